From an optimization exercise on the open Yosys and OpenROAD flow, aimed at small area, a short achievable clock period and few clock cycles; shortcuts taken in it are not production practice.
Function was checked by simulation only, so behaviour that the tests miss may differ from the original.
Runs are listed by start time; runs that overlapped did not see each other's results, and the first one shown may already differ from the original design.
The series may have gaps, and a smaller design here may also do less where the tests do not look.
Power and IR drop assume default switching activity.

--- config.mk ---
export PLATFORM = sky130hd
export DESIGN_NAME = berexp_x
export DESIGN_NICKNAME = berexp_x
export VERILOG_FILES = /design/flow/design.v
export SDC_FILE = /design/flow/constraint.sdc
export NUM_CORES = 4
export LEC_CHECK = 0
export CAP_MARGIN = 20
export CORE_MARGIN = 2
export CORE_UTILIZATION = 40
export PLACE_DENSITY = 0.55
export SETUP_SLACK_MARGIN = 0.8
export SLEW_MARGIN = 20
--- constraint.sdc ---
create_clock -name core_clock -period 18.0 [get_ports {clk}]
set_input_delay 3.6000 -clock core_clock [delete_from_list [all_inputs] [get_ports {clk}]]
set_output_delay 3.6000 -clock core_clock [all_outputs]
set_load 0.01 [all_outputs]
--- design.v ---
module MUL81 (
    input logic [80:0] MUL_data_in_a,
    input logic [80:0] MUL_data_in_b,
    input logic        MUL_data_valid,
    output logic [80:0] MUL_data_out
);
    logic [161:0] MUL_data_out_ex;
    assign MUL_data_out_ex = MUL_data_in_a * MUL_data_in_b;
always_comb begin
    if (MUL_data_valid) begin
        MUL_data_out = MUL_data_out_ex[152:72];
    end else begin
        MUL_data_out = 'b0;
    end
end
endmodule
module SUB81 (
    input logic [80:0] data_in_a,
    input logic [80:0] data_in_b,
    input logic        data_valid,
    output logic [80:0] data_out
);
    always_comb begin
        if (data_valid) begin
            data_out = data_in_a - data_in_b;
        end else begin
            data_out = 'b0;
        end
    end
endmodule
module bef_loop #(
parameter iLN2 = 73'h171547652b820000000, 
parameter LN2  = 72'hb17217f7d1d0000000
)
( 
   input clk,
    input rst_n,
    input logic valid,
    input logic [7:0] rdm8,
    input logic [4:0] z0,
    input logic [71:0] r_72,
    input logic [71:0] sqr2_isigma,
    output logic [62:0] z_63,
    output logic [5:0] s_6,
    input logic [80:0] MUL_data_out,
    output logic      MUL_data_valid,
    output logic [80:0] MUL_data_in_a,
    output logic [80:0] MUL_data_in_b,
    output logic done
);
logic [80:0] SUB_data_out;
logic       SUB_data_valid;
logic [80:0] SUB_data_in_a;
logic [80:0] SUB_data_in_b;
logic [2:0] cnt;
logic [80:0] z_r;
logic [80:0] sqr_z_r;
logic [7:0] s_tmp; 
logic [80:0] MUL_tmp; 
logic [80:0] MUL_tmp2,MUL_tmp3; 
logic [80:0] x_81;
logic [71:0] r_Ber; 
wire b = rdm8[0]; 
always_ff @(posedge clk or negedge rst_n) begin
    if (!rst_n) begin
        cnt <= 'd0;
    end else if (valid) begin
        cnt <= (cnt < 'd7)? cnt + 'd1 : cnt;
    end else begin
        cnt <= 'd0;
    end
end
always_ff @(posedge clk or negedge rst_n) begin
    if (!rst_n) begin
        done <= 'b0;
    end else if (valid && (cnt == 'd6)) begin
        done <= 'b1;
    end else begin
        done <= 'b0;
    end
end
always_comb begin
    case (cnt) 
        'd1: begin SUB_data_valid = '1;
                  SUB_data_in_a = (b == 'd0)? {4'b0,z0,r_72} : {4'b0,z0,72'b0} + '1; 
                  SUB_data_in_b = (b == 'd0)? 'd0             : {9'b0,r_72};
        end
        'd4: begin SUB_data_valid = 'd1; SUB_data_in_a = MUL_tmp; SUB_data_in_b = MUL_tmp2; end
        'd7: begin SUB_data_valid = 'd1; SUB_data_in_a = x_81 ; SUB_data_in_b = MUL_tmp3; end
        default : begin SUB_data_valid = 'd0; SUB_data_in_a = 'd0; SUB_data_in_b = 'd0; end
        endcase
end
always_ff @(posedge clk) begin if (cnt == 'd1) z_r <= SUB_data_out; end
always_ff @(posedge clk) begin if (cnt == 'd4) x_81 <= SUB_data_out; end
always_ff @(posedge clk) begin if (cnt == 'd7) r_Ber <= SUB_data_out[71:0]; end
always_comb begin
    case (cnt)
    'd2: begin MUL_data_valid = 'd1; MUL_data_in_a = z_r; MUL_data_in_b = z_r; end
    'd3: begin MUL_data_valid = 'd1; MUL_data_in_a = sqr_z_r; MUL_data_in_b = sqr2_isigma; end
    'd5: begin MUL_data_valid = 'd1; MUL_data_in_a = x_81; MUL_data_in_b = {8'b0,iLN2}; end
    'd6: begin MUL_data_valid = 'd1; MUL_data_in_a = {1'b0,s_tmp,72'b0}; MUL_data_in_b = {9'b0,LN2}; end
    default: begin MUL_data_valid = 'd0; MUL_data_in_a = 'd0; MUL_data_in_b = 'd0;end
    endcase
end
always_ff @(posedge clk) begin if (cnt == 'd2) sqr_z_r <= MUL_data_out;end
always_ff @(posedge clk) begin if (cnt == 'd3) MUL_tmp <= MUL_data_out;end
always_ff @(posedge clk) begin if (cnt == 'd5) s_tmp = MUL_data_out[79:72];end
always_ff @(posedge clk) begin if (cnt == 'd6) MUL_tmp3 = MUL_data_out;end
always_comb begin
    case (z0)
    'd0:  MUL_tmp2 = 81'h000000000000000000000000000;
    'd1:  MUL_tmp2 = 81'h0000000004d3e2f060ef0000000;
    'd2:  MUL_tmp2 = 81'h00000000134f8bc183bc0000000;
    'd3:  MUL_tmp2 = 81'h000000002b72fa7368670000000;
    'd4:  MUL_tmp2 = 81'h000000004d3e2f060ef00000000;
    'd5:  MUL_tmp2 = 81'h0000000078b1297977570000000;
    'd6:  MUL_tmp2 = 81'h00000000adcbe9cda19c0000000;
    'd7:  MUL_tmp2 = 81'h00000000ec8e70028dbf0000000;
    'd8:  MUL_tmp2 = 81'h0000000134f8bc183bc00000000;
    'd9:  MUL_tmp2 = 81'h00000001870ace0eab9f0000000;
    'd10: MUL_tmp2 = 81'h00000001e2c4a5e5dd5c0000000;
    'd11: MUL_tmp2 = 81'h000000024826439dd0f70000000;
    'd12: MUL_tmp2 = 81'h00000002b72fa73686700000000;
    'd13: MUL_tmp2 = 81'h000000032fe0d0affdc70000000;
    'd14: MUL_tmp2 = 81'h00000003b239c00a36fc0000000;
    'd15: MUL_tmp2 = 81'h000000043e3a7545320f0000000;
    'd16: MUL_tmp2 = 81'h00000004d3e2f060ef000000000;
    'd17: MUL_tmp2 = 81'h000000057333315d6dcf0000000;
    'd18: MUL_tmp2 = 81'h000000061c2b383aae7c0000000;
    default: MUL_tmp2 = 81'h000000000000000000000000000;
    endcase
end
always_ff @(posedge clk or negedge rst_n) begin 
    if (!rst_n) begin 
        s_6 <= 'd0;
    end else if (cnt == 'd6) begin
        s_6 <= (s_tmp < 'd63)? s_tmp[5:0] : 'd63;
    end
end
assign z_63   = r_Ber[71:9];
SUB81 uSUB81 (
    .data_in_a(SUB_data_in_a),
    .data_in_b(SUB_data_in_b),
    .data_out(SUB_data_out),
    .data_valid(SUB_data_valid)
);
endmodule
module berexp_x (
    input  logic        clk,
    input  logic        rst_n,
    input  logic        valid,
    input  logic        b,
    input  logic [4:0]  z0,
    input  logic [71:0] r_72,
    input  logic [71:0] sqr2_isigma,
    output logic [62:0] z_63,
    output logic [5:0]  s_6,
    output logic        done
);
    logic [80:0] mul_a;
    logic [80:0] mul_b;
    logic [80:0] mul_out;
    logic        mul_valid;
    bef_loop u_bef_loop (
        .clk            (clk),
        .rst_n          (rst_n),
        .valid          (valid),
        .rdm8           ({7'd0, b}),
        .z0             (z0),
        .r_72           (r_72),
        .sqr2_isigma    (sqr2_isigma),
        .z_63           (z_63),
        .s_6            (s_6),
        .MUL_data_out   (mul_out),
        .MUL_data_valid (mul_valid),
        .MUL_data_in_a  (mul_a),
        .MUL_data_in_b  (mul_b),
        .done           (done)
    );
    MUL81 u_mul81 (
        .MUL_data_in_a  (mul_a),
        .MUL_data_in_b  (mul_b),
        .MUL_data_out   (mul_out),
        .MUL_data_valid (mul_valid)
    );
endmodule
--- run.sh ---
#!/bin/bash
# synth_recipe.tcl (not shown) runs the flow's synth.tcl, then flattens the netlist and writes it again
# the make line also repeats each setting of config.mk as NAME=value (left out here)
make -C /OpenROAD-flow-scripts/flow DESIGN_CONFIG=/design/flow/config.mk WORK_HOME=/design/flow/orfs CLKGATE_MAP_FILE= SYNTH_SCRIPT=/design/flow/synth_recipe.tcl finish
==> qor.csv, run 1 <==
stage;metric;value;unit
worst_setup_path;critPathKind;input pin to register;
timing;setup_ws;1.766;ns
cells_and_area;nFillCells;55040;
route;route.vias.total;180500;
synth;netlist_instances;25170;
worst_setup_path;start_kind;input pin;
worst_setup_path;required;18.31;ns
timing;tightest_slew;1.280;ns
route;drt_iter0_drc;20800;
die;ioPinCount;223;
timing;post-route-period-util;90.19;%
synth;synth_edf_count;476;
power_and_ir_drop;irDropWorstVdd;0.07827;mV
clock_tree;cts_setup_buffers;0;
global_route;grt_max_degree;104;
cells_and_area;seqCellArea;14550;um^2
clock_tree;postCtsHoldBufs;0;
synth;ys_types;90;
clock_tree;root_buffer;clkbuf_16;
die;initial_utilization;40.09;%
route;ant_nets;0;
synth;synth.net_count;32350;
power_and_ir_drop;pwr-share-comb;66.3;%
die;dieArea;558800;um^2
route;finalWirelength;1031;mm
clock_tree;cts_tree;yes;
power_and_ir_drop;netSwitchingFraction;58.07;%
cells_and_area;area_growth;6.271;%
placed_design;dp_hpwl;831.0;mm
global_route;grt_overflow_total;0;
die;rows;273;
clock_tree;cts_max_level;2;
synth;synth.avg_cell_area;8.787;um^2
min_path;hold_path_class;register to register;
die;core_area;551600;um^2
clock_tree;numCtsBuffers;45;
placed_design;place_ws;1.938;ns
outcome;outcome;finished clean;
timing;tns;0;ns
route;post-route-drc-count;0;
timing;grt_setup_unrepaired;false;
power_and_ir_drop;power.share.clock;14.2;%
timing;max_freq;61.60;MHz
die;die_x;747.5;um
timing;max-slew-margin-rel;14.65;%
synth;yosysWarnings;3;
cells_and_area;multiInputGateArea;178600;um^2
cells_and_area;drive_gt1_share;3.957;%
clock_tree;cts_resized;0;
timing;fin_crit;16.23;ns
global_route;grt_pass1_vias;188900;
timing;finalClockSkew;0.06063;ns
clock_tree;cts_max_path_buffers;3;
worst_setup_path;end_kind;register;
timing;finalHoldViolCount;0;
clock_tree;clock_sinks;486;
clock_tree;clkSlewWorstSetupHoldPaths;0.08;ns
global_route;antenna_found_initial;111;
worst_setup_path;crit_top_cell;fa_1;
worst_setup_path;slowest_stage;nor4_1;
global_route;grt_usage;37.14;%
synth;seq_area_frac_synth;6.577;%
route;wire_per_inst;32.32;um
cells_and_area;nets;31670;
power_and_ir_drop;power_leakage;0.1150;uW
route;first_pass_iters;7;
power_and_ir_drop;power_density;30.41;nW/um^2
worst_setup_path;slowest_delay;0.97;ns
placed_design;io_buffers;222;
timing;finalSetupViolCount;0;
flow_run;drv_cap;0;
die;die_y;747.5;um
placed_design;gp_congestion;1.107;
power_and_ir_drop;p_int;2996;uW
synth;synthFlopType;edfxtp_1;
global_route;grt_first_pass_wirelength;1453;mm
power_and_ir_drop;pwr-share-seq;19.5;%
synth;syn_area;221100;um^2
synth;async_flop_share;2.058;%
power_and_ir_drop;p_switching;4150;uW
clock_tree;insertion_delay;0.64;ns
timing;final-max-slew-violation-count;0;
synth;ys_ff_latch;486;
worst_setup_path;crit_arrival;16.55;ns
worst_setup_path;path_max_fanout;22;
route;viasPerCell;5.661;
-- kinds of logic (layout without fill, tap and decap cells) --
logic type	count (synthesis)	after routing	synth area share, %
compound gates	1310	1310	3.756
mux	17	17	0.08770
fa+ha+maj	7032	7032	60.87
flops	486	486	6.577
buf+inv	7914	7261	13.44
simple gates	8236	8236	14.59
xor+xnor	172	172	0.6812
other cells	0	85	0
-- power by group through the flow --
stage          combinational, uW  clock (uW)  sequential, uW
2_1_floorplan               2170           0            1410
4_1_cts                     4520        1020            1390
3_5_place_dp                4500           0            1410
6_report                    4740        1020            1390
3_3_place_gp                4510           0            1410
5_1_grt                     4830        1060            1390
-- final timing paths --
| check | cells after the start | slack (ns) | startpoint | to |
|---|---|---|---|---|
| max reg2reg | 37 | 2.58 | u_bef_loop.cnt[0] | u_bef_loop.MUL_tmp[73] |
| max in group asynchronous | 1 | 14.12 | rst_n | u_bef_loop.cnt[2] |
| min in group asynchronous | 1 | 3.37 | rst_n | u_bef_loop.s_6[4] |
| max | 31 | 1.77 | sqr2_isigma[50] | u_bef_loop.MUL_tmp[73] |
| min reg2reg | 2 | 0.51 | u_bef_loop.s_6[5] | u_bef_loop.s_6[5] |
| min | 2 | 0.51 | u_bef_loop.s_6[5] | u_bef_loop.s_6[5] |
-- per-layer routing --
metal / track usage [%] / vias up / wire length [um]
met4: 27.16 / 48 / 96350
met3: 11.73 / 3018 / 125200
li1: - / 70270 / -
met1: 45.02 / 95130 / 360300
met2: 55.86 / 12040 / 448100
met5: 0 / - / 614
-- critical path, delay by kind of cell --
| family | cells | cell delay, ns |
|---|---|---|
| and+or+nand+nor | 7 | 3.60 |
| adders and majority gates | 11 | 5.02 |
| buffers and inverters | 7 | 0.91 |
| AOI/OAI and AO/OA | 6 | 3.33 |
-- cell usage after synthesis (20+ instances only) --
library cell / number / area [um^2]
a211oi_1: 22 / 165.2
a21o_1: 134 / 1006
a21oi_1: 405 / 2027
a221oi_1: 27 / 236.5
a222oi_1: 32 / 320.3
a22oi_1: 81 / 608.1
a31oi_1: 58 / 362.9
and2_1: 105 / 656.9
and3_1: 69 / 431.7
buf_1: 181 / 679.4
clkbuf_1: 1333 / 5004
edfxtp_1: 476 / 14290
fa_1: 6210 / 124300
ha_1: 822 / 10280
inv_1: 6386 / 23970
nand2_1: 5101 / 19150
nand3_1: 191 / 955.9
nand4_1: 89 / 556.8
nor2_1: 2508 / 9414
nor2b_1: 21 / 131.4
nor3_1: 51 / 255.2
nor4_1: 20 / 125.1
o211ai_1: 28 / 210.2
o21a_1: 33 / 247.7
o21ai_0: 288 / 1441
o21bai_1: 64 / 480.5
o31ai_1: 22 / 165.2
xnor2_1: 112 / 980.9
xor2_1: 60 / 525.5
-- area by class of cell --
cell class / instances / share of cell area (%)
antenna: 85 / 0.09051
clock buffer: 50 / 0.4872
clock inverter: 29 / 0.1416
inverter: 6390 / 10.21
multi-input combinational: 16770 / 76.01
sequential: 486 / 6.189
tap: 7287 / 3.880
timing repair buffer: 792 / 2.990
-- through the flow --
stage / power (uW) / hold slack, ns / util (%) / instances / instance area (um^2)
2_1_floorplan: 3578 / 0.4824 / - / 25170 / 221100
3_3_place_gp: 5920 / 0.4847 / 42.26 / 31720 / 233100
3_5_place_dp: 5913 / 0.4841 / 42.27 / 31720 / 233200
4_1_cts: 6932 / 0.5082 / 42.54 / 31800 / 234700
5_1_grt: 7283 / 0.5532 / 42.56 / 31800 / 234800
6_report: 7146 / 0.5080 / 42.60 / 31890 / 235000
-- cell usage in the layout, fill, tap and decap left out, types with 20 or more instances in the layout --
| cell type | netlist | final |
|---|---|---|
| o21a_1 | 33 | 33 |
| nand3_2 | 0 | 21 |
| o31ai_1 | 22 | 22 |
| buf_4 | 1 | 528 |
| o21ai_0 | 288 | 281 |
| nand2_1 | 5101 | 5022 |
| a21oi_1 | 405 | 360 |
| clkbuf_16 | 0 | 45 |
| xor2_1 | 60 | 60 |
| diode_2 | 0 | 85 |
| clkdlybuf4s50_1 | 0 | 219 |
| o21bai_1 | 64 | 64 |
| and3_1 | 69 | 41 |
| nand3_1 | 191 | 153 |
| a22oi_1 | 81 | 81 |
| a222oi_1 | 32 | 32 |
| a21o_1 | 134 | 132 |
| buf_12 | 0 | 38 |
| nor3_1 | 51 | 50 |
| nand2_4 | 0 | 24 |
| inv_1 | 6386 | 6383 |
| ha_1 | 822 | 817 |
| nor2_1 | 2508 | 2489 |
| nor2b_1 | 21 | 20 |
| and2_1 | 105 | 77 |
| fa_1 | 6210 | 6210 |
| nand2_2 | 0 | 55 |
| a221oi_1 | 27 | 27 |
| edfxtp_1 | 476 | 476 |
| nand4_1 | 89 | 89 |
| a21oi_4 | 0 | 42 |
| o211ai_1 | 28 | 28 |
| a211oi_1 | 22 | 21 |
| xnor2_1 | 112 | 112 |
| a31oi_1 | 58 | 40 |
Testbench counts, summed over its fixed seeds: cycles 12,800.
==> inputs of run 2 (changes only) <==
==> design.v (replaced) <==
module berexp_x (
    input  logic        clk,
    input  logic        rst_n,
    input  logic        valid,
    input  logic        b,
    input  logic [4:0]  z0,
    input  logic [71:0] r_72,
    input  logic [71:0] sqr2_isigma,
    output logic [62:0] z_63,
    output logic [5:0]  s_6,
    output logic        done
);
    localparam int W   = 9;                     
    localparam int MW  = 81 + W;                
    localparam int K1  = (72 + W - 1) / W + 1;  
    localparam int O1  = W * (K1 - 1) - 72;     
    localparam int K2  = (72 + W - 1) / W;      
    localparam int O2  = W * K2 - 72;           
    localparam int K3  = (45 + W - 1) / W;      
    localparam int SB  = 116 - W * (K3 - 1);    
    localparam int S_SQ  = 1;
    localparam int S_M2  = S_SQ + K1;
    localparam int S_T   = S_M2 + K2;
    localparam int S_M3  = S_T + 1;
    localparam int S_RR  = S_M3 + K3;
    localparam int S_END = S_RR + 1;
    localparam logic [80:0] NC1  = 81'h1ffb2c1d0f9f110000000;  
    localparam logic [80:0] NLN2 = 81'h1ff4e8de8082e30000000;  
    localparam logic [W*K3-1:0] KI = (W*K3)'(45'h171547652b82);  
    logic [5:0]    st;
    logic [80:0]   a_reg;
    logic [W-1:0]  d_reg;
    logic [MW-1:0] acc;
    logic [80:0]     zr;
    logic [W*K1-1:0] zr_sh;
    logic [W*K2-1:0] isg_sh;
    logic [8:0]      z0sq;
    assign zr     = {(b ? {4'b0, z0} + 9'h1ff : {4'b0, z0}), r_72 ^ {72{b}}};
    assign zr_sh  = (W*K1)'(zr) << O1;
    assign isg_sh = (W*K2)'(sqr2_isigma) << O2;
    always_comb begin
        case (z0)
            5'd1: z0sq = 9'd1;
            5'd2: z0sq = 9'd4;
            5'd3: z0sq = 9'd9;
            5'd4: z0sq = 9'd16;
            5'd5: z0sq = 9'd25;
            5'd6: z0sq = 9'd36;
            5'd7: z0sq = 9'd49;
            5'd8: z0sq = 9'd64;
            5'd9: z0sq = 9'd81;
            5'd10: z0sq = 9'd100;
            5'd11: z0sq = 9'd121;
            5'd12: z0sq = 9'd144;
            5'd13: z0sq = 9'd169;
            5'd14: z0sq = 9'd196;
            5'd15: z0sq = 9'd225;
            5'd16: z0sq = 9'd256;
            5'd17: z0sq = 9'd289;
            5'd18: z0sq = 9'd324;
            default: z0sq = 9'd0;
        endcase
    end
    logic          c_fb_sh, c_fb_x, c_a_c1, c_a_ln2;
    logic [80:0]   a_eff;
    logic [MW-1:0] fb;
    logic [MW-1:0] mac;
    always_comb begin
        a_eff = c_a_c1 ? NC1 : (c_a_ln2 ? NLN2 : a_reg);
        fb    = c_fb_sh ? acc >> W : (c_fb_x ? MW'(a_reg) : '0);
    end
    localparam int NR = 4;
    localparam logic [MW-1:0] BC = MW'(0) - (MW'(1) << 82) - (MW'(1) << 84)
                                   - (MW'(1) << 86) - (MW'(1) << 88);
    logic [W:0]    dx;
    logic [MW-1:0] row [0:NR];
    logic [MW-1:0] negs;
    assign dx = {1'b0, d_reg};
    always_comb begin
        negs = '0;
        for (int j = 0; j <= NR; j++) begin
            logic b0, b1, b2, one, two, neg;
            logic [81:0] sel;
            b0  = (j == 0) ? 1'b0 : dx[2*j-1];
            b1  = dx[2*j];
            b2  = dx[2*j+1];
            one = b1 ^ b0;
            two = (b2 & ~b1 & ~b0) | (~b2 & b1 & b0);
            neg = b2 & ~(b1 & b0);
            sel = ({1'b0, a_eff} & {82{one}}) | ({a_eff, 1'b0} & {82{two}});
            if (j < NR) begin
                row[j] = MW'({~neg, sel ^ {82{neg}}}) << (2*j);
                negs[2*j] = neg;
            end else begin
                row[j] = MW'(sel) << (2*j);
            end
        end
    end
    assign mac = fb + row[0] + row[1] + row[2] + row[3] + row[4] + negs + BC;
    logic [W-1:0] d_nxt;
    always_comb begin
        d_nxt = '0;
        if (st == 0)
            d_nxt = zr_sh[W-1:0];
        for (int k = 1; k < K1; k++)
            if (st == S_SQ + k - 1) d_nxt = zr_sh[k*W +: W];
        if (st == S_M2 - 1) d_nxt = isg_sh[W-1:0];
        for (int k = 1; k < K2; k++)
            if (st == S_M2 + k - 1) d_nxt = isg_sh[k*W +: W];
        if (st == S_T - 1) d_nxt = W'(z0sq);
        if (st == S_M3 - 1) d_nxt = KI[W-1:0];
        for (int k = 1; k < K3; k++)
            if (st == S_M3 + k - 1) d_nxt = KI[k*W +: W];
        if (st == S_RR - 1) d_nxt = W'(mac[SB+7:SB]);
    end
    always_ff @(posedge clk) begin
        acc   <= mac;
        d_reg <= d_nxt;
        if (st == 0)
            a_reg <= zr;
        else if (st == S_M2 - 1 || st == S_T)
            a_reg <= mac[80:0];
    end
    logic [5:0] st_n;
    always_comb begin
        if (!valid)           st_n = '0;
        else if (st != S_END) st_n = st + 6'd1;
        else                  st_n = st;
    end
    always_ff @(posedge clk) begin
        c_fb_sh <= (st_n > S_SQ && st_n < S_M2) || (st_n > S_M2 && st_n <= S_T)
                || (st_n > S_M3 && st_n < S_RR);
        c_fb_x  <= (st_n == S_RR);
        c_a_c1  <= (st_n == S_T);
        c_a_ln2 <= (st_n == S_RR);
    end
    always_ff @(posedge clk or negedge rst_n) begin
        if (!rst_n) begin
            st   <= '0;
            done <= 1'b0;
        end else begin
            done <= valid && (st == S_RR - 1);
            st   <= st_n;
        end
    end
    assign s_6  = (d_reg[7:6] != 2'b00) ? 6'd63 : d_reg[5:0];
    assign z_63 = acc[71:9];
endmodule
==> qor.csv, run 2 <==
stage;metric;value;unit;change
clock_tree;cts_resized;0;;unchanged
outcome;outcome;finished clean;;unchanged
synth;synth_area_leaders;fa_1, xnor2_1, edfxtp_1;;was fa_1, inv_1, nand2_1
synth;synth_top_area_share;19.88;%;was 56.22%
cells_and_area;seqCellArea;4482;um^2;was 14,550 um^2
cells_and_area;drive_gt1_share;4.241;%;was 3.957%
worst_setup_path;path_buf_inv;5;;was 7
global_route;grt_pass1_vias;29550;;was 188,900
route;m1WireLength;57.27;mm;was 360.3 mm
route;wire_per_inst;27.46;um;was 32.32 um
route;finalWirelength;134.6;mm;was 1031 mm
worst_setup_path;crit_chain;buf_4, ha_2, buf_4, buf_4, and2_1, a22oi_1, xnor2_1, fa_1, fa_1, inv_1, fa_1, inv_1, ha_1, nand4_2, or4_4, nor3_1, o211ai_1, a2111oi_0, a41oi_1, nand2_1, xor2_1, a21o_1;;
clock_tree;cts_setup_buffers;0;;unchanged
timing;finalHoldViolCount;0;;unchanged
clock_tree;cts_max_level;4;;was 2
timing;max-slew-margin-rel;29.85;%;was 14.65%
clock_tree;cts_tree;yes;;unchanged
synth;yosysWarnings;2;;was 3
synth;synthFlopType;dfxtp_1;;was edfxtp_1
die;initial_utilization;40.21;%;was 40.09%
cells_and_area;nets;4427;;was 31,670
route;dr_wl_met3;13.37;mm;was 125.2 mm
worst_setup_path;slowest_delay;0.73;ns;was 0.97 ns
route;drt_iter0_drc;3469;;was 20,800
global_route;grt_first_pass_wirelength;200.2;mm;was 1453 mm
timing;grt_setup_unrepaired;false;;unchanged
cells_and_area;final_common_cell;inv_1;;unchanged
cells_and_area;area_growth;8.280;%;was 6.271%
worst_setup_path;required;18.27;ns;was 18.31 ns
timing;tns;0;ns;unchanged
synth;ys_types;99;;was 90
placed_design;place_ws;9.408;ns;was 1.938 ns
die;rows;104;;was 273
route;wl_met2;59.16;mm;was 448.1 mm
die;die_x;287.9;um;was 747.5 um
global_route;grt_usage;32.40;%;was 37.14%
clock_tree;clkSlewWorstSetupHoldPaths;0.08;ns;about the same
timing;final-max-slew-violation-count;0;;unchanged
synth;ys_ff_latch;181;;was 486
worst_setup_path;timing.rr.start;d_reg[1];;was u_bef_loop.cnt[0]
cells_and_area;multiInputGateArea;24310;um^2;was 178,600 um^2
global_route;grt_overflow_total;0;;unchanged
synth;yosys.area.top_type;fa_1;;unchanged
synth;seq_area_frac_synth;13.87;%;was 6.577%
timing;setup_ws;9.165;ns;was 1.766 ns
clock_tree;clock_sinks;181;;was 486
timing;post-route-period-util;49.08;%;was 90.19%
die;dieArea;82860;um^2;was 558,800 um^2
placed_design;dp_hpwl;99.68;mm;was 831.0 mm
route;route.vias.total;30390;;was 180,500
cells_and_area;n_antenna_cell;0;;was 85
worst_setup_path;start_kind;register;;was input pin
route;viasPerCell;6.198;;was 5.661
timing;tightest_slew;1.045;ns;was 1.280 ns
cells_and_area;nFillCells;8138;;was 55,040
clock_tree;root_buffer;clkbuf_16;;unchanged
timing;fin_crit;8.835;ns;was 16.23 ns
timing;finalSetupViolCount;0;;unchanged
synth;yosysMostFrequentCell;inv_1;;unchanged
timing;finalClockSkew;0.01363;ns;was 0.06063 ns
worst_setup_path;slowest_stage;dfxtp_4;;was nor4_1
cells_and_area;fin_cells;4903;;was 31,890
placed_design;place_inst;4871;;was 31,720
placed_design;gp_congestion;0.9954;;was 1.107
synth;synth.avg_cell_area;8.151;um^2;was 8.787 um^2
clock_tree;cts_max_path_buffers;2;;was 3
worst_setup_path;path_max_fanout;51;;was 22
route;post-route-drc-count;0;;unchanged
global_route;antenna_found_initial;4;;was 111
worst_setup_path;end_kind;register;;unchanged
timing;max_freq;113.2;MHz;was 61.60 MHz
min_path;hold_path_class;register to register;;unchanged
worst_setup_path;crit_family;adder cells;;unchanged
cells_and_area;final_cell_mix;inv_1, xnor2_1, fa_1, nor2_1, a22oi_1;;was inv_1, fa_1, nand2_1, nor2_1, ha_1
die;ioPinCount;223;;unchanged
global_route;grt_max_degree;74;;was 104
clock_tree;numCtsBuffers;17;;was 45
cells_and_area;fin_util;43.54;%;was 42.60%
route;dr.max_layer_used;met5;;unchanged
synth;netlist_instances;3954;;was 25,170
placed_design;io_buffers;222;;unchanged
worst_setup_path;critPathKind;register to register;;was input pin to register
worst_setup_path;crit_path_start;d_reg[1];;was sqr2_isigma[50]
synth;synth.net_count;4551;;was 32,350
clock_tree;insertion_delay;0.51;ns;was 0.64 ns
die;die_y;287.9;um;was 747.5 um
synth;syn_area;32230;um^2;was 221,100 um^2
synth;synthTopCellsByCount;inv_1, xnor2_1, fa_1;;was inv_1, fa_1, nand2_1
min_path;hold_start;acc[9];;was u_bef_loop.s_6[5]
route;first_pass_iters;6;;was 7
route;ant_nets;0;;unchanged
die;core_area;80160;um^2;was 551,600 um^2
synth;synth_edf_count;81;;was 476
clock_tree;postCtsHoldBufs;0;;unchanged
flow_run;drv_cap;0;;unchanged
synth;async_flop_share;3.867;%;was 2.058%
worst_setup_path;crit_arrival;9.10;ns;was 16.55 ns
[run 2: cell count changes after synthesis, moves of 234 or more]
cell      before  now
clkbuf_1    1333  289
nand2_1     5101  271
xnor2_1      112  359
ha_1         822  124
edfxtp_1     476   81
a21oi_1      405  171
nor2_1      2508  311
fa_1        6210  320
inv_1       6386  432
[run 2: kinds of logic after synthesis]
group | count (synthesis) | share of synthesized area (%)
adder cells (fa/ha/maj) | 444 | 24.69
buffers and inverters | 849 | 11.04
AO/OA/AOI/OAI | 1182 | 25.87
multiplexers | 61 | 1.929
AND/OR/NAND/NOR | 825 | 11.39
flip-flops | 181 | 13.87
XOR/XNOR | 412 | 11.22
[run 2: metrics by stage]
stage          instance area, um^2  hold slack (ns)
2_1_floorplan                32230           0.7094
3_3_place_gp                 34340           0.8323
3_5_place_dp                 34340           0.8400
4_1_cts                      34900           0.8612
5_1_grt                      34900           0.9210
6_report                     34900           0.8456
[run 2: path summary, 6_finish.rpt]
| kind | slack, ns | cells past startpoint | end |
|---|---|---|---|
| setup / recovery | 9.17 | 22 | a_reg[79] |
| hold / removal | 0.85 | 3 | a_reg[0] |
| setup reg to reg | 9.17 | 22 | a_reg[79] |
| hold reg to reg | 0.85 | 3 | a_reg[0] |
| max in group asynchronous | 14.38 | 1 | st[3] |
| min in group asynchronous | 3.36 | 1 | st[1] |
[run 2: layout make-up]
cell class	instances	share of cell area (%)
clock buffer	18	1.258
clock inverter	14	0.3334
inverter	435	4.679
multi-input combinational	2924	69.66
sequential	181	12.84
tap	1060	3.800
timing repair buffer	271	7.425
[run 2: metal layers]
| layer | global-route usage, % | vias up |
|---|---|---|
| met4 | 11.17 | 2 |
| met1 | 45.31 | 15040 |
| met2 | 49.51 | 1782 |
| li1 | - | 13340 |
| met5 | 0 | - |
| met3 | 6.727 | 225 |
[run 2: tightest hold or removal path, stage by stage, from the launching register on]
cell	delay [ns]
dfxtp_1	0.35
nand2_1	0.10
a221o_1	0.15
o21ai_0	0.07
Testbench counts for the RTL of run 2, summed over its fixed seeds: cycles 40,000.
Power of run 2 is not shown: default switching activity piles up to over one toggle a cycle in this logic, so the estimate is an artifact.
==> inputs of run 3 (changes only) <==
--- a/design.v
+++ b/design.v
@@ -29,7 +29,7 @@
     localparam logic [W*K3-1:0] KI = (W*K3)'(45'h171547652b82);  
     logic [5:0]    st;
     logic [80:0]   a_reg;
-    logic [W-1:0]  d_reg;
+    logic [5:0]    s6_r;
     logic [MW-1:0] acc;
     logic [80:0]     zr;
     logic [W*K1-1:0] zr_sh;
@@ -72,25 +72,17 @@
     localparam int NR = 4;
     localparam logic [MW-1:0] BC = MW'(0) - (MW'(1) << 82) - (MW'(1) << 84)
                                    - (MW'(1) << 86) - (MW'(1) << 88);
-    logic [W:0]    dx;
+    logic [NR:0]   b_one, b_two, b_neg;      
     logic [MW-1:0] row [0:NR];
     logic [MW-1:0] negs;
-    assign dx = {1'b0, d_reg};
     always_comb begin
         negs = '0;
         for (int j = 0; j <= NR; j++) begin
-            logic b0, b1, b2, one, two, neg;
             logic [81:0] sel;
-            b0  = (j == 0) ? 1'b0 : dx[2*j-1];
-            b1  = dx[2*j];
-            b2  = dx[2*j+1];
-            one = b1 ^ b0;
-            two = (b2 & ~b1 & ~b0) | (~b2 & b1 & b0);
-            neg = b2 & ~(b1 & b0);
-            sel = ({1'b0, a_eff} & {82{one}}) | ({a_eff, 1'b0} & {82{two}});
+            sel = ({1'b0, a_eff} & {82{b_one[j]}}) | ({a_eff, 1'b0} & {82{b_two[j]}});
             if (j < NR) begin
-                row[j] = MW'({~neg, sel ^ {82{neg}}}) << (2*j);
-                negs[2*j] = neg;
+                row[j] = MW'({~b_neg[j], sel ^ {82{b_neg[j]}}}) << (2*j);
+                negs[2*j] = b_neg[j];
             end else begin
                 row[j] = MW'(sel) << (2*j);
             end
@@ -113,9 +105,22 @@
             if (st == S_M3 + k - 1) d_nxt = KI[k*W +: W];
         if (st == S_RR - 1) d_nxt = W'(mac[SB+7:SB]);
     end
+    logic [W:0] dx;
+    assign dx = {1'b0, d_nxt};
+    always_ff @(posedge clk) begin
+        for (int j = 0; j <= NR; j++) begin
+            logic b0, b1, b2;
+            b0 = (j == 0) ? 1'b0 : dx[2*j-1];
+            b1 = dx[2*j];
+            b2 = dx[2*j+1];
+            b_one[j] <= b1 ^ b0;
+            b_two[j] <= (b2 & ~b1 & ~b0) | (~b2 & b1 & b0);
+            b_neg[j] <= b2 & ~(b1 & b0);
+        end
+    end
     always_ff @(posedge clk) begin
         acc   <= mac;
-        d_reg <= d_nxt;
+        s6_r  <= (mac[SB+7:SB+6] != 2'b00) ? 6'd63 : mac[SB+5:SB];
         if (st == 0)
             a_reg <= zr;
         else if (st == S_M2 - 1 || st == S_T)
@@ -143,6 +148,6 @@
             st   <= st_n;
         end
     end
-    assign s_6  = (d_reg[7:6] != 2'b00) ? 6'd63 : d_reg[5:0];
+    assign s_6  = s6_r;
     assign z_63 = acc[71:9];
 endmodule
==> flow/run.sh (new file) <==
#!/bin/bash
# The standard layout (standard synthesis, floorplan, placement, CTS,
# routing), with one change: the timing repair steps aim for a setup slack
# of 11 ns at the design's 18 ns clock, so that the resizer works on the
# design's real critical paths instead of stopping once 18 ns is met.
# The clock period and the SDC constraints are those of the design.
set -euo pipefail
bash standard.sh SETUP_SLACK_MARGIN=11 finish > standard_flow.log 2>&1
==> standard.sh (new file) <==
#!/bin/bash
# synth_recipe.tcl (not shown) runs the flow's synth.tcl, then flattens the netlist and writes it again
# the make line also repeats each setting of config.mk as NAME=value (left out here)
make -C /OpenROAD-flow-scripts/flow DESIGN_CONFIG=/design/flow/config.mk WORK_HOME=/design/flow/orfs CLKGATE_MAP_FILE= SYNTH_SCRIPT=/design/flow/synth_recipe.tcl "${@:-finish}"
--- a/config.mk
+++ b/config.mk
@@ -9,5 +9,4 @@
 export CORE_MARGIN = 2
 export CORE_UTILIZATION = 40
 export PLACE_DENSITY = 0.55
-export SETUP_SLACK_MARGIN = 0.8
 export SLEW_MARGIN = 20
removed: run.sh
==> qor.csv, run 3 <==
stage;metric;value;unit;change
synth;synth_edf_count;81;;unchanged
route;ant_nets;0;;unchanged
cells_and_area;final_cell_mix;inv_1, xnor2_1, a22oi_1, fa_1, nor2_1;;was inv_1, xnor2_1, fa_1, nor2_1, a22oi_1
global_route;grt_usage;31.70;%;was 32.40%
die;core_area;79000;um^2;was 80,160 um^2
clock_tree;cts_max_path_buffers;2;;unchanged
global_route;grt_first_pass_wirelength;196.0;mm;was 200.2 mm
synth;synth_top_area_share;20.06;%;was 19.88%
route;wire_per_inst;27.19;um;was 27.46 um
route;route.vias.total;29500;;was 30,390
worst_setup_path;required;18.27;ns;about the same
timing;setup_ws;11.17;ns;was 9.165 ns
timing;grt_setup_unrepaired;false;;unchanged
timing;tns;0;ns;unchanged
synth;ys_types;97;;was 99
synth;seq_area_frac_synth;14.68;%;was 13.87%
die;dieArea;82120;um^2;was 82,860 um^2
placed_design;io_buffers;222;;unchanged
worst_setup_path;crit_path_start;c_a_ln2;;was d_reg[1]
placed_design;dp_hpwl;96.35;mm;was 99.68 mm
clock_tree;numCtsBuffers;17;;unchanged
clock_tree;postCtsHoldBufs;0;;unchanged
route;viasPerCell;6.121;;was 6.198
die;rows;103;;was 104
route;drt_iter0_drc;3409;;was 3,469
synth;synthTopCellsByCount;inv_1, xnor2_1, a22oi_1;;was inv_1, xnor2_1, fa_1
synth;synth.avg_cell_area;8.267;um^2;was 8.151 um^2
route;finalWirelength;131.0;mm;was 134.6 mm
timing;max_freq;146.4;MHz;was 113.2 MHz
worst_setup_path;worst_r2r_endpoint;a_reg[58];;was a_reg[79]
cells_and_area;multiInputGateArea;23930;um^2;was 24,310 um^2
cells_and_area;area_growth;9.364;%;was 8.280%
placed_design;place_ws;9.827;ns;was 9.408 ns
outcome;outcome;finished clean;;unchanged
global_route;grt_overflow_total;0;;unchanged
worst_setup_path;timing.rr.start;c_a_ln2;;was d_reg[1]
worst_setup_path;critPathKind;register to register;;unchanged
global_route;grt_max_degree;88;;was 74
synth;async_flop_share;3.646;%;was 3.867%
clock_tree;clock_sinks;192;;was 181
synth;synth_area_leaders;fa_1, xnor2_1, a22oi_1;;was fa_1, xnor2_1, edfxtp_1
clock_tree;cts_tree;yes;;unchanged
clock_tree;insertion_delay;0.52;ns;was 0.51 ns
route;first_pass_iters;9;;was 6
timing;finalHoldViolCount;0;;unchanged
timing;finalClockSkew;0.01346;ns;was 0.01363 ns
global_route;grt_pass1_vias;29490;;was 29,550
timing;post-route-period-util;37.94;%;was 49.08%
synth;yosys.area.top_type;fa_1;;unchanged
synth;yosysWarnings;2;;unchanged
clock_tree;root_buffer;clkbuf_16;;unchanged
cells_and_area;nFillCells;7995;;was 8,138
worst_setup_path;endpoint;a_reg[58];;was a_reg[79]
synth;ys_ff_latch;192;;was 181
die;die_x;286.6;um;was 287.9 um
synth;synthFlopType;dfxtp_1;;unchanged
timing;finalSetupViolCount;0;;unchanged
cells_and_area;nets;4350;;was 4,427
timing;final-max-slew-violation-count;0;;unchanged
cells_and_area;seqCellArea;4723;um^2;was 4482 um^2
timing;max-slew-margin-rel;26.20;%;was 29.85%
synth;yosysMostFrequentCell;inv_1;;unchanged
die;initial_utilization;40.43;%;was 40.21%
clock_tree;cts_max_level;4;;unchanged
worst_setup_path;crit_arrival;7.09;ns;was 9.10 ns
timing;fin_crit;6.829;ns;was 8.835 ns
worst_setup_path;end_kind;register;;unchanged
worst_setup_path;slowest_delay;0.52;ns;was 0.73 ns
worst_setup_path;reg2reg_depth;23;;was 22
worst_setup_path;slowest_stage;a21oi_1;;was dfxtp_4
placed_design;gp_congestion;0.9721;;was 0.9954
cells_and_area;final_common_cell;inv_1;;unchanged
worst_setup_path;reg2reg_slack;11.17;ns;was 9.17 ns
synth;syn_area;31940;um^2;was 32,230 um^2
global_route;antenna_found_initial;8;;was 4
die;ioPinCount;223;;unchanged
cells_and_area;drive_gt1_share;4.805;%;was 4.241%
synth;netlist_instances;3863;;was 3,954
worst_setup_path;path_max_fanout;49;;was 51
route;post-route-drc-count;0;;unchanged
flow_run;drv_cap;0;;unchanged
timing;tightest_slew;1.107;ns;was 1.045 ns
min_path;hold_path_class;register to register;;unchanged
die;die_y;286.6;um;was 287.9 um
synth;synth.net_count;4459;;was 4,551
clock_tree;clkSlewWorstSetupHoldPaths;0.08;ns;about the same
worst_setup_path;start_kind;register;;unchanged
worst_setup_path;crit_chain;buf_12, clkinvlp_4, buf_4, nor2_4, buf_12, a22o_1, fa_1, fa_1, inv_1, fa_1, inv_1, ha_1, a21oi_1, o21ai_0, a221oi_1, nand2b_1, o21ba_2, a21oi_1, o21bai_1, a21oi_1, o21bai_1, xor2_1, mux2_2;;was buf_4, ha_2, buf_4, buf_4, and2_1, a22oi_1, xnor2_1, fa_1, fa_1, inv_1, fa_1, inv_1, ha_1, nand4_2, or4_4, nor3_1, o211ai_1, a2111oi_0, a41oi_1, nand2_1, xor2_1, a21o_1
==> run 3: worst min-delay path by stage <==
stage | cells past startpoint | endpoint | start
finish | 2 | a_reg[0] | acc[9]
detailed placement | 2 | a_reg[0] | acc[9]
floorplan | 2 | a_reg[0] | acc[9]
global route | 2 | a_reg[0] | acc[9]
global placement | 2 | a_reg[0] | acc[9]
CTS | 2 | a_reg[0] | acc[9]
==> run 3: critical path: cells and delay by family, from the launching register on <==
kind	cells	cell delay, ns
AO/OA/AOI/OAI	9	2.44
XOR/XNOR	1	0.19
adder cells (fa/ha/maj)	4	1.81
buffers and inverters	6	0.99
flip-flops	1	0.45
multiplexers	1	0.28
AND/OR/NAND/NOR	2	0.31
==> run 3: layout make-up <==
class / count / share of cell area, %
Clock buffer: 22 / 1.419
Antenna cell: 2 / 0.01433
Inverter: 443 / 4.772
Tap cell: 1050 / 3.762
Timing Repair Buffer: 273 / 7.749
Clock inverter: 10 / 0.2472
Multi-Input combinational cell: 2827 / 68.51
Sequential cell: 192 / 13.52
==> run 3: logic make-up (layout without fill, tap and decap cells) <==
kind of cell | Yosys count | count (layout) | share of synthesized area, %
AND/OR/NAND/NOR | 779 | 781 | 11.02
multiplexers | 16 | 16 | 0.5368
adder cells (fa/ha/maj) | 443 | 443 | 24.88
other | 0 | 2 | 0
flip-flops | 192 | 192 | 14.68
XOR/XNOR | 491 | 491 | 13.49
buffers and inverters | 846 | 748 | 10.94
AO/OA/AOI/OAI | 1096 | 1096 | 24.45
==> run 3: per-stage QoR <==
stage | hold slack, ns | area (um^2) | cells | utilization, %
after CTS | 0.7760 | 34740 | 4813 | 43.98
after global routing | 0.8569 | 34920 | 4818 | 44.21
after floorplan | 0.6063 | 31940 | 3863 | -
after global placement | 0.7589 | 34040 | 4777 | 43.09
after detailed placement | 0.7335 | 34040 | 4777 | 43.09
final | 0.7996 | 34930 | 4819 | 44.21
==> run 3: timing repair <==
item,4_1_cts,5_1_grt
pin swaps,2,1
resized for setup,26,29
gates cloned,2,0
setup buffers,2,4
setup endpoints to repair,125,40
==> run 3: per-layer routing <==
metal | vias to the layer above | share of wire [%] | global-route usage, %
li1 | 12950 | - | -
met1 | 14500 | 42 | 43.56
met2 | 1800 | 45 | 49.72
met3 | 244 | 9.9 | 6.486
met4 | 2 | 3.4 | 10.43
met5 | - | 0.0099 | 0
Testbench counts for the RTL of run 3, summed over its fixed seeds: cycles 40,000.
Power of run 3 is left out for the same reason.
==> inputs of run 4 (changes only) <==
==> design.v (replaced) <==
module berexp_x (
    input  logic        clk,
    input  logic        rst_n,
    input  logic        valid,
    input  logic        b,
    input  logic [4:0]  z0,
    input  logic [71:0] r_72,
    input  logic [71:0] sqr2_isigma,
    output logic [62:0] z_63,
    output logic [5:0]  s_6,
    output logic        done
);
    localparam int W  = 9;
    localparam int MW = 90;
    localparam logic [80:0] NC1  = 81'h1ffb2c1d0f9f110000000;  
    localparam logic [80:0] NLN2 = 81'h1ff4e8de8082e30000000;  
    localparam logic [44:0] KI = 45'(45'h171547652b82);  
    localparam logic [MW-1:0] BC = 90'h2ac00000000000000000000;  
    logic [4:0] st, st_n;
    logic [80:0]   a_reg;
    logic [5:0]    s6_r;
    logic [MW-1:0] acc, ps, pc;
    logic [80:0]      zr;
    logic [80:0] zr_sh;
    logic [71:0] isg_sh;
    logic [8:0]       z0sq;
    assign zr     = {(b ? {4'b0, z0} + 9'h1ff : {4'b0, z0}), r_72 ^ {72{b}}};
    assign zr_sh  = 81'(zr) << 0;
    assign isg_sh = 72'(sqr2_isigma) << 0;
    always_comb begin
        case (z0)
            5'd1: z0sq = 9'd1;
            5'd2: z0sq = 9'd4;
            5'd3: z0sq = 9'd9;
            5'd4: z0sq = 9'd16;
            5'd5: z0sq = 9'd25;
            5'd6: z0sq = 9'd36;
            5'd7: z0sq = 9'd49;
            5'd8: z0sq = 9'd64;
            5'd9: z0sq = 9'd81;
            5'd10: z0sq = 9'd100;
            5'd11: z0sq = 9'd121;
            5'd12: z0sq = 9'd144;
            5'd13: z0sq = 9'd169;
            5'd14: z0sq = 9'd196;
            5'd15: z0sq = 9'd225;
            5'd16: z0sq = 9'd256;
            5'd17: z0sq = 9'd289;
            5'd18: z0sq = 9'd324;
            default: z0sq = 9'd0;
        endcase
    end
    logic c_fb_sh, c_fb_z, c_a_ln2, c_am, c_ao, c_az, c_s;
    logic [4:0] b_one, b_two, b_neg;
    logic [80:0] a_eff;
    assign a_eff = c_a_ln2 ? NLN2 : a_reg;
    logic [81:0] sel0;
    assign sel0 = ({1'b0, a_eff} & {82{b_one[0]}}) | ({a_eff, 1'b0} & {82{b_two[0]}});
    logic [81:0] sel1;
    assign sel1 = ({1'b0, a_eff} & {82{b_one[1]}}) | ({a_eff, 1'b0} & {82{b_two[1]}});
    logic [81:0] sel2;
    assign sel2 = ({1'b0, a_eff} & {82{b_one[2]}}) | ({a_eff, 1'b0} & {82{b_two[2]}});
    logic [81:0] sel3;
    assign sel3 = ({1'b0, a_eff} & {82{b_one[3]}}) | ({a_eff, 1'b0} & {82{b_two[3]}});
    logic [81:0] sel4;
    assign sel4 = ({1'b0, a_eff} & {82{b_one[4]}}) | ({a_eff, 1'b0} & {82{b_two[4]}});
    logic [MW-1:0] r0_0;
    assign r0_0 = 90'({~b_neg[0], sel0 ^ {82{b_neg[0]}}});
    logic [MW-1:0] r0_1;
    assign r0_1 = (90'({~b_neg[1], sel1 ^ {82{b_neg[1]}}}) << 2) | (90'(b_neg[0]) << 0);
    logic [MW-1:0] r0_2;
    assign r0_2 = (90'({~b_neg[2], sel2 ^ {82{b_neg[2]}}}) << 4) | (90'(b_neg[1]) << 2);
    logic [MW-1:0] r0_3;
    assign r0_3 = (90'({~b_neg[3], sel3 ^ {82{b_neg[3]}}}) << 6) | (90'(b_neg[2]) << 4);
    logic [MW-1:0] r0_4;
    assign r0_4 = (90'(sel4) << 8) | (90'(b_neg[3]) << 6);
    logic [MW-1:0] s1_0, c1_0;
    assign s1_0 = r0_0 ^ r0_1 ^ r0_2;
    assign c1_0 = ((r0_0 & r0_1) | (r0_0 & r0_2) | (r0_1 & r0_2)) << 1;
    logic [MW-1:0] s1_1, c1_1;
    assign s1_1 = r0_3 ^ r0_4 ^ BC;
    assign c1_1 = ((r0_3 & r0_4) | (r0_3 & BC) | (r0_4 & BC)) << 1;
    logic [MW-1:0] s2_0, c2_0;
    assign s2_0 = s1_0 ^ c1_0 ^ s1_1;
    assign c2_0 = ((s1_0 & c1_0) | (s1_0 & s1_1) | (c1_0 & s1_1)) << 1;
    logic [MW-1:0] s3_0, c3_0;
    assign s3_0 = s2_0 ^ c2_0 ^ c1_1;
    assign c3_0 = ((s2_0 & c2_0) | (s2_0 & c1_1) | (c2_0 & c1_1)) << 1;
    always_ff @(posedge clk) begin
        ps <= s3_0;
        pc <= c3_0;
    end
    logic [MW-1:0] fb, mac;
    assign fb  = c_fb_sh ? acc >> W : (c_fb_z ? '0 : MW'(a_reg));
    assign mac = fb + ps + pc;
    always_ff @(posedge clk) begin
        acc <= mac;
        if (c_am || c_ao)
            a_reg <= c_am ? mac[80:0] : (c_az ? zr : NC1);
        if (c_s)
            s6_r <= (mac[87:86] != 2'b00) ? 6'd63 : mac[85:80];
    end
    logic [W-1:0] d_stage, d_nxt;
    always_comb begin
        d_nxt = '0;
        case (st)
            5'd0: d_nxt = zr_sh[17:9];
            5'd1: d_nxt = zr_sh[26:18];
            5'd2: d_nxt = zr_sh[35:27];
            5'd3: d_nxt = zr_sh[44:36];
            5'd4: d_nxt = zr_sh[53:45];
            5'd5: d_nxt = zr_sh[62:54];
            5'd6: d_nxt = zr_sh[71:63];
            5'd7: d_nxt = zr_sh[80:72];
            5'd9: d_nxt = isg_sh[8:0];
            5'd10: d_nxt = isg_sh[17:9];
            5'd11: d_nxt = isg_sh[26:18];
            5'd12: d_nxt = isg_sh[35:27];
            5'd13: d_nxt = isg_sh[44:36];
            5'd14: d_nxt = isg_sh[53:45];
            5'd15: d_nxt = isg_sh[62:54];
            5'd16: d_nxt = isg_sh[71:63];
            5'd17: d_nxt = W'(z0sq);
            5'd19: d_nxt = KI[8:0];
            5'd20: d_nxt = KI[17:9];
            5'd21: d_nxt = KI[26:18];
            5'd22: d_nxt = KI[35:27];
            5'd23: d_nxt = KI[44:36];
            default: d_nxt = '0;
        endcase
    end
    always_ff @(posedge clk) d_stage <= d_nxt;
    function automatic logic [14:0] booth_enc(input logic [W-1:0] d);
        logic [W+1:0] x;
        x = 11'(d);
        for (int j = 0; j <= 4; j++) begin
            logic b0, b1, b2;
            b0 = (j == 0) ? 1'b0 : x[2*j-1];
            b1 = x[2*j];
            b2 = x[2*j+1];
            booth_enc[3*j]   = b1 ^ b0;
            booth_enc[3*j+1] = (b2 & ~b1 & ~b0) | (~b2 & b1 & b0);
            booth_enc[3*j+2] = b2 & ~(b1 & b0);
        end
    endfunction
    logic [14:0] enc_d, enc_s, enc_n;
    assign enc_d = c_az ? booth_enc(zr_sh[8:0]) : booth_enc(d_stage);
    assign enc_s = booth_enc(W'(mac[87:80]));
    assign enc_n = c_s ? enc_s : enc_d;
    always_ff @(posedge clk) begin
        for (int j = 0; j <= 4; j++) begin
            b_one[j] <= enc_n[3*j];
            b_two[j] <= enc_n[3*j+1];
            b_neg[j] <= enc_n[3*j+2];
        end
    end
    always_comb begin
        if (!valid)             st_n = '0;
        else if (st != 5'd29) st_n = st + 5'd1;
        else                    st_n = st;
    end
    always_ff @(posedge clk) begin
        c_fb_sh <= !(st_n == 5'd2 || st_n == 5'd12 || st_n == 5'd22
                     || st_n == 5'd28);
        c_fb_z  <= (st_n != 5'd28);
        c_a_ln2 <= (st_n == 5'd27);
        c_am    <= (st_n == 5'd10) || (st_n == 5'd20);
        c_ao    <= (st_n == 5'd0) || (st_n == 5'd18);
        c_az    <= (st_n == 5'd0);
        c_s     <= (st_n == 5'd26);
    end
    always_ff @(posedge clk or negedge rst_n) begin
        if (!rst_n) begin
            st   <= '0;
            done <= 1'b0;
        end else begin
            done <= valid && (st == 5'd27);
            st   <= st_n;
        end
    end
    assign s_6  = s6_r;
    assign z_63 = acc[71:9];
endmodule
==> flow/run.sh (replaced) <==
#!/bin/bash
# The standard layout (standard synthesis, floorplan, placement, CTS,
# routing), with one change: the timing repair steps aim for a setup slack
# of 13 ns at the design's 18 ns clock, so that the resizer works on the
# design's real critical paths instead of stopping once 18 ns is met.
# The clock period and the SDC constraints are those of the design.
set -euo pipefail
bash standard.sh SETUP_SLACK_MARGIN=13 finish > standard_flow.log 2>&1
==> qor.csv, run 4 <==
stage;metric;value;unit;change
synth;synthXorXnorAreaFrac;12.25;%;was 13.49%
worst_setup_path;path_buf_inv;1;;was 6
die;die_y;301.8;um;was 286.6 um
worst_setup_path;end_kind;output port;;was register
cells_and_area;final_common_cell;xnor2_1;;was inv_1
worst_setup_path;start_kind;register;;unchanged
clock_tree;postCtsHoldBufs;0;;unchanged
placed_design;io_buffers;222;;unchanged
worst_setup_path;critPathKind;register to output port;;was register to register
global_route;grt_first_pass_wirelength;219.5;mm;was 196.0 mm
clock_tree;clkSlewWorstSetupHoldPaths;0.06;ns;was 0.08 ns
worst_setup_path;required;14.40;ns;was 18.27 ns
global_route;grt_pass1_vias;30700;;was 29,490
die;die_x;301.8;um;was 286.6 um
cells_and_area;largest_register_ff_count;90;;
synth;ys_ff_latch;380;;was 192
timing;finalHoldViolCount;0;;unchanged
clock_tree;numCtsBuffers;48;;was 17
cells_and_area;area_growth;12.56;%;was 9.364%
global_route;grt_usage;32.96;%;was 31.70%
die;dieArea;91070;um^2;was 82,120 um^2
timing;max_freq;201.6;MHz;was 146.4 MHz
die;initial_utilization;40.26;%;was 40.43%
synth;ys_types;84;;was 97
clock_tree;cts_max_level;2;;was 4
synth;yosysWarnings;1;;was 2
cells_and_area;nets;4390;;was 4,350
timing;tightest_slew;1.163;ns;was 1.107 ns
synth;synth-simple-area-share;9.829;%;was 11.02%
synth;seq_area_frac_synth;23.99;%;was 14.68%
synth;syn_area;35470;um^2;was 31,940 um^2
route;post-route-drc-count;0;;unchanged
placed_design;gp_congestion;0.9930;;was 0.9721
route;ant_nets;0;;unchanged
flow_run;drv_cap;0;;unchanged
die;ioPinCount;223;;unchanged
worst_setup_path;slowest_delay;0.42;ns;was 0.52 ns
synth;synth.net_count;4447;;was 4,459
min_path;hold_path_class;register to register;;unchanged
cells_and_area;drive_gt1_share;7.937;%;was 4.805%
worst_setup_path;crit_family;flip-flops;;was compound AO/OA/AOI/OAI gates
worst_setup_path;reg2reg_slack;13.05;ns;was 11.17 ns
timing;whs;0.6755;ns;was 0.7996 ns
worst_setup_path;path_max_fanout;2;;was 49
timing;final-max-slew-violation-count;0;;unchanged
worst_setup_path;crit_chain;dlygate4sd2_1;;was buf_12, clkinvlp_4, buf_4, nor2_4, buf_12, a22o_1, fa_1, fa_1, inv_1, fa_1, inv_1, ha_1, a21oi_1, o21ai_0, a221oi_1, nand2b_1, o21ba_2, a21oi_1, o21bai_1, a21oi_1, o21bai_1, xor2_1, mux2_2
die;rows;109;;was 103
synth;yosysMostFrequentCell;xnor2_1;;was inv_1
timing;finalSetupViolCount;0;;unchanged
clock_tree;clock_sinks;380;;was 192
cells_and_area;final_area;39920;um^2;was 34,930 um^2
timing;finalClockSkew;0.01790;ns;was 0.01346 ns
placed_design;placed_cell_area;37870;um^2;was 34,040 um^2
synth;synthMuxAreaShare;0.08467;%;was 0.5367%
clock_tree;cts_tree;yes;;unchanged
synth;synth_area_leaders;fa_1, dfxtp_1, xnor2_1;;was fa_1, xnor2_1, a22oi_1
cells_and_area;top_register;ps;;
placed_design;dp_hpwl;113.5;mm;was 96.35 mm
route;drt_iter0_drc;3255;;was 3,409
global_route;antenna_found_initial;10;;was 8
synth;synth_top_area_share;17.95;%;was 20.06%
timing;grt_setup_unrepaired;false;;unchanged
timing;tns;0;ns;unchanged
route;viasPerCell;6.295;;was 6.121
global_route;grt_overflow_total;0;;unchanged
synth;synth_fa_ha_area_share;25.57;%;was 24.88%
clock_tree;cts_max_path_buffers;3;;was 2
worst_setup_path;slowest_stage;dfxtp_1;;was a21oi_1
route;finalWirelength;150.7;mm;was 131.0 mm
worst_setup_path;crit_arrival;1.36;ns;was 7.09 ns
synth;synth_compound_area_share;22.45;%;was 24.45%
cells_and_area;final_cell_mix;xnor2_1, nor2_1, a22oi_1, fa_1, dfxtp_1;;was inv_1, xnor2_1, a22oi_1, fa_1, nor2_1
timing;max-slew-margin-rel;22.45;%;was 26.20%
synth;synth.avg_cell_area;9.433;um^2;was 8.267 um^2
die;core_area;88100;um^2;was 79,000 um^2
cells_and_area;nFillCells;8620;;was 7,995
synth;synth_top_family_by_area;adder cells;;unchanged
route;first_pass_iters;6;;was 9
outcome;outcome;finished clean;;unchanged
synth;synthTopCellsByCount;xnor2_1, nor2_1, a22oi_1, fa_1, dfxtp_1;;was inv_1, xnor2_1, a22oi_1
route;route.vias.total;30910;;was 29,500
route;wire_per_inst;30.69;um;was 27.19 um
timing;post-route-period-util;27.56;%;was 37.94%
synth;yosys.area.top_type;fa_1;;unchanged
synth;netlist_instances;3760;;was 3,863
clock_tree;root_buffer;clkbuf_16;;unchanged
synth;async_flop_share;1.579;%;was 3.646%
clock_tree;insertion_delay;0.63;ns;was 0.52 ns
global_route;grt_max_degree;87;;was 88
synth;synthFlopType;dfxtp_1;;unchanged
timing;fin_crit;4.961;ns;was 6.829 ns
synth;synth_edf_count;87;;was 81
[run 4: cell types whose count changed in the layout (fill, tap and decap cells not counted), sizes merged, moves of 53 or more]
cell,change
dfxtp,+183
ha,+93
xor2,-53
dlygate4sd2,+69
a221oi,+67
inv,-363
nand2,-53
clkdlybuf4s50,-75
[run 4: cell type report]
type                            count  area, um^2  share of cell area, %
Timing Repair Buffer              289        2700                  6.764
Sequential cell                   380        8588                  21.51
Inverter                           87       334.1                 0.8368
Tap cell                         1165        1458                  3.651
Multi-Input combinational cell   2897       25190                  63.09
Clock buffer                       68        1421                  3.560
Antenna cell                        3       7.507                0.01881
Clock inverter                     21       224.0                 0.5610
[run 4: stage by stage]
step | std cells | setup slack (ns) | util (%)
global placement | 4802 | 11.93 | 42.97
detailed placement | 4802 | 11.92 | 42.98
CTS | 4901 | 13.01 | 45.11
floorplan | 3760 | 13.02 | -
global route | 4907 | 12.98 | 45.30
finish | 4910 | 13.04 | 45.31
[run 4: final timing paths]
kind	start	to	depth (start not counted)
worst max register to register	a_reg[31]	s6_r[0]	13
max in group asynchronous	rst_n	st[3]	1
worst min register to register	ps[0]	a_reg[0]	3
worst max-delay path	acc[56]	z_63[47]	1
min in group asynchronous	rst_n	st[1]	1
worst min-delay path	ps[0]	a_reg[0]	3
[run 4: repair_timing]
action | 4_1_cts | 5_1_grt
hold endpoints to repair | 0 | 0
pin swaps | 3 | 9
setup endpoints to repair | 134 | 31
setup buffers | 10 | 6
gates cloned | 0 | 0
gates resized for setup | 159 | 33
[run 4: cell families (layout without fill, tap and decap cells)]
family,after synthesis,count (layout)
xor gates and xnor gates,492,492
AOI/OAI and AO/OA,1101,1101
adders and majority gates,534,534
other,0,3
buffers and inverters,483,465
muxes,3,3
DFF,380,380
and+or+nand+nor,767,767
[run 4: routing by layer]
| metal | vias up | track usage (%) | wire length, um |
|---|---|---|---|
| li1 | 13350 | - | - |
| met1 | 15460 | 45.05 | 62400 |
| met2 | 1800 | 49.95 | 65480 |
| met3 | 296 | 8.202 | 15830 |
| met4 | 4 | 13.26 | 6982 |
| met5 | - | 0 | 23 |
Testbench counts for the RTL of run 4, summed over its fixed seeds: cycles 46,400.
Power of run 4 is left out for the same reason.
==> inputs of run 5 (changes only) <==
==> design.v (replaced) <==
module berexp_x (
    input  logic        clk,
    input  logic        rst_n,
    input  logic        valid,
    input  logic        b,
    input  logic [4:0]  z0,
    input  logic [71:0] r_72,
    input  logic [71:0] sqr2_isigma,
    output logic [62:0] z_63,
    output logic [5:0]  s_6,
    output logic        done
);
    localparam int W  = 9;
    localparam int MW = 91;
    localparam logic [80:0] NC1  = 81'h1ffb2c1d0f9f110000000;  
    localparam logic [80:0] NLN2 = 81'h1ff4e8de8082e30000000;  
    localparam logic [44:0] KI = 45'(45'h171547652b82);  
    localparam logic [MW-1:0] BC = 91'h55800000000000000000000;  
    logic [4:0] st, st_n;
    logic [81:0]   a_reg;
    logic [8:0]    h2_r;
    logic [5:0]    s6_r;
    logic [MW-1:0] acc, ps, pc;
    logic [80:0]      zr;
    logic [81:0]      zr2;
    logic [8:0]       h, h2;
    logic [71:0] zr_sh;
    logic [71:0] isg_sh;
    logic [8:0]       z0sq;
    assign zr     = {(b ? {4'b0, z0} + 9'h1ff : {4'b0, z0}), r_72 ^ {72{b}}};
    assign h      = zr[80:72];
    assign zr2    = {h, 1'b0, zr[71:0]};
    assign h2     = 9'(h * h);
    assign zr_sh  = 72'(zr[71:0]) << 0;
    assign isg_sh = 72'(sqr2_isigma) << 0;
    always_comb begin
        case (z0)
            5'd1: z0sq = 9'd1;
            5'd2: z0sq = 9'd4;
            5'd3: z0sq = 9'd9;
            5'd4: z0sq = 9'd16;
            5'd5: z0sq = 9'd25;
            5'd6: z0sq = 9'd36;
            5'd7: z0sq = 9'd49;
            5'd8: z0sq = 9'd64;
            5'd9: z0sq = 9'd81;
            5'd10: z0sq = 9'd100;
            5'd11: z0sq = 9'd121;
            5'd12: z0sq = 9'd144;
            5'd13: z0sq = 9'd169;
            5'd14: z0sq = 9'd196;
            5'd15: z0sq = 9'd225;
            5'd16: z0sq = 9'd256;
            5'd17: z0sq = 9'd289;
            5'd18: z0sq = 9'd324;
            default: z0sq = 9'd0;
        endcase
    end
    logic c_fb_sh, c_fb_z, c_a_ln2, c_amq, c_amx, c_ao, c_az, c_s, c_h;
    logic [4:0] b_one, b_two, b_neg;
    logic [81:0] a_eff;
    assign a_eff = c_a_ln2 ? {1'b0, NLN2} : a_reg;
    logic [82:0] sel0;
    assign sel0 = ({1'b0, a_eff} & {83{b_one[0]}}) | ({a_eff, 1'b0} & {83{b_two[0]}});
    logic [82:0] sel1;
    assign sel1 = ({1'b0, a_eff} & {83{b_one[1]}}) | ({a_eff, 1'b0} & {83{b_two[1]}});
    logic [82:0] sel2;
    assign sel2 = ({1'b0, a_eff} & {83{b_one[2]}}) | ({a_eff, 1'b0} & {83{b_two[2]}});
    logic [82:0] sel3;
    assign sel3 = ({1'b0, a_eff} & {83{b_one[3]}}) | ({a_eff, 1'b0} & {83{b_two[3]}});
    logic [82:0] sel4;
    assign sel4 = ({1'b0, a_eff} & {83{b_one[4]}}) | ({a_eff, 1'b0} & {83{b_two[4]}});
    logic [MW-1:0] r0_0;
    assign r0_0 = 91'({~b_neg[0], sel0 ^ {83{b_neg[0]}}});
    logic [MW-1:0] r0_1;
    assign r0_1 = (91'({~b_neg[1], sel1 ^ {83{b_neg[1]}}}) << 2) | (91'(b_neg[0]) << 0);
    logic [MW-1:0] r0_2;
    assign r0_2 = (91'({~b_neg[2], sel2 ^ {83{b_neg[2]}}}) << 4) | (91'(b_neg[1]) << 2);
    logic [MW-1:0] r0_3;
    assign r0_3 = (91'({~b_neg[3], sel3 ^ {83{b_neg[3]}}}) << 6) | (91'(b_neg[2]) << 4);
    logic [MW-1:0] r0_4;
    assign r0_4 = (91'(sel4) << 8) | (91'(b_neg[3]) << 6);
    logic [MW-1:0] r0_h;
    assign r0_h = 91'(h2_r & {9{c_h}}) << 81;   
    logic [MW-1:0] s1_0, c1_0;
    assign s1_0 = r0_0 ^ r0_1 ^ r0_2;
    assign c1_0 = ((r0_0 & r0_1) | (r0_0 & r0_2) | (r0_1 & r0_2)) << 1;
    logic [MW-1:0] s1_1, c1_1;
    assign s1_1 = r0_3 ^ r0_4 ^ BC;
    assign c1_1 = ((r0_3 & r0_4) | (r0_3 & BC) | (r0_4 & BC)) << 1;
    logic [MW-1:0] s2_0, c2_0;
    assign s2_0 = s1_0 ^ c1_0 ^ s1_1;
    assign c2_0 = ((s1_0 & c1_0) | (s1_0 & s1_1) | (c1_0 & s1_1)) << 1;
    logic [MW-1:0] s3_0, c3_0;
    assign s3_0 = s2_0 ^ c2_0 ^ c1_1;
    assign c3_0 = ((s2_0 & c2_0) | (s2_0 & c1_1) | (c2_0 & c1_1)) << 1;
    logic [MW-1:0] s4_0, c4_0;
    assign s4_0 = s3_0 ^ c3_0 ^ r0_h;
    assign c4_0 = ((s3_0 & c3_0) | (s3_0 & r0_h) | (c3_0 & r0_h)) << 1;
    always_ff @(posedge clk) begin
        ps <= s4_0;
        pc <= c4_0;
    end
    logic [MW-1:0] fb, mac;
    assign fb  = c_fb_sh ? acc >> W : (c_fb_z ? '0 : MW'(a_reg[80:0]));
    assign mac = fb + ps + pc;
    always_ff @(posedge clk) begin
        acc <= mac;
        if (c_amq || c_amx || c_ao)
            a_reg <= c_amq ? 82'(mac[89:9]) : c_amx ? 82'(mac[80:0]) : (c_az ? zr2 : 82'(NC1));
        if (c_az)
            h2_r <= h2;
        if (c_s)
            s6_r <= (mac[87:86] != 2'b00) ? 6'd63 : mac[85:80];
    end
    logic [W-1:0] d_stage, d_nxt;
    always_comb begin
        d_nxt = '0;
        case (st)
            5'd0: d_nxt = zr_sh[17:9];
            5'd1: d_nxt = zr_sh[26:18];
            5'd2: d_nxt = zr_sh[35:27];
            5'd3: d_nxt = zr_sh[44:36];
            5'd4: d_nxt = zr_sh[53:45];
            5'd5: d_nxt = zr_sh[62:54];
            5'd6: d_nxt = zr_sh[71:63];
            5'd8: d_nxt = isg_sh[8:0];
            5'd9: d_nxt = isg_sh[17:9];
            5'd10: d_nxt = isg_sh[26:18];
            5'd11: d_nxt = isg_sh[35:27];
            5'd12: d_nxt = isg_sh[44:36];
            5'd13: d_nxt = isg_sh[53:45];
            5'd14: d_nxt = isg_sh[62:54];
            5'd15: d_nxt = isg_sh[71:63];
            5'd16: d_nxt = W'(z0sq);
            5'd18: d_nxt = KI[8:0];
            5'd19: d_nxt = KI[17:9];
            5'd20: d_nxt = KI[26:18];
            5'd21: d_nxt = KI[35:27];
            5'd22: d_nxt = KI[44:36];
            default: d_nxt = '0;
        endcase
    end
    always_ff @(posedge clk) d_stage <= d_nxt;
    function automatic logic [14:0] booth_enc(input logic [W-1:0] d);
        logic [W+1:0] x;
        x = 11'(d);
        for (int j = 0; j <= 4; j++) begin
            logic b0, b1, b2;
            b0 = (j == 0) ? 1'b0 : x[2*j-1];
            b1 = x[2*j];
            b2 = x[2*j+1];
            booth_enc[3*j]   = b1 ^ b0;
            booth_enc[3*j+1] = (b2 & ~b1 & ~b0) | (~b2 & b1 & b0);
            booth_enc[3*j+2] = b2 & ~(b1 & b0);
        end
    endfunction
    logic [14:0] enc_d, enc_s, enc_n;
    assign enc_d = c_az ? booth_enc(zr_sh[8:0]) : booth_enc(d_stage);
    assign enc_s = booth_enc(W'(mac[87:80]));
    assign enc_n = c_s ? enc_s : enc_d;
    always_ff @(posedge clk) begin
        for (int j = 0; j <= 4; j++) begin
            b_one[j] <= enc_n[3*j];
            b_two[j] <= enc_n[3*j+1];
            b_neg[j] <= enc_n[3*j+2];
        end
    end
    always_comb begin
        if (!valid)             st_n = '0;
        else if (st != 5'd28) st_n = st + 5'd1;
        else                    st_n = st;
    end
    always_ff @(posedge clk) begin
        c_fb_sh <= !(st_n == 5'd2 || st_n == 5'd11 || st_n == 5'd21
                     || st_n == 5'd27);
        c_fb_z  <= (st_n != 5'd27);
        c_a_ln2 <= (st_n == 5'd26);
        c_amq   <= (st_n == 5'd9);
        c_amx   <= (st_n == 5'd19);
        c_h     <= (st_n == 5'd8);
        c_ao    <= (st_n == 5'd0) || (st_n == 5'd17);
        c_az    <= (st_n == 5'd0);
        c_s     <= (st_n == 5'd25);
    end
    always_ff @(posedge clk or negedge rst_n) begin
        if (!rst_n) begin
            st   <= '0;
            done <= 1'b0;
        end else begin
            done <= valid && (st == 5'd26);
            st   <= st_n;
        end
    end
    assign s_6  = s6_r;
    assign z_63 = acc[71:9];
endmodule
==> flow/run.sh (replaced) <==
#!/bin/bash
# The standard layout (standard synthesis, floorplan, placement, CTS,
# routing) with two changes:
#  - the timing repair steps aim for a setup slack of 13 ns at the design's
#    18 ns clock, so that the resizer works on the design's real critical
#    paths instead of stopping once 18 ns is met;
#  - every input and output port still gets its own buffer, but a plain
#    sky130_fd_sc_hd__buf_2 rather than the delay cell ORFS picks by default.
# The clock period and the SDC constraints are those of the design.
set -euo pipefail
bash standard.sh SETUP_SLACK_MARGIN=13 "BUFFER_PORTS_ARGS=-buffer_cell sky130_fd_sc_hd__buf_2" finish > standard_flow.log 2>&1
==> qor.csv, run 5 <==
stage;metric;value;unit;change
outcome;outcome;finished clean;;unchanged
placed_design;dp_hpwl;113.7;mm;was 113.5 mm
placed_design;gp_congestion;0.9657;;was 0.9930
worst_setup_path;path_max_fanout;6;;was 2
timing;finalSetupViolCount;0;;unchanged
worst_setup_path;critPathKind;input pin to register;;was register to output port
die;rows;113;;was 109
synth;synth.avg_cell_area;9.470;um^2;was 9.433 um^2
die;core_area;95150;um^2;was 88,100 um^2
cells_and_area;nets;4882;;was 4,390
global_route;grt_pass1_vias;33830;;was 30,700
timing;tns;0;ns;unchanged
clock_tree;cts_max_level;2;;unchanged
synth;synth_area_leaders;fa_1, dfxtp_1, ha_1;;was fa_1, dfxtp_1, xnor2_1
clock_tree;clkSlewWorstSetupHoldPaths;0.06;ns;about the same
worst_setup_path;worst_r2r_endpoint;b_two[3];;was s6_r[0]
cells_and_area;fin_cells;5382;;was 4,910
timing;post-route-period-util;39.11;%;was 27.56%
clock_tree;root_buffer;clkbuf_16;;unchanged
route;route.vias.total;33690;;was 30,910
timing;max-slew-margin-rel;22.33;%;was 22.45%
synth;yosys.area.top_type;fa_1;;unchanged
synth;synth_top_area_share;17.80;%;was 17.95%
route;first_pass_iters;6;;unchanged
cells_and_area;largest_register_ff_count;91;;was 90
clock_tree;clock_sinks;393;;was 380
route;ant_nets;0;;unchanged
placed_design;placed_cell_area;39870;um^2;was 37,870 um^2
clock_tree;cts_tree;yes;;unchanged
clock_tree;numCtsBuffers;46;;was 48
clock_tree;cts_max_path_buffers;3;;unchanged
route;viasPerCell;6.260;;was 6.295
clock_tree;postCtsHoldBufs;0;;unchanged
global_route;grt_max_degree;132;;was 87
timing;finalClockSkew;0.02107;ns;was 0.01790 ns
synth;syn_area;38460;um^2;was 35,470 um^2
cells_and_area;top_register;ps;;unchanged
synth;ys_types;90;;was 84
synth;synth_edf_count;96;;was 87
die;die_y;314.1;um;was 301.8 um
flow_run;drv_cap;0;;unchanged
worst_setup_path;required;18.34;ns;was 14.40 ns
clock_tree;insertion_delay;0.61;ns;was 0.63 ns
cells_and_area;area_growth;13.60;%;was 12.56%
synth;async_flop_share;1.527;%;was 1.579%
worst_setup_path;crit_arrival;7.38;ns;was 1.36 ns
timing;final-max-slew-violation-count;0;;unchanged
synth;synth.net_count;4867;;was 4,447
worst_setup_path;start_kind;input pin;;was register
synth;ys_ff_latch;393;;was 380
global_route;grt_first_pass_wirelength;229.4;mm;was 219.5 mm
global_route;grt_overflow_total;0;;unchanged
die;dieArea;98640;um^2;was 91,070 um^2
die;initial_utilization;40.42;%;was 40.26%
die;die_x;314.1;um;was 301.8 um
route;post-route-drc-count;0;;unchanged
worst_setup_path;reg2reg_depth;20;;was 13
synth;seq_area_frac_synth;23.03;%;was 23.99%
synth;netlist_instances;4061;;was 3,760
cells_and_area;final_cell_mix;xnor2_1, nor2_1, a22oi_1, fa_1, dfxtp_1;;unchanged
route;finalWirelength;155.9;mm;was 150.7 mm
cells_and_area;final_common_cell;xnor2_1;;unchanged
synth;yosysMostFrequentCell;xnor2_1;;unchanged
min_path;hold_path_class;register to register;;unchanged
route;wire_per_inst;28.97;um;was 30.69 um
timing;max_freq;142.1;MHz;was 201.6 MHz
worst_setup_path;reg2reg_slack;12.98;ns;was 13.05 ns
timing;grt_setup_unrepaired;true;;was false
min_path;worstHoldPathCells;1;;was 3
worst_setup_path;timing.rr.start;c_fb_sh;;was a_reg[31]
cells_and_area;final_area;43690;um^2;was 39,920 um^2
timing;tightest_slew;1.161;ns;was 1.163 ns
synth;synthTopCellsByCount;xnor2_1, nor2_1, a22oi_1;;was xnor2_1, nor2_1, a22oi_1, fa_1, dfxtp_1
synth;synthFlopType;dfxtp_1;;unchanged
min_path;hold_end;ps[0];;was a_reg[0]
worst_setup_path;end_kind;register;;was output port
placed_design;io_buffers;222;;unchanged
timing;fin_crit;7.039;ns;was 4.961 ns
global_route;antenna_found_initial;5;;was 10
timing;finalHoldViolCount;0;;unchanged
synth;yosysWarnings;1;;unchanged
cells_and_area;drive_gt1_share;16.72;%;was 7.937%
route;drt_iter0_drc;3741;;was 3,255
min_path;hold_start;b_neg[0];;was ps[0]
die;ioPinCount;223;;unchanged
placed_design;place_inst;5188;;was 4,802
global_route;grt_usage;31.17;%;was 32.96%
## run 5: changes by cell type after synthesis, sizes merged, moves of 17 or more
| cell | delta |
|---|---|
| clkbuf | +17 |
| nor2 | +41 |
| inv | +80 |
| a22oi | +35 |
| fa | +24 |
| o21ai | -28 |
| xor2 | +46 |
| ha | +95 |
| a221oi | +45 |
| xnor2 | -21 |
## run 5: cell type report
type                            instances  area (um^2)
Sequential cell                       393         8889
Tap cell                             1265         1583
Fill cell                            9179        51470
Multi-Input combinational cell       3091        28210
Antenna cell                            3        7.507
Inverter                              165        626.9
Clock inverter                         27        385.4
Clock buffer                           59         1379
Timing Repair Buffer                  379         2611
## run 5: what timing repair did
action,4_1_cts,5_1_grt
gates resized for setup,120,99
pin swaps,39,48
cloned,3,0
setup endpoints to repair,172,66
buffers inserted,62,40
## run 5: routing by layer
layer  GRT usage [%]  wire length, um  vias up
li1                -                -    14480
met1           42.30            65170    17030
met2           48.03            69840     1845
met4           13.05             6986        4
met3           6.719            13900      339
met5               0               27        -
## run 5: per-stage QoR
step,hold WS [ns],setup slack [ns],util (%)
detailed placement,0.5518,9.968,41.90
global route,0.5860,10.79,45.90
finish,0.5539,10.96,45.91
floorplan,0.5018,10.67,-
global placement,0.5530,9.973,41.90
CTS,0.5568,10.99,45.10
## run 5: worst max path at each step
stage	start	end	slack, ns	depth (start not counted)
6_report	z0[0]	h2_r[8]	10.96	16
5_1_grt	z0[0]	h2_r[8]	10.79	16
4_1_cts	z0[0]	h2_r[8]	10.99	16
3_5_place_dp	b	h2_r[8]	9.97	15
3_3_place_gp	b	h2_r[8]	9.97	15
2_1_floorplan	z0[1]	h2_r[8]	10.67	16
## run 5: logic make-up after synthesis
logic type / count (synthesis) / share of synthesized area [%]
AO/OA/AOI/OAI: 1138 / 21.49
AND/OR/NAND/NOR: 779 / 9.084
adder cells (fa/ha/maj): 653 / 27.92
buffers and inverters: 577 / 6.513
XOR/XNOR: 515 / 11.80
flip-flops: 393 / 23.03
multiplexers: 6 / 0.1627
## run 5: critical path, stage by stage
cell	delay, ns
buf_12	0.10
clkinvlp_4	0.14
nand3_2	0.11
or4_4	0.51
nand2b_4	0.17
fa_1	0.53
inv_1	0.06
fa_1	0.50
inv_1	0.05
fa_1	0.46
fa_1	0.50
inv_1	0.06
ha_4	0.22
a21oi_2	0.14
xnor2_1	0.14
xnor2_1	0.08
Testbench counts for the RTL of run 5, summed over its fixed seeds: cycles 44,800.
Power of run 5 is left out for the same reason.
==> inputs of run 6 (changes only) <==
--- a/design.v
+++ b/design.v
@@ -24,13 +24,13 @@
     logic [80:0]      zr;
     logic [81:0]      zr2;
     logic [8:0]       h, h2;
+    assign h2 = 9'(a_reg[81:73] * a_reg[81:73]);   
     logic [71:0] zr_sh;
     logic [71:0] isg_sh;
     logic [8:0]       z0sq;
     assign zr     = {(b ? {4'b0, z0} + 9'h1ff : {4'b0, z0}), r_72 ^ {72{b}}};
     assign h      = zr[80:72];
     assign zr2    = {h, 1'b0, zr[71:0]};
-    assign h2     = 9'(h * h);
     assign zr_sh  = 72'(zr[71:0]) << 0;
     assign isg_sh = 72'(sqr2_isigma) << 0;
     always_comb begin
@@ -56,7 +56,7 @@
             default: z0sq = 9'd0;
         endcase
     end
-    logic c_fb_sh, c_fb_z, c_a_ln2, c_amq, c_amx, c_ao, c_az, c_s, c_h;
+    logic c_fb_sh, c_fb_z, c_a_ln2, c_amq, c_amx, c_ao, c_az, c_s, c_h, c_h1;
     logic [4:0] b_one, b_two, b_neg;
     logic [81:0] a_eff;
     assign a_eff = c_a_ln2 ? {1'b0, NLN2} : a_reg;
@@ -108,7 +108,7 @@
         acc <= mac;
         if (c_amq || c_amx || c_ao)
             a_reg <= c_amq ? 82'(mac[89:9]) : c_amx ? 82'(mac[80:0]) : (c_az ? zr2 : 82'(NC1));
-        if (c_az)
+        if (c_h1)
             h2_r <= h2;
         if (c_s)
             s6_r <= (mac[87:86] != 2'b00) ? 6'd63 : mac[85:80];
@@ -179,6 +179,7 @@
         c_amq   <= (st_n == 5'd9);
         c_amx   <= (st_n == 5'd19);
         c_h     <= (st_n == 5'd8);
+        c_h1    <= (st_n == 5'd1);
         c_ao    <= (st_n == 5'd0) || (st_n == 5'd17);
         c_az    <= (st_n == 5'd0);
         c_s     <= (st_n == 5'd25);
==> qor.csv, run 6 <==
stage;metric;value;unit;change
route;ant_nets;0;;unchanged
placed_design;placed_cell_area;39910;um^2;was 39,870 um^2
clock_tree;cts_tree;yes;;unchanged
min_path;hold_start;h2_r[0];;was b_neg[0]
die;rows;113;;unchanged
route;drt_iter0_drc;3574;;was 3,741
clock_tree;clock_sinks;394;;was 393
global_route;grt_pass1_vias;33210;;was 33,830
worst_setup_path;path_max_fanout;51;;was 6
outcome;outcome;finished clean;;unchanged
timing;finalHoldViolCount;0;;unchanged
placed_design;io_buffers;222;;unchanged
worst_setup_path;crit_arrival;5.44;ns;was 7.38 ns
timing;final-max-slew-violation-count;0;;unchanged
clock_tree;insertion_delay;0.63;ns;was 0.61 ns
timing;max_freq;201.5;MHz;was 142.1 MHz
synth;ys_types;90;;unchanged
timing;fin_crit;4.964;ns;was 7.039 ns
timing;finalClockSkew;0.04172;ns;was 0.02107 ns
die;dieArea;98950;um^2;was 98,640 um^2
die;core_area;95290;um^2;was 95,150 um^2
worst_setup_path;critPathKind;input pin to register;;unchanged
timing;post-route-period-util;27.58;%;was 39.11%
worst_setup_path;timing.rr.start;c_fb_sh;;unchanged
worst_setup_path;path_buf_inv;2;;was 5
cells_and_area;top_register;ps;;unchanged
timing;max-slew-margin-rel;19.83;%;was 22.33%
synth;synth_top_area_share;17.69;%;was 17.80%
clock_tree;numCtsBuffers;47;;was 46
route;first_pass_iters;7;;was 6
route;wire_per_inst;29.40;um;was 28.97 um
timing;finalSetupViolCount;0;;unchanged
synth;ys_ff_latch;394;;was 393
clock_tree;cts_max_path_buffers;3;;unchanged
cells_and_area;final_common_cell;xnor2_1;;unchanged
synth;netlist_instances;4093;;was 4,061
cells_and_area;seqCellArea;8912;um^2;was 8889 um^2
die;die_x;314.6;um;was 314.1 um
clock_tree;cts_max_level;2;;unchanged
synth;yosysWarnings;1;;unchanged
synth;synth_area_leaders;fa_1, dfxtp_1, ha_1;;unchanged
worst_setup_path;reg2reg_depth;17;;was 20
synth;synthFlopType;dfxtp_1;;unchanged
worst_setup_path;worst_r2r_endpoint;a_reg[72];;was b_two[3]
placed_design;gp_congestion;0.9940;;was 0.9657
synth;yosysMostFrequentCell;xnor2_1;;unchanged
route;viasPerCell;6.229;;was 6.260
route;finalWirelength;156.6;mm;was 155.9 mm
synth;syn_area;38580;um^2;was 38,460 um^2
synth;synthTopCellsByCount;xnor2_1, a22oi_1, fa_1;;was xnor2_1, nor2_1, a22oi_1
route;post-route-drc-count;0;;unchanged
cells_and_area;nets;4829;;was 4,882
worst_setup_path;end_kind;register;;unchanged
worst_setup_path;slowest_stage;clkbuf_8;;was fa_1
route;dr_wl_met3;17.50;mm;was 13.90 mm
cells_and_area;area_growth;9.840;%;was 13.60%
cells_and_area;multiInputGateArea;27900;um^2;was 28,210 um^2
timing;tightest_slew;1.194;ns;was 1.161 ns
global_route;grt_first_pass_wirelength;232.0;mm;was 229.4 mm
worst_setup_path;reg2reg_slack;13.10;ns;was 12.98 ns
synth;async_flop_share;1.523;%;was 1.527%
worst_setup_path;start_kind;input pin;;unchanged
global_route;antenna_found_initial;5;;unchanged
clock_tree;clkSlewWorstSetupHoldPaths;0.06;ns;about the same
route;dr.max_layer_used;met5;;unchanged
route;wl_met2;67.09;mm;was 69.84 mm
die;initial_utilization;40.48;%;was 40.42%
worst_setup_path;slowest_delay;0.39;ns;was 0.53 ns
cells_and_area;nFillCells;9327;;was 9,179
worst_setup_path;required;18.48;ns;was 18.34 ns
timing;grt_setup_unrepaired;true;;unchanged
die;die_y;314.6;um;was 314.1 um
synth;synth_edf_count;96;;unchanged
route;route.vias.total;33190;;was 33,690
synth;seq_area_frac_synth;23.01;%;was 23.03%
clock_tree;postCtsHoldBufs;0;;unchanged
worst_setup_path;crit_family;buffers and inverters;;was adder cells
worst_setup_path;crit_chain;clkbuf_8, buf_12, nand3_1, or2_2, a2bb2oi_1, o22ai_1, a31oi_1;;was buf_12, clkinvlp_4, nand3_2, or4_4, nand2b_4, fa_1, inv_1, fa_1, inv_1, fa_1, fa_1, inv_1, ha_4, a21oi_2, xnor2_1, xnor2_1
cells_and_area;final_area;42380;um^2;was 43,690 um^2
placed_design;dp_hpwl;116.8;mm;was 113.7 mm
cells_and_area;final_cell_mix;xnor2_1, a22oi_1, fa_1, nor2_1, ha_1;;was xnor2_1, nor2_1, a22oi_1, fa_1, dfxtp_1
min_path;worstHoldPathCells;2;;was 1
global_route;grt_usage;31.60;%;was 31.17%
synth;yosys.area.top_type;fa_1;;unchanged
route;m1WireLength;64.88;mm;was 65.17 mm
global_route;grt_overflow_total;0;;unchanged
min_path;hold_path_class;register to register;;unchanged
synth;synth.net_count;4899;;was 4,867
die;ioPinCount;223;;unchanged
synth;synth.avg_cell_area;9.426;um^2;was 9.470 um^2
timing;tns;0;ns;unchanged
flow_run;drv_cap;0;;unchanged
cells_and_area;largest_register_ff_count;91;;unchanged
clock_tree;root_buffer;clkbuf_16;;unchanged
cells_and_area;drive_gt1_share;13.37;%;was 16.72%
min_path;hold_end;ps[81];;was ps[0]
global_route;grt_max_degree;179;;was 132
[run 6: worst max path at each step]
| stage | start | to | slack [ns] | cells past startpoint |
|---|---|---|---|---|
| floorplan | b | b_neg[1] | 12.96 | 9 |
| global placement | b | a_reg[79] | 11.85 | 7 |
| detailed placement | b | a_reg[79] | 11.82 | 7 |
| CTS | c_fb_sh | a_reg[63] | 13.00 | 18 |
| global route | c_fb_sh | a_reg[65] | 12.86 | 17 |
| finish | b | a_reg[79] | 13.04 | 7 |
[run 6: logic make-up after synthesis]
group | share of synthesized area [%]
flip-flops | 23.01
AO/OA/AOI/OAI | 21.55
buffers and inverters | 6.194
multiplexers | 0.2724
adder cells (fa/ha/maj) | 27.81
AND/OR/NAND/NOR | 9.496
XOR/XNOR | 11.66
[run 6: final cells by class]
| class | instances | share of cell area [%] |
|---|---|---|
| Timing Repair Buffer | 291 | 4.187 |
| Tap cell | 1265 | 3.735 |
| Sequential cell | 394 | 21.03 |
| Inverter | 158 | 1.403 |
| Multi-Input combinational cell | 3131 | 65.83 |
| Clock buffer | 66 | 3.263 |
| Clock inverter | 22 | 0.5462 |
| Antenna cell | 1 | 0.005905 |
[run 6: worst register-to-register path: cells and delay by family (launching register included)]
family	cells	cell delay (ns)
multiplexers	1	0.30
buffers and inverters	3	0.64
flip-flops	1	0.44
XOR/XNOR	1	0.28
AO/OA/AOI/OAI	4	0.95
AND/OR/NAND/NOR	6	1.19
adder cells (fa/ha/maj)	2	0.84
[run 6: timing repair]
| action | CTS | global route |
|---|---|---|
| gates resized for setup | 60 | 61 |
| endpoints found under the setup margin | 138 | 53 |
| gates cloned | 2 | 0 |
| setup buffers | 11 | 10 |
| pin swaps | 8 | 11 |
[run 6: routing by layer]
| metal | GRT usage [%] | vias up |
|---|---|---|
| met5 | 0 | - |
| met1 | 42.99 | 16490 |
| met2 | 46.91 | 1927 |
| met3 | 9.618 | 345 |
| li1 | - | 14420 |
| met4 | 12.14 | 4 |
[run 6: metrics by stage]
step | utilization (%) | hold WS, ns | setup slack, ns | instances
finish | 44.47 | 0.6473 | 13.04 | 5328
global route | 44.47 | 0.6799 | 12.86 | 5327
CTS | 44.04 | 0.6549 | 13.00 | 5316
detailed placement | 41.89 | 0.6371 | 11.82 | 5215
global placement | 41.88 | 0.6479 | 11.85 | 5215
floorplan | - | 0.4244 | 12.96 | 4093
Testbench counts for the RTL of run 6, summed over its fixed seeds: cycles 44,800.
Power of run 6 is left out for the same reason.
==> inputs of run 7 (changes only) <==
==> design.v (replaced) <==
module berexp_x (
    input  logic        clk,
    input  logic        rst_n,
    input  logic        valid,
    input  logic        b,
    input  logic [4:0]  z0,
    input  logic [71:0] r_72,
    input  logic [71:0] sqr2_isigma,
    output logic [62:0] z_63,
    output logic [5:0]  s_6,
    output logic        done
);
    localparam int W  = 9;
    localparam int MW = 90;
    localparam logic [80:0] NC1  = 81'h1ffb2c1d0f9f110000000;  
    localparam logic [80:0] NLN2 = 81'h1ff4e8de8082e30000000;  
    localparam logic [44:0] KI = 45'(45'h171547652b82);  
    localparam logic [MW-1:0] BC0 = 90'h2a000000000000000000000;  
    logic [4:0] st, st_n;
    logic [80:0]   a_reg;
    logic [5:0]    s6_r;
    logic [MW-1:0] acc, ps, pc;
    logic [80:0]      zr;
    logic [80:0] zr_sh;
    logic [71:0] isg_sh;
    logic [8:0]       z0sq;
    assign zr     = {(b ? {4'b0, z0} + 9'h1ff : {4'b0, z0}), r_72 ^ {72{b}}};
    assign zr_sh  = 81'(zr) << 0;
    assign isg_sh = 72'(sqr2_isigma) << 0;
    always_comb begin
        case (z0)
            5'd1: z0sq = 9'd1;
            5'd2: z0sq = 9'd4;
            5'd3: z0sq = 9'd9;
            5'd4: z0sq = 9'd16;
            5'd5: z0sq = 9'd25;
            5'd6: z0sq = 9'd36;
            5'd7: z0sq = 9'd49;
            5'd8: z0sq = 9'd64;
            5'd9: z0sq = 9'd81;
            5'd10: z0sq = 9'd100;
            5'd11: z0sq = 9'd121;
            5'd12: z0sq = 9'd144;
            5'd13: z0sq = 9'd169;
            5'd14: z0sq = 9'd196;
            5'd15: z0sq = 9'd225;
            5'd16: z0sq = 9'd256;
            5'd17: z0sq = 9'd289;
            5'd18: z0sq = 9'd324;
            default: z0sq = 9'd0;
        endcase
    end
    logic c_fb_sh, c_fb_z, c_a_ln2, c_am, c_ao, c_az, c_s;
    logic [4:0] b_one, b_two, b_neg;
    logic [80:0] a_eff;
    assign a_eff = c_a_ln2 ? NLN2 : a_reg;
    logic [81:0] sel0;
    assign sel0 = ({1'b0, a_eff} & {82{b_one[0]}}) | ({a_eff, 1'b0} & {82{b_two[0]}});
    logic [81:0] sel1;
    assign sel1 = ({1'b0, a_eff} & {82{b_one[1]}}) | ({a_eff, 1'b0} & {82{b_two[1]}});
    logic [81:0] sel2;
    assign sel2 = ({1'b0, a_eff} & {82{b_one[2]}}) | ({a_eff, 1'b0} & {82{b_two[2]}});
    logic [81:0] sel3;
    assign sel3 = ({1'b0, a_eff} & {82{b_one[3]}}) | ({a_eff, 1'b0} & {82{b_two[3]}});
    logic [81:0] sel4;
    assign sel4 = ({1'b0, a_eff} & {82{b_one[4]}}) | ({a_eff, 1'b0} & {82{b_two[4]}});
    logic [MW-1:0] r0_0;
    assign r0_0 = BC0 | 90'({~b_neg[0], b_neg[0], b_neg[0], sel0 ^ {82{b_neg[0]}}});
    logic [MW-1:0] r0_1;
    assign r0_1 = (90'({~b_neg[1], sel1 ^ {82{b_neg[1]}}}) << 2) | (90'(b_neg[0]) << 0);
    logic [MW-1:0] r0_2;
    assign r0_2 = (90'({~b_neg[2], sel2 ^ {82{b_neg[2]}}}) << 4) | (90'(b_neg[1]) << 2);
    logic [MW-1:0] r0_3;
    assign r0_3 = (90'({~b_neg[3], sel3 ^ {82{b_neg[3]}}}) << 6) | (90'(b_neg[2]) << 4);
    logic [MW-1:0] r0_4;
    assign r0_4 = (90'(sel4) << 8) | (90'(b_neg[3]) << 6);
    logic [MW-1:0] s1_0, c1_0;
    assign s1_0 = r0_0 ^ r0_1 ^ r0_2;
    assign c1_0 = ((r0_0 & r0_1) | (r0_0 & r0_2) | (r0_1 & r0_2)) << 1;
    logic [MW-1:0] s2_0, c2_0;
    assign s2_0 = s1_0 ^ c1_0 ^ r0_3;
    assign c2_0 = ((s1_0 & c1_0) | (s1_0 & r0_3) | (c1_0 & r0_3)) << 1;
    logic [MW-1:0] s3_0, c3_0;
    assign s3_0 = s2_0 ^ c2_0 ^ r0_4;
    assign c3_0 = ((s2_0 & c2_0) | (s2_0 & r0_4) | (c2_0 & r0_4)) << 1;
    always_ff @(posedge clk) begin
        ps <= s3_0;
        pc <= c3_0;
    end
    logic [MW-1:0] fb, mac;
    assign fb  = c_fb_sh ? acc >> W : (c_fb_z ? '0 : MW'(a_reg));
    assign mac = fb + ps + pc;
    always_ff @(posedge clk) begin
        acc <= mac;
        if (c_am || c_ao)
            a_reg <= c_am ? mac[80:0] : (c_az ? zr : NC1);
        if (c_s)
            s6_r <= (mac[87:86] != 2'b00) ? 6'd63 : mac[85:80];
    end
    logic [W-1:0] d_stage, d_nxt;
    always_comb begin
        d_nxt = '0;
        case (st)
            5'd0: d_nxt = zr_sh[17:9];
            5'd1: d_nxt = zr_sh[26:18];
            5'd2: d_nxt = zr_sh[35:27];
            5'd3: d_nxt = zr_sh[44:36];
            5'd4: d_nxt = zr_sh[53:45];
            5'd5: d_nxt = zr_sh[62:54];
            5'd6: d_nxt = zr_sh[71:63];
            5'd7: d_nxt = zr_sh[80:72];
            5'd9: d_nxt = isg_sh[8:0];
            5'd10: d_nxt = isg_sh[17:9];
            5'd11: d_nxt = isg_sh[26:18];
            5'd12: d_nxt = isg_sh[35:27];
            5'd13: d_nxt = isg_sh[44:36];
            5'd14: d_nxt = isg_sh[53:45];
            5'd15: d_nxt = isg_sh[62:54];
            5'd16: d_nxt = isg_sh[71:63];
            5'd17: d_nxt = W'(z0sq);
            5'd19: d_nxt = KI[8:0];
            5'd20: d_nxt = KI[17:9];
            5'd21: d_nxt = KI[26:18];
            5'd22: d_nxt = KI[35:27];
            5'd23: d_nxt = KI[44:36];
            default: d_nxt = '0;
        endcase
    end
    always_ff @(posedge clk) d_stage <= d_nxt;
    function automatic logic [14:0] booth_enc(input logic [W-1:0] d);
        logic [W+1:0] x;
        x = 11'(d);
        for (int j = 0; j <= 4; j++) begin
            logic b0, b1, b2;
            b0 = (j == 0) ? 1'b0 : x[2*j-1];
            b1 = x[2*j];
            b2 = x[2*j+1];
            booth_enc[3*j]   = b1 ^ b0;
            booth_enc[3*j+1] = (b2 & ~b1 & ~b0) | (~b2 & b1 & b0);
            booth_enc[3*j+2] = b2 & ~(b1 & b0);
        end
    endfunction
    logic [14:0] enc_d, enc_s, enc_n;
    assign enc_d = c_az ? booth_enc(zr_sh[8:0]) : booth_enc(d_stage);
    assign enc_s = booth_enc(W'(mac[87:80]));
    assign enc_n = c_s ? enc_s : enc_d;
    always_ff @(posedge clk) begin
        for (int j = 0; j <= 4; j++) begin
            b_one[j] <= enc_n[3*j];
            b_two[j] <= enc_n[3*j+1];
            b_neg[j] <= enc_n[3*j+2];
        end
    end
    always_comb begin
        if (!valid)             st_n = '0;
        else if (st != 5'd29) st_n = st + 5'd1;
        else                    st_n = st;
    end
    always_ff @(posedge clk) begin
        c_fb_sh <= !(st_n == 5'd2 || st_n == 5'd12 || st_n == 5'd22
                     || st_n == 5'd28);
        c_fb_z  <= (st_n != 5'd28);
        c_a_ln2 <= (st_n == 5'd27);
        c_am    <= (st_n == 5'd10) || (st_n == 5'd20);
        c_ao    <= (st_n == 5'd0) || (st_n == 5'd18);
        c_az    <= (st_n == 5'd0);
        c_s     <= (st_n == 5'd26);
    end
    always_ff @(posedge clk or negedge rst_n) begin
        if (!rst_n) begin
            st   <= '0;
            done <= 1'b0;
        end else begin
            done <= valid && (st == 5'd27);
            st   <= st_n;
        end
    end
    assign s_6  = s6_r;
    assign z_63 = acc[71:9];
endmodule
==> qor.csv, run 7 <==
stage;metric;value;unit;change
clock_tree;insertion_delay;0.61;ns;was 0.63 ns
synth;yosysMostFrequentCell;xnor2_1;;unchanged
worst_setup_path;path_buf_inv;1;;was 2
synth;synthFlopType;dfxtp_1;;unchanged
synth;synth.net_count;4551;;was 4,899
timing;final-max-slew-violation-count;0;;unchanged
synth;synthTopCellsByCount;xnor2_1, inv_1, nor2_1;;was xnor2_1, a22oi_1, fa_1
die;die_y;301.6;um;was 314.6 um
synth;synth_compound_area_share;22.32;%;was 21.55%
worst_setup_path;crit_path_start;acc[64];;was b
placed_design;dp_hpwl;106.7;mm;was 116.8 mm
timing;setup_ws;13.03;ns;was 13.04 ns
route;route.vias.total;30590;;was 33,190
route;wire_per_inst;28.28;um;was 29.40 um
synth;syn_area;35430;um^2;was 38,580 um^2
clock_tree;cts_max_level;2;;unchanged
clock_tree;cts_max_path_buffers;3;;unchanged
route;viasPerCell;5.994;;was 6.229
die;die_x;301.6;um;was 314.6 um
worst_setup_path;end_kind;output port;;was register
cells_and_area;final_common_cell;xnor2_1;;unchanged
worst_setup_path;timing.rr.start;c_fb_sh;;unchanged
synth;synthMuxAreaShare;0.2931;%;was 0.2724%
global_route;grt_pass1_vias;30520;;was 33,210
synth;synthXorXnorAreaFrac;12.34;%;was 11.66%
worst_setup_path;reg2reg_depth;15;;was 17
synth;ys_types;91;;was 90
worst_setup_path;path_depth;1;;was 7
placed_design;place_ws;11.67;ns;was 11.82 ns
worst_setup_path;endpoint;z_63[55];;was a_reg[79]
route;finalWirelength;144.3;mm;was 156.6 mm
worst_setup_path;worst_r2r_endpoint;a_reg[80];;was a_reg[72]
worst_setup_path;start_kind;register;;was input pin
worst_setup_path;path_max_fanout;2;;was 51
synth;netlist_instances;3948;;was 4,093
cells_and_area;top_register;ps;;unchanged
timing;max_freq;201.0;MHz;was 201.5 MHz
clock_tree;clkSlewWorstSetupHoldPaths;0.06;ns;about the same
timing;finalSetupViolCount;0;;unchanged
cells_and_area;nets;4499;;was 4,829
synth;async_flop_share;1.579;%;was 1.523%
synth;synth_top_family_by_area;adder cells;;unchanged
clock_tree;postCtsHoldBufs;0;;unchanged
cells_and_area;multiInputGateArea;24220;um^2;was 27,900 um^2
synth;synth_edf_count;87;;was 96
synth;ys_ff_latch;380;;was 394
worst_setup_path;required;14.40;ns;was 18.48 ns
die;initial_utilization;40.22;%;was 40.48%
timing;fin_crit;4.975;ns;was 4.964 ns
timing;grt_setup_unrepaired;false;;was true
worst_setup_path;slowest_delay;0.55;ns;was 0.39 ns
timing;whs;0.5622;ns;was 0.6473 ns
timing;tightest_slew;1.258;ns;was 1.194 ns
worst_setup_path;crit_chain;buf_2;;was clkbuf_8, buf_12, nand3_1, or2_2, a2bb2oi_1, o22ai_1, a31oi_1
synth;synth_top_area_share;18.14;%;was 17.69%
route;ant_nets;0;;unchanged
cells_and_area;largest_register_ff_count;90;;was 91
cells_and_area;drive_gt1_share;12.56;%;was 13.37%
route;drt_iter0_drc;3213;;was 3,574
worst_setup_path;critPathKind;register to output port;;was input pin to register
placed_design;gp_congestion;0.9931;;was 0.9940
flow_run;drv_cap;0;;unchanged
global_route;grt_overflow_total;0;;unchanged
timing;post-route-period-util;27.64;%;was 27.58%
placed_design;place_inst;4988;;was 5,215
global_route;grt_max_degree;164;;was 179
min_path;hold_path_class;register to register;;unchanged
worst_setup_path;slowest_stage;dfxtp_1;;was clkbuf_8
cells_and_area;fin_cells;5103;;was 5,328
global_route;antenna_found_initial;7;;was 5
worst_setup_path;crit_arrival;1.37;ns;was 5.44 ns
clock_tree;numCtsBuffers;48;;was 47
timing;finalClockSkew;0.01872;ns;was 0.04172 ns
worst_setup_path;crit_family;flip-flops;;was buffers and inverters
clock_tree;clock_sinks;380;;was 394
synth;synth_area_leaders;fa_1, dfxtp_1, xnor2_1;;was fa_1, dfxtp_1, ha_1
cells_and_area;seqCellArea;8538;um^2;was 8912 um^2
timing;tns;0;ns;unchanged
route;post-route-drc-count;0;;unchanged
synth;synth-simple-area-share;9.548;%;was 9.496%
timing;max-slew-margin-rel;15.37;%;was 19.83%
clock_tree;cts_tree;yes;;unchanged
global_route;grt_usage;31.44;%;was 31.60%
outcome;outcome;finished clean;;unchanged
synth;synth.avg_cell_area;8.975;um^2;was 9.426 um^2
synth;yosysWarnings;1;;unchanged
synth;synth_fa_ha_area_share;22.69;%;was 27.81%
cells_and_area;final_cell_mix;xnor2_1, inv_1, nor2_1, a22oi_1, fa_1;;was xnor2_1, a22oi_1, fa_1, nor2_1, ha_1
global_route;grt_first_pass_wirelength;211.5;mm;was 232.0 mm
timing;finalHoldViolCount;0;;unchanged
die;core_area;88100;um^2;was 95,290 um^2
clock_tree;root_buffer;clkbuf_16;;unchanged
synth;yosys.area.top_type;fa_1;;unchanged
cells_and_area;nFillCells;8737;;was 9,327
synth;seq_area_frac_synth;24.01;%;was 23.01%
die;dieArea;90980;um^2;was 98,950 um^2
die;rows;109;;was 113
worst_setup_path;reg2reg_slack;13.09;ns;was 13.10 ns
cells_and_area;area_growth;10.42;%;was 9.840%
route;first_pass_iters;9;;was 7
die;ioPinCount;223;;unchanged
placed_design;io_buffers;222;;unchanged
[run 7: cell types whose count changed after synthesis, moves of 17 or more]
cell / before / now
fa_1: 341 / 321
xnor2_1: 414 / 393
ha_1: 312 / 129
a221oi_1: 132 / 77
inv_1: 152 / 362
a22o_1: 102 / 122
o21ai_0: 126 / 144
and2_1: 26 / 7
a22oi_1: 345 / 328
clkbuf_1: 300 / 273
a21oi_1: 178 / 158
[run 7: how the worst min path moves through the flow]
stage	startpoint	end	slack, ns	cells past startpoint
floorplan	d_stage[0]	b_one[0]	0.50	2
global placement	pc[89]	acc[89]	0.54	2
detailed placement	pc[89]	acc[89]	0.56	2
CTS	pc[89]	acc[89]	0.56	2
global route	pc[89]	acc[89]	0.60	2
finish	pc[89]	acc[89]	0.56	2
[run 7: metal layers]
metal | track usage, % | up-vias | wire (um)
li1 | - | 13450 | -
met1 | 43.23 | 15260 | 59810
met2 | 48.63 | 1620 | 64200
met3 | 7.499 | 252 | 15040
met4 | 10.10 | 2 | 5264
met5 | 0 | - | 13
[run 7: layout make-up]
type	instances	share of cell area [%]
Clock buffer	65	3.572
Tap cell	1165	3.725
Sequential cell	380	21.82
Timing Repair Buffer	289	4.624
Clock inverter	23	0.8186
Multi-Input combinational cell	2811	61.90
Antenna cell	4	0.02558
Inverter	366	3.514
[run 7: kinds of logic (layout without fill, tap and decap cells)]
group	count (synthesis)	count (layout)
adder cells (fa/ha/maj)	450	450
AO/OA/AOI/OAI	1097	1097
multiplexers	10	10
flip-flops	380	380
other	0	4
XOR/XNOR	496	496
buffers and inverters	758	743
AND/OR/NAND/NOR	757	758
[run 7: per-stage QoR]
stage          instance area [um^2]  utilization, %
6_report                      39130           44.41
5_1_grt                       39120           44.40
4_1_cts                       38750           43.98
3_5_place_dp                  36680           41.63
3_3_place_gp                  36680           41.63
2_1_floorplan                 35470               -
[run 7: what timing repair did]
| item | 4_1_cts | 5_1_grt |
|---|---|---|
| gates cloned | 3 | 1 |
| setup endpoints to repair | 156 | 34 |
| gates resized for setup | 41 | 51 |
| buffers inserted | 10 | 9 |
| pin swaps | 8 | 11 |
[run 7: worst min-delay path, stage by stage (launching register included)]
cell and delay, ns:
dfxtp_1 0.33, xnor2_1 0.09, xnor2_1 0.12
Testbench counts for the RTL of run 7, summed over its fixed seeds: cycles 46,400.
Power of run 7 is left out for the same reason.
==> inputs of run 8 (changes only) <==
==> design.v (replaced) <==
module berexp_x (
    input  logic        clk,
    input  logic        rst_n,
    input  logic        valid,
    input  logic        b,
    input  logic [4:0]  z0,
    input  logic [71:0] r_72,
    input  logic [71:0] sqr2_isigma,
    output logic [62:0] z_63,
    output logic [5:0]  s_6,
    output logic        done
);
    localparam int W  = 12;
    localparam int MW = 93;
    localparam logic [80:0] NC1  = 81'h1ffb2c1d0f9f110000000;  
    localparam logic [80:0] NLN2 = 81'h1ff4e8de8082e30000000;  
    localparam logic [47:0] KI = 48'(45'h171547652b82);  
    localparam logic [MW-1:0] BC0 = 93'haa000000000000000000000;  
    logic [4:0] st, st_n;
    logic [80:0]   a_reg;
    logic [5:0]    s6_r;
    logic [MW-1:0] acc, ps, pc;
    logic [80:0]      zr;
    logic [83:0] zr_sh;
    logic [71:0] isg_sh;
    logic [8:0]       z0sq;
    assign zr     = {(b ? {4'b0, z0} + 9'h1ff : {4'b0, z0}), r_72 ^ {72{b}}};
    assign zr_sh  = 84'(zr) << 0;
    assign isg_sh = 72'(sqr2_isigma) << 0;
    always_comb begin
        case (z0)
            5'd1: z0sq = 9'd1;
            5'd2: z0sq = 9'd4;
            5'd3: z0sq = 9'd9;
            5'd4: z0sq = 9'd16;
            5'd5: z0sq = 9'd25;
            5'd6: z0sq = 9'd36;
            5'd7: z0sq = 9'd49;
            5'd8: z0sq = 9'd64;
            5'd9: z0sq = 9'd81;
            5'd10: z0sq = 9'd100;
            5'd11: z0sq = 9'd121;
            5'd12: z0sq = 9'd144;
            5'd13: z0sq = 9'd169;
            5'd14: z0sq = 9'd196;
            5'd15: z0sq = 9'd225;
            5'd16: z0sq = 9'd256;
            5'd17: z0sq = 9'd289;
            5'd18: z0sq = 9'd324;
            default: z0sq = 9'd0;
        endcase
    end
    logic c_fb_sh, c_fb_z, c_a_ln2, c_am, c_ao, c_az, c_s;
    logic [6:0] b_one, b_two, b_neg;
    logic [80:0] a_eff;
    assign a_eff = c_a_ln2 ? NLN2 : a_reg;
    logic [81:0] sel0;
    assign sel0 = ({1'b0, a_eff} & {82{b_one[0]}}) | ({a_eff, 1'b0} & {82{b_two[0]}});
    logic [81:0] sel1;
    assign sel1 = ({1'b0, a_eff} & {82{b_one[1]}}) | ({a_eff, 1'b0} & {82{b_two[1]}});
    logic [81:0] sel2;
    assign sel2 = ({1'b0, a_eff} & {82{b_one[2]}}) | ({a_eff, 1'b0} & {82{b_two[2]}});
    logic [81:0] sel3;
    assign sel3 = ({1'b0, a_eff} & {82{b_one[3]}}) | ({a_eff, 1'b0} & {82{b_two[3]}});
    logic [81:0] sel4;
    assign sel4 = ({1'b0, a_eff} & {82{b_one[4]}}) | ({a_eff, 1'b0} & {82{b_two[4]}});
    logic [81:0] sel5;
    assign sel5 = ({1'b0, a_eff} & {82{b_one[5]}}) | ({a_eff, 1'b0} & {82{b_two[5]}});
    logic [81:0] sel6;
    assign sel6 = ({1'b0, a_eff} & {82{b_one[6]}}) | ({a_eff, 1'b0} & {82{b_two[6]}});
    logic [MW-1:0] r0_0;
    assign r0_0 = BC0 | 93'({~b_neg[0], b_neg[0], b_neg[0], sel0 ^ {82{b_neg[0]}}});
    logic [MW-1:0] r0_1;
    assign r0_1 = (93'({~b_neg[1], sel1 ^ {82{b_neg[1]}}}) << 2) | (93'(b_neg[0]) << 0);
    logic [MW-1:0] r0_2;
    assign r0_2 = (93'({~b_neg[2], sel2 ^ {82{b_neg[2]}}}) << 4) | (93'(b_neg[1]) << 2);
    logic [MW-1:0] r0_3;
    assign r0_3 = (93'({~b_neg[3], sel3 ^ {82{b_neg[3]}}}) << 6) | (93'(b_neg[2]) << 4);
    logic [MW-1:0] r0_4;
    assign r0_4 = (93'({~b_neg[4], sel4 ^ {82{b_neg[4]}}}) << 8) | (93'(b_neg[3]) << 6);
    logic [MW-1:0] r0_5;
    assign r0_5 = (93'({~b_neg[5], sel5 ^ {82{b_neg[5]}}}) << 10) | (93'(b_neg[4]) << 8);
    logic [MW-1:0] r0_6;
    assign r0_6 = (93'(sel6) << 12) | (93'(b_neg[5]) << 10);
    logic [MW-1:0] s1_0, c1_0;
    assign s1_0 = r0_0 ^ r0_1 ^ r0_2;
    assign c1_0 = ((r0_0 & r0_1) | (r0_0 & r0_2) | (r0_1 & r0_2)) << 1;
    logic [MW-1:0] s1_1, c1_1;
    assign s1_1 = r0_3 ^ r0_4 ^ r0_5;
    assign c1_1 = ((r0_3 & r0_4) | (r0_3 & r0_5) | (r0_4 & r0_5)) << 1;
    logic [MW-1:0] s2_0, c2_0;
    assign s2_0 = s1_0 ^ c1_0 ^ s1_1;
    assign c2_0 = ((s1_0 & c1_0) | (s1_0 & s1_1) | (c1_0 & s1_1)) << 1;
    logic [MW-1:0] s3_0, c3_0;
    assign s3_0 = s2_0 ^ c2_0 ^ c1_1;
    assign c3_0 = ((s2_0 & c2_0) | (s2_0 & c1_1) | (c2_0 & c1_1)) << 1;
    logic [MW-1:0] s4_0, c4_0;
    assign s4_0 = s3_0 ^ c3_0 ^ r0_6;
    assign c4_0 = ((s3_0 & c3_0) | (s3_0 & r0_6) | (c3_0 & r0_6)) << 1;
    always_ff @(posedge clk) begin
        ps <= s4_0;
        pc <= c4_0;
    end
    logic [MW-1:0] fb, mac;
    assign fb  = c_fb_sh ? acc >> W : (c_fb_z ? '0 : MW'(a_reg));
    assign mac = fb + ps + pc;
    always_ff @(posedge clk) begin
        acc <= mac;
        if (c_am || c_ao)
            a_reg <= c_am ? mac[80:0] : (c_az ? zr : NC1);
        if (c_s)
            s6_r <= (mac[87:86] != 2'b00) ? 6'd63 : mac[85:80];
    end
    logic [W-1:0] d_stage, d_nxt;
    always_comb begin
        d_nxt = '0;
        case (st)
            5'd0: d_nxt = zr_sh[23:12];
            5'd1: d_nxt = zr_sh[35:24];
            5'd2: d_nxt = zr_sh[47:36];
            5'd3: d_nxt = zr_sh[59:48];
            5'd4: d_nxt = zr_sh[71:60];
            5'd5: d_nxt = zr_sh[83:72];
            5'd7: d_nxt = isg_sh[11:0];
            5'd8: d_nxt = isg_sh[23:12];
            5'd9: d_nxt = isg_sh[35:24];
            5'd10: d_nxt = isg_sh[47:36];
            5'd11: d_nxt = isg_sh[59:48];
            5'd12: d_nxt = isg_sh[71:60];
            5'd13: d_nxt = W'(z0sq);
            5'd15: d_nxt = KI[11:0];
            5'd16: d_nxt = KI[23:12];
            5'd17: d_nxt = KI[35:24];
            5'd18: d_nxt = KI[47:36];
            default: d_nxt = '0;
        endcase
    end
    always_ff @(posedge clk) d_stage <= d_nxt;
    function automatic logic [20:0] booth_enc(input logic [W-1:0] d);
        logic [W+1:0] x;
        x = 14'(d);
        for (int j = 0; j <= 6; j++) begin
            logic b0, b1, b2;
            b0 = (j == 0) ? 1'b0 : x[2*j-1];
            b1 = x[2*j];
            b2 = x[2*j+1];
            booth_enc[3*j]   = b1 ^ b0;
            booth_enc[3*j+1] = (b2 & ~b1 & ~b0) | (~b2 & b1 & b0);
            booth_enc[3*j+2] = b2 & ~(b1 & b0);
        end
    endfunction
    logic [20:0] enc_d, enc_s, enc_n;
    assign enc_d = c_az ? booth_enc(zr_sh[11:0]) : booth_enc(d_stage);
    assign enc_s = booth_enc(W'(mac[87:80]));
    assign enc_n = c_s ? enc_s : enc_d;
    always_ff @(posedge clk) begin
        for (int j = 0; j <= 6; j++) begin
            b_one[j] <= enc_n[3*j];
            b_two[j] <= enc_n[3*j+1];
            b_neg[j] <= enc_n[3*j+2];
        end
    end
    always_comb begin
        if (!valid)             st_n = '0;
        else if (st != 5'd24) st_n = st + 5'd1;
        else                    st_n = st;
    end
    always_ff @(posedge clk) begin
        c_fb_sh <= !(st_n == 5'd2 || st_n == 5'd10 || st_n == 5'd18
                     || st_n == 5'd23);
        c_fb_z  <= (st_n != 5'd23);
        c_a_ln2 <= (st_n == 5'd22);
        c_am    <= (st_n == 5'd8) || (st_n == 5'd16);
        c_ao    <= (st_n == 5'd0) || (st_n == 5'd14);
        c_az    <= (st_n == 5'd0);
        c_s     <= (st_n == 5'd21);
    end
    always_ff @(posedge clk or negedge rst_n) begin
        if (!rst_n) begin
            st   <= '0;
            done <= 1'b0;
        end else begin
            done <= valid && (st == 5'd22);
            st   <= st_n;
        end
    end
    assign s_6  = s6_r;
    assign z_63 = acc[71:9];
endmodule
==> qor.csv, run 8 <==
stage;metric;value;unit;change
outcome;outcome;finished clean;;unchanged
worst_setup_path;path_buf_inv;1;;unchanged
synth;synth_top_area_share;22.67;%;was 18.14%
cells_and_area;final_common_cell;xnor2_1;;unchanged
worst_setup_path;reg2reg_depth;16;;was 15
global_route;grt_max_degree;82;;was 164
min_path;hold_end;b_one[6];;was acc[89]
die;rows;119;;was 109
synth;netlist_instances;4663;;was 3,948
die;dieArea;108800;um^2;was 90,980 um^2
worst_setup_path;start_kind;register;;unchanged
global_route;met1_usage;43.02;%;was 43.23%
synth;synth.net_count;5448;;was 4,551
worst_setup_path;end_kind;output port;;unchanged
global_route;grt_pass1_vias;36360;;was 30,520
die;core_area;105300;um^2;was 88,100 um^2
flow_run;drv_cap;0;;unchanged
route;finalWirelength;172.0;mm;was 144.3 mm
cells_and_area;area_growth;9.198;%;was 10.42%
placed_design;place_inst;5848;;was 4,988
worst_setup_path;path_max_fanout;2;;unchanged
timing;tightest_slew;1.168;ns;was 1.258 ns
global_route;grtUsageMet3;6.618;%;was 7.499%
placed_design;gp_congestion;0.9615;;was 0.9931
clock_tree;numCtsBuffers;43;;was 48
synth;yosysWarnings;1;;unchanged
global_route;antenna_found_initial;7;;unchanged
timing;finalClockSkew;0.02779;ns;was 0.01872 ns
timing;fin_crit;4.949;ns;was 4.975 ns
synth;synth.avg_cell_area;9.110;um^2;was 8.975 um^2
cells_and_area;largest_register_ff_count;93;;was 90
cells_and_area;final_area;46390;um^2;was 39,130 um^2
synth;synth_edf_count;87;;unchanged
worst_setup_path;timing.rr.start;c_fb_sh;;unchanged
clock_tree;cts_tree;yes;;unchanged
min_path;hold_path_class;register to register;;unchanged
route;route.vias.total;36230;;was 30,590
synth;async_flop_share;1.515;%;was 1.579%
synth;seq_area_frac_synth;20.78;%;was 24.01%
cells_and_area;nets;5328;;was 4,499
die;die_x;329.9;um;was 301.6 um
min_path;hold_start;d_stage[11];;was pc[89]
synth;syn_area;42480;um^2;was 35,430 um^2
synth;synthFlopType;dfxtp_1;;unchanged
synth;synthTopCellsByCount;xnor2_1, fa_1, inv_1;;was xnor2_1, inv_1, nor2_1
placed_design;io_buffers;222;;unchanged
clock_tree;cts_max_level;2;;unchanged
global_route;grt_busiest_layer;met2;;unchanged
worst_setup_path;required;14.40;ns;about the same
cells_and_area;drive_gt1_share;11.89;%;was 12.56%
worst_setup_path;crit_arrival;1.35;ns;was 1.37 ns
clock_tree;postCtsHoldBufs;0;;unchanged
placed_design;place_ws;11.37;ns;was 11.67 ns
worst_setup_path;worst_r2r_endpoint;s6_r[4];;was a_reg[80]
route;ant_nets;0;;unchanged
worst_setup_path;slowest_stage;dfxtp_1;;unchanged
timing;finalHoldViolCount;0;;unchanged
worst_setup_path;critPathKind;register to output port;;unchanged
worst_setup_path;reg2reg_slack;13.07;ns;was 13.09 ns
timing;tns;0;ns;unchanged
min_path;worstHoldPathCells;2;;unchanged
worst_setup_path;crit_path_start;acc[27];;was acc[64]
cells_and_area;fin_cells;5969;;was 5,103
route;viasPerCell;6.070;;was 5.994
route;wire_per_inst;28.81;um;was 28.28 um
clock_tree;clock_sinks;396;;was 380
timing;post-route-period-util;27.50;%;was 27.64%
cells_and_area;final_cell_mix;xnor2_1, fa_1, inv_1, a22oi_1, nor2_1;;was xnor2_1, inv_1, nor2_1, a22oi_1, fa_1
timing;final-max-slew-violation-count;0;;unchanged
global_route;use_met2;48.57;%;was 48.63%
placed_design;dp_hpwl;124.4;mm;was 106.7 mm
cells_and_area;top_register;ps;;unchanged
global_route;grt_usage;31.28;%;was 31.44%
die;initial_utilization;40.36;%;was 40.22%
route;first_pass_iters;6;;was 9
synth;synth_area_leaders;fa_1, dfxtp_1, xnor2_1;;unchanged
worst_setup_path;crit_chain;buf_2;;unchanged
timing;finalSetupViolCount;0;;unchanged
timing;max_freq;202.1;MHz;was 201.0 MHz
clock_tree;cts_max_path_buffers;3;;unchanged
synth;yosysMostFrequentCell;xnor2_1;;unchanged
timing;setup_ws;13.05;ns;was 13.03 ns
global_route;grt_first_pass_wirelength;250.9;mm;was 211.5 mm
synth;ys_types;94;;was 91
die;die_y;329.9;um;was 301.6 um
clock_tree;root_buffer;clkbuf_16;;unchanged
clock_tree;insertion_delay;0.59;ns;was 0.61 ns
route;post-route-drc-count;0;;unchanged
global_route;grt_overflow_total;0;;unchanged
clock_tree;clkSlewWorstSetupHoldPaths;0.07;ns;was 0.06 ns
timing;grt_setup_unrepaired;true;;was false
synth;yosys.area.top_type;fa_1;;unchanged
route;drt_iter0_drc;3983;;was 3,213
timing;max-slew-margin-rel;21.97;%;was 15.37%
die;ioPinCount;223;;unchanged
worst_setup_path;crit_family;flip-flops;;unchanged
placed_design;placed_cell_area;43850;um^2;was 36,680 um^2
synth;ys_ff_latch;396;;was 380
worst_setup_path;slowest_delay;0.54;ns;was 0.55 ns
==> run 8: cell types whose count changed in the layout (fill, tap and decap cells not counted), sizes merged, moves of 40 or more <==
| cell | before | now |
|---|---|---|
| and2 | 7 | 75 |
| a22oi | 328 | 412 |
| xor2 | 100 | 140 |
| xnor2 | 396 | 527 |
| inv | 368 | 441 |
| fa | 321 | 481 |
==> run 8: metrics by stage <==
step,utilization (%),hold slack (ns)
after global routing,44.06,0.5822
final,44.07,0.5320
after CTS,43.34,0.5236
after global placement,41.60,0.5255
after floorplan,-,0.4785
after detailed placement,41.65,0.5111
==> run 8: worst max path at each step <==
stage,end,slack [ns],cells after the start
after floorplan,b_one[1],13.02,7
after detailed placement,d_stage[6],11.37,6
after global placement,d_stage[6],11.40,6
final,z_63[18],13.05,1
after global routing,a_reg[49],12.97,18
after CTS,b_one[3],12.97,7
==> run 8: final cells by class <==
cell class	instances	area, um^2
Antenna cell	3	7.507
Clock buffer	59	1219
Clock inverter	18	284.0
Fill cell	10340	58880
Inverter	442	1660
Multi-Input combinational cell	3337	30530
Sequential cell	396	8899
Tap cell	1391	1740
Timing Repair Buffer	323	2044
==> run 8: cell families (layout without fill, tap and decap cells) <==
group	after synthesis	in the layout	synth area share (%)
AOI/OAI and AO/OA	1156	1156	19.53
xor gates and xnor gates	667	667	13.85
adders and majority gates	632	632	27.11
buffers and inverters	930	842	8.863
DFF	396	396	20.78
muxes	7	7	0.1679
other	0	3	0
and+or+nand+nor	875	875	9.693
==> run 8: timing repair <==
item | 4_1_cts | 5_1_grt
setup buffers | 13 | 25
resized for setup | 28 | 90
pin swaps | 2 | 11
cloned | 0 | 2
endpoints found under the setup margin | 111 | 38
==> run 8: layer usage <==
layer	wire length (um)	up-vias
met5	27	-
met3	17450	333
met4	6323	4
met2	77710	2008
met1	70470	18420
li1	-	15470
Testbench counts for the RTL of run 8, summed over its fixed seeds: cycles 38,400.
Power of run 8 is left out for the same reason.
==> inputs of run 9 (changes only) <==
--- a/config.mk
+++ b/config.mk
@@ -7,6 +7,6 @@
 export LEC_CHECK = 0
 export CAP_MARGIN = 20
 export CORE_MARGIN = 2
-export CORE_UTILIZATION = 40
-export PLACE_DENSITY = 0.55
+export CORE_UTILIZATION = 55
+export PLACE_DENSITY = 0.7
 export SLEW_MARGIN = 20
==> qor.csv, run 9 <==
stage;metric;value;unit;change
clock_tree;cts_tree;yes;;unchanged
worst_setup_path;path_max_fanout;14;;was 2
synth;synth_compound_area_share;19.53;%;unchanged
synth;synth_edf_count;87;;unchanged
route;drt_iter0_drc;4621;;was 3,983
route;viasPerCell;6.565;;was 6.070
synth;seq_area_frac_synth;20.78;%;unchanged
cells_and_area;fin_util;60.17;%;was 44.07%
flow_run;drv_cap;0;;unchanged
clock_tree;cts_max_path_buffers;3;;unchanged
global_route;grt_overflow_total;0;;unchanged
synth;synth_top_area_share;22.67;%;unchanged
die;rows;101;;was 119
clock_tree;insertion_delay;0.61;ns;was 0.59 ns
synth;yosysMostFrequentCell;xnor2_1;;unchanged
clock_tree;clkSlewWorstSetupHoldPaths;0.06;ns;was 0.07 ns
die;die_y;281.9;um;was 329.9 um
cells_and_area;area_growth;7.941;%;was 9.198%
global_route;grt_first_pass_wirelength;238.8;mm;was 250.9 mm
timing;finalSetupViolCount;0;;unchanged
synth;synth_fa_ha_area_share;27.11;%;unchanged
die;ioPinCount;223;;unchanged
synth;synthMuxAreaShare;0.1679;%;unchanged
cells_and_area;top_register;ps;;unchanged
synth;yosys.area.top_type;fa_1;;unchanged
synth;synth_top_family_by_area;adder cells;;unchanged
route;finalWirelength;162.0;mm;was 172.0 mm
cells_and_area;drive_gt1_share;12.06;%;was 11.89%
synth;async_flop_share;1.515;%;unchanged
clock_tree;root_buffer;clkbuf_16;;unchanged
timing;fin_crit;4.985;ns;was 4.949 ns
min_path;hold_path_class;register to register;;unchanged
timing;max_freq;200.6;MHz;was 202.1 MHz
worst_setup_path;crit_arrival;5.33;ns;was 1.35 ns
worst_setup_path;crit_family;compound AO/OA/AOI/OAI gates;;was flip-flops
synth;synthTopCellsByCount;xnor2_1, fa_1, inv_1;;unchanged
timing;final-max-slew-violation-count;0;;unchanged
synth;netlist_instances;4663;;unchanged
clock_tree;clock_sinks;396;;unchanged
route;first_pass_iters;9;;was 6
cells_and_area;final_cell_mix;xnor2_1, fa_1, inv_1, a22oi_1, nor2_1;;unchanged
timing;finalHoldViolCount;0;;unchanged
placed_design;gp_congestion;0.9972;;was 0.9615
worst_setup_path;crit_chain;a22o_1, fa_1, ha_1, nand3_1, o221ai_2, o221ai_1, a211oi_2, buf_4, nor3b_2, nor2_1, o21ai_4, a31oi_2, xnor2_2, or3_2;;was buf_2
clock_tree;numCtsBuffers;47;;was 43
worst_setup_path;critPathKind;register to register;;was register to output port
global_route;grt_max_degree;75;;was 82
cells_and_area;final_common_cell;xnor2_1;;unchanged
synth;synthFlopType;dfxtp_1;;unchanged
die;core_area;76200;um^2;was 105,300 um^2
worst_setup_path;end_kind;register;;was output port
route;ant_nets;0;;unchanged
global_route;grt_pass1_vias;37000;;was 36,360
die;dieArea;79480;um^2;was 108,800 um^2
synth;ys_types;94;;unchanged
worst_setup_path;slowest_delay;0.89;ns;was 0.54 ns
synth;synth.avg_cell_area;9.110;um^2;unchanged
route;route.vias.total;36820;;was 36,230
cells_and_area;seqCellArea;8890;um^2;was 8899 um^2
die;initial_utilization;55.75;%;was 40.36%
synth;synth-simple-area-share;9.693;%;unchanged
timing;post-route-period-util;27.70;%;was 27.50%
placed_design;dp_hpwl;115.7;mm;was 124.4 mm
worst_setup_path;start_kind;register;;unchanged
timing;finalClockSkew;0.02952;ns;was 0.02779 ns
global_route;grt_usage;40.53;%;was 31.28%
cells_and_area;multiInputGateArea;30470;um^2;was 30,530 um^2
synth;synth_area_leaders;fa_1, dfxtp_1, xnor2_1;;unchanged
global_route;antenna_found_initial;14;;was 7
cells_and_area;nets;5324;;was 5,328
route;wire_per_inst;28.88;um;was 28.81 um
worst_setup_path;slowest_stage;edfxtp_1;;was dfxtp_1
timing;tightest_slew;1.178;ns;was 1.168 ns
die;die_x;281.9;um;was 329.9 um
outcome;outcome;finished clean;;unchanged
clock_tree;cts_max_level;2;;unchanged
worst_setup_path;path_buf_inv;1;;unchanged
timing;tns;0;ns;unchanged
timing;max-slew-margin-rel;21.30;%;was 21.97%
synth;ys_ff_latch;396;;unchanged
synth;yosysWarnings;1;;unchanged
placed_design;io_buffers;222;;unchanged
synth;synth.net_count;5448;;unchanged
synth;synthXorXnorAreaFrac;13.85;%;unchanged
route;post-route-drc-count;0;;unchanged
worst_setup_path;required;18.35;ns;was 14.40 ns
cells_and_area;largest_register_ff_count;93;;unchanged
cells_and_area;nFillCells;6717;;was 10,340
clock_tree;postCtsHoldBufs;0;;unchanged
timing;grt_setup_unrepaired;false;;was true
synth;syn_area;42480;um^2;unchanged
==> run 9: cell counts after synthesis <==
No cell type changed its count.
==> run 9: final timing paths <==
path | startpoint | to | slack (ns) | cells after the start
hold / removal | d_stage[11] | b_one[6] | 0.54 | 2
max in group asynchronous | rst_n | st[0] | 15.03 | 1
min in group asynchronous | rst_n | done | 2.82 | 1
setup reg to reg | a_reg[6] | s6_r[4] | 13.01 | 14
setup / recovery | a_reg[6] | s6_r[4] | 13.01 | 14
hold reg to reg | d_stage[11] | b_one[6] | 0.54 | 2
==> run 9: worst reg2reg max path, stage by stage (launching register included) <==
cell,delay [ns]
edfxtp_1,0.89
a22o_1,0.25
fa_1,0.43
ha_1,0.36
nand3_1,0.11
o221ai_2,0.41
o221ai_1,0.27
a211oi_2,0.26
buf_4,0.17
nor3b_2,0.22
nor2_1,0.16
o21ai_4,0.31
a31oi_2,0.20
xnor2_2,0.23
or3_2,0.47
==> run 9: logic make-up (layout without fill, tap and decap cells) <==
kind of cell,Yosys count,count (layout)
AO/OA/AOI/OAI,1156,1156
XOR/XNOR,667,668
adder cells (fa/ha/maj),632,632
buffers and inverters,930,844
flip-flops,396,396
multiplexers,7,7
other,0,1
AND/OR/NAND/NOR,875,875
==> run 9: cell type report <==
type                            count  share of cell area, %
Antenna cell                        1               0.005457
Clock buffer                       64                  2.952
Clock inverter                     24                 0.5157
Inverter                          442                  3.624
Multi-Input combinational cell   3338                  66.44
Sequential cell                   396                  19.39
Tap cell                         1030                  2.811
Timing Repair Buffer              314                  4.265
==> run 9: timing repair <==
| item | CTS | global route |
|---|---|---|
| hold endpoints to repair | 0 | 0 |
| resized for setup | 42 | 74 |
| gates cloned | 2 | 3 |
| pin swaps | 3 | 15 |
| buffers inserted | 6 | 32 |
| endpoints found under the setup margin | 212 | 62 |
==> run 9: stage by stage <==
| stage | area, um^2 | setup WS [ns] | hold WS [ns] | cells |
|---|---|---|---|---|
| after floorplan | 42520 | 13.02 | 0.4785 | 4663 |
| after global placement | 43250 | 11.55 | 0.5221 | 5477 |
| after detailed placement | 43250 | 11.47 | 0.5131 | 5477 |
| after CTS | 45140 | 13.00 | 0.5309 | 5573 |
| after global routing | 45850 | 12.97 | 0.5590 | 5608 |
| final | 45850 | 13.01 | 0.5394 | 5609 |
==> run 9: layer usage <==
layer | track usage, % | up-vias | wire, um
li1 | - | 15490 | -
met1 | 52.54 | 18170 | 60680
met2 | 62.36 | 2616 | 72050
met3 | 10.75 | 544 | 19660
met4 | 20.85 | 4 | 9583
met5 | 0.1221 | - | 19
Power of run 9 is left out for the same reason.

[port drivers added, routing unchanged]
The flow's constraints put no driver on any port. The routed layouts listed below were extracted and timed again, unchanged, in two steps. Step 1 sets driving cells, clkbuf_16 on the clock port and buf_2 on the other inputs (assumed; they add their load-dependent delay and slew). Step 2 also shifts input and output timing later by t, the mid clock arrival at the registers, as if the neighbouring blocks saw the same clock. Three values: ideal ports, drivers, drivers and shift; two values: the first two.
run	t, ns	setup slack, ns	hold slack, ns	worst data-port slew with drivers (ns)
run 1	0.695	1.766 / 1.816 / 1.122	0.508 / 0.508 / 0.508	0.10
run 2	0.566	9.165 / 9.165 / 9.165	0.846 / 0.846 / 0.846	0.07
run 3	0.579	11.171 / 11.171 / 10.965	0.800 / 0.800 / 0.800	0.07
run 4	0.687	13.039 / 12.970 / 12.402	0.675 / 0.675 / 0.675	0.07
run 5	0.671	10.961 / 10.908 / 10.236	0.554 / 0.554 / 0.554	0.21
run 6	0.681	13.036 / 13.002 / 12.389	0.647 / 0.647 / 0.647	0.07
run 7	0.674	13.025 / 12.956 / 12.464	0.562 / 0.562 / 0.562	0.11
run 8	0.656	13.051 / 12.975 / 12.507	0.532 / 0.532 / 0.532	0.06
run 9	0.669	13.015 / 12.954 / 12.418	0.539 / 0.539 / 0.539	0.07
After both steps every run listed still meets setup and hold. For run 5, which loses most, drivers alone change the setup slack by -0.053 ns; drivers and shift together by -0.725 ns.
